Context: an optimization exercise on an open-source flow, tuned for a short achievable clock period and few clock cycles. The choices shown serve that exercise and are no tape-out recipe. At most, simulation tests tie the RTL to the original design; equivalence was not proved. The runs stand in the order in which they began. Some may have run side by side, so a run need not build on the results above it, and the first need not be the original design. The series may have gaps, and a smaller design here may also do less where the tests do not look. Function not checked in runs 1 and 3: the RTL went through the layout flow alone. Power and IR drop assume default switching activity.

==> design/flow/design.v <==
module alu_32bit(
    input  wire [31:0] a,
    input  wire [31:0] b,
    input  wire [3:0]  alu_ctrl,
    output reg  [31:0] y,
    output wire        zero
);
    assign zero = (y == 32'b0);
    always @* begin
        case (alu_ctrl)
            4'b0000: y = a & b;
            4'b0001: y = a | b;
            4'b0010: y = a + b;
            4'b0110: y = a - b;
            4'b0111: y = ($signed(a) < $signed(b)) ? 32'd1 : 32'd0;
            4'b1100: y = ~(a | b);
            default: y = 32'b0;
        endcase
    end
endmodule
module register_file(
    input  wire        clk,
    input  wire        we3,
    input  wire [4:0]  a1, a2, a3,
    input  wire [31:0] wd3,
    output wire [31:0] rd1, rd2
);
    reg [31:0] rf[31:0];
    assign rd1 = (a1 == 0) ? 32'b0 : rf[a1];
    assign rd2 = (a2 == 0) ? 32'b0 : rf[a2];
    always @(posedge clk) begin
        if (we3 && (a3 != 0)) rf[a3] <= wd3;
    end
endmodule
module pc_reg(
    input  wire        clk,
    input  wire        rst,
    input  wire [31:0] pc_next,
    output reg  [31:0] pc
);
    always @(posedge clk or posedge rst) begin
        if (rst) pc <= 32'b0;
        else     pc <= pc_next;
    end
endmodule
module signext(input wire [15:0] a, output wire [31:0] y);
    assign y = {{16{a[15]}}, a};
endmodule
module sl2(input wire [31:0] a, output wire [31:0] y);
    assign y = {a[29:0], 2'b00};
endmodule
module mux2 #(parameter W=32) (
    input  wire [W-1:0] d0, d1,
    input  wire         s,
    output wire [W-1:0] y
);
    assign y = s ? d1 : d0;
endmodule
module mux3 #(parameter W=32) (
    input  wire [W-1:0] d0, d1, d2,
    input  wire [1:0]   s,
    output reg  [W-1:0] y
);
    always @* begin
        case (s)
            2'b00: y = d0;
            2'b01: y = d1;
            2'b10: y = d2;
            default: y = d0;
        endcase
    end
endmodule
module maindec(
    input  wire [5:0] op,
    output reg        memtoreg, memwrite,
    output reg        branch, alusrc,
    output reg        regdst, regwrite,
    output reg        jump,
    output reg  [1:0] aluop
);
    always @* begin
        memtoreg=0; memwrite=0; branch=0; alusrc=0;
        regdst=0; regwrite=0; jump=0; aluop=2'b00;
        case(op)
            6'b000000: begin regdst=1; regwrite=1; aluop=2'b10; end  
            6'b100011: begin memtoreg=1; regwrite=1; alusrc=1; aluop=2'b00; end  
            6'b101011: begin memwrite=1; alusrc=1; aluop=2'b00; end  
            6'b000100: begin branch=1; aluop=2'b01; end  
            6'b001000: begin regwrite=1; alusrc=1; aluop=2'b00; end  
            6'b000010: begin jump=1; end  
        endcase
    end
endmodule
module aludec(
    input  wire [5:0] funct,
    input  wire [1:0] aluop,
    output reg  [3:0] alucontrol
);
    always @* begin
        case (aluop)
            2'b00: alucontrol = 4'b0010;  
            2'b01: alucontrol = 4'b0110;  
            default: begin  
                case (funct)
                    6'b100000: alucontrol = 4'b0010;       
                    6'b100010: alucontrol = 4'b0110;       
                    6'b100100: alucontrol = 4'b0000;       
                    6'b100101: alucontrol = 4'b0001;       
                    6'b101010: alucontrol = 4'b0111;       
                    default:   alucontrol = 4'b0000;
                endcase
            end
        endcase
    end
endmodule
module controller_single(
    input  wire [5:0] op, funct,
    output wire       memtoreg, memwrite,
    output wire       branch, alusrc,
    output wire       regdst, regwrite,
    output wire       jump,
    output wire [3:0] alucontrol
);
    wire [1:0] aluop;
    maindec md(op, memtoreg, memwrite, branch, alusrc, regdst, regwrite, jump, aluop);
    aludec  ad(funct, aluop, alucontrol);
endmodule
module mips_single_cycle (
    input  wire        clk,
    input  wire        rst,
    output wire [31:0] imem_addr,
    input  wire [31:0] imem_rdata,
    output wire        dmem_we,
    output wire [31:0] dmem_addr,
    output wire [31:0] dmem_wdata,
    input  wire [31:0] dmem_rdata
);
    wire [31:0] pc, instr, signimm, srca, srcb, aluout, readdata, pcplus4, pcbranch, pcjump;
    wire        memtoreg, memwrite, branch, alusrc, regdst, regwrite, jump, zero;
    wire [3:0]  alucontrol;
    wire [4:0]  writereg;
    wire [31:0] result;
    controller_single ctrl(
        .op(instr[31:26]), .funct(instr[5:0]),
        .memtoreg(memtoreg), .memwrite(memwrite),
        .branch(branch), .alusrc(alusrc),
        .regdst(regdst), .regwrite(regwrite),
        .jump(jump),
        .alucontrol(alucontrol)
    );
    wire [31:0] pcnext;
    pc_reg PC(clk, rst, pcnext, pc);
    assign imem_addr  = pc;
    assign instr      = imem_rdata;
    assign dmem_we    = memwrite;
    assign dmem_addr  = aluout;
    assign dmem_wdata = srcb;
    assign readdata   = dmem_rdata;
    wire [31:0] writedata;
    assign writereg = regdst ? instr[15:11] : instr[20:16];
    register_file RF(clk, regwrite, instr[25:21], instr[20:16], writereg, writedata, srca, srcb);
    signext SE(instr[15:0], signimm);
    wire [31:0] srcb_mux = alusrc ? signimm : srcb;
    alu_32bit ALU(srca, srcb_mux, alucontrol, aluout, zero);
    assign result    = memtoreg ? readdata : aluout;
    assign writedata = result;
    assign pcplus4  = pc + 32'd4;
    assign pcbranch = pcplus4 + ({{14{instr[15]}}, instr[15:0], 2'b00});  
    assign pcjump   = {pcplus4[31:28], instr[25:0], 2'b00};
    wire pcsrc = branch & zero;
    assign pcnext = jump ? pcjump : (pcsrc ? pcbranch : pcplus4);
endmodule
==> design/flow/run.sh <==
#!/bin/bash
# synth_recipe.tcl (not shown) runs the flow's synth.tcl, then flattens the netlist and writes it again
# the make line also repeats each setting of config.mk as NAME=value (left out here)
make -C /OpenROAD-flow-scripts/flow DESIGN_CONFIG=/design/flow/config.mk WORK_HOME=/design/flow/orfs CLKGATE_MAP_FILE= SYNTH_SCRIPT=/design/flow/synth_recipe.tcl finish
==> design/flow/config.mk <==
export PLATFORM = sky130hd
export DESIGN_NAME = mips_single_cycle
export DESIGN_NICKNAME = mips_single_cycle
export VERILOG_FILES = /design/flow/design.v
export SDC_FILE = /design/flow/constraint.sdc
export NUM_CORES = 4
export LEC_CHECK = 0
export ABC_CLOCK_PERIOD_IN_PS = 4000
export CAP_MARGIN = 20
export CORE_MARGIN = 2
export CORE_UTILIZATION = 45
export SETUP_SLACK_MARGIN = 3.0
export SLEW_MARGIN = 20
==> design/flow/constraint.sdc <==
create_clock -name core_clock -period 8.0 [get_ports {clk}]
set_input_delay 1.6000 -clock core_clock [delete_from_list [all_inputs] [get_ports {clk}]]
set_output_delay 1.6000 -clock core_clock [all_outputs]
set_load 0.01 [all_outputs]
==> results of run 1 <==
critical path: stages:
cell and delay (ps):
buf_16 130, buf_12 130, buf_16 130, buf_4 120, buf_12 100, mux4_2 490, mux4_2 510, mux2i_2 220
buf_4 180, nor3_2 40, a21o_1 200, ha_4 320, buf_6 110, nor2_2 40, a21oi_2 210, nand3_4 150
a211oi_4 330, buf_4 170, a31oi_2 100, or4_1 410, o211ai_1 220, buf_2 220
power by group through the flow:
stage / clock network (mW) / logic, mW / registers (mW)
final: 5.19 / 5.41 / 7.12
after global routing: 5.45 / 5.76 / 7.13
after CTS: 5.24 / 5.05 / 7.12
after detailed placement: 0 / 4.77 / 7.24
after global placement: 0 / 4.75 / 7.23
after floorplan: 0 / 2.56 / 7.22
routing by layer:
metal / wire length [microns] / track usage / vias to the layer above / part of all wire
met4: 7740 / 0.110 / 0 / 0.040
met1: 75000 / 0.413 / 20000 / 0.39
li1: - / - / 16100 / -
met3: 19200 / 0.0545 / 381 / 0.10
met2: 90400 / 0.473 / 1942 / 0.47
met5: 0 / 0 / - / 0
stage by stage:
step                      std cells  setup TNS, ps  total power [mW]  setup WS, ps
after floorplan                3529              0              9.78           833
final                          6080              0              17.7           244
after global placement         5705         -15870              12.0          -530
after CTS                      5990              0              17.4           222
after global routing           6080              0              18.3          81.2
after detailed placement       5705         -19560              12.0          -544
how the worst max path moves through the flow:
| stage | end | cells past startpoint | startpoint | slack, ps |
|---|---|---|---|---|
| floorplan | dmem_addr[29] | 20 | imem_rdata[16] | 830 |
| global placement | dmem_addr[31] | 21 | imem_rdata[16] | -530 |
| detailed placement | PC.pc[12] | 26 | imem_rdata[16] | -540 |
| CTS | dmem_addr[29] | 24 | imem_rdata[16] | 220 |
| global route | dmem_addr[29] | 26 | imem_rdata[16] | 80 |
| finish | dmem_addr[19] | 22 | imem_rdata[16] | 240 |
what timing repair did:
| action | in CTS | in global routing |
|---|---|---|
| pin swaps | 66 | 114 |
| resized for setup | 260 | 242 |
| endpoints found under the hold margin | 0 | 0 |
| buffers inserted | 64 | 83 |
| setup endpoints to repair | 1357 | 1589 |
| cloned | 20 | 5 |
area by class of cell:
| type | count | area [sq um] |
|---|---|---|
| multi-input combinational | 2117 | 25700 |
| clock buffer | 123 | 2780 |
| antenna | 1 | 2.50 |
| inverter | 116 | 438 |
| fill | 9400 | 51100 |
| tap | 1637 | 2050 |
| clock inverter | 78 | 832 |
| sequential | 1054 | 31500 |
| timing repair buffer | 954 | 9520 |
cells in the final DEF, fill, tap and decap left out, types with 79 or more instances in the layout:
cell / instances
edfxtp_1: 1024
buf_4: 619
mux4_2: 548
nor2_1: 140
mux2i_1: 127
nand2_1: 119
clkdlybuf4s50_1: 117
clkbuf_16: 113
inv_1: 106
a21oi_1: 100
ha_1: 99
buf_6: 79
cell families (layout without fill, tap and decap cells):
group           Yosys count  in the layout  share of synthesized area
flops                  1054           1054                      0.560
mux                     757            757                      0.258
simple gates            609            609                     0.0526
compound gates          511            512                     0.0632
buf+inv                 359           1271                     0.0252
fa+ha+maj               129            129                     0.0291
xor+xnor                 76             76                     0.0118
other cells               1             35                  0.0000666
==> impl_metrics.csv, run 1 <==
group,metric,value,unit
worst_setup_path,crit_path_start_kind,"input port",
clocking,htree_levels,3,
pwr,seqPwrFrac,0.402,
placement,gp_congestion,0.947,
worst_setup_path,r2r-end,"PC.pc[10]",
placement,io_buffer_count,160,
yosys,ys.flop_type,"edfxtp_1",
route,drt_wl_total,192,mm
sta,finalCritPeriodShare,0.969,
clocking,clockBufferDepth,3,
route,drc_errors,0,
sta,fin_crit,7760,ps
worst_setup_path,r2r_slack,1340,ps
global_routing,grt_pass1_wl,271,mm
route,post_drt_wl_per_cell,31.6,microns
floorplanning,core,124000,sq um
yosys,yosysMostFrequentCell,"edfxtp_1",
worst_setup_path,worst-path-max-fanout,6,
worst_hold_path,hold-path-cell-count,2,
yosys,yosysSeqAreaShare,0.560,
worst_setup_path,rr_worst_depth,27,
sta,hold_ws,654,ps
floorplanning,start_util,0.454,
placement,dp.final_hpwl,124,mm
route,routed_via_density,6.32,
sta,fmax,129,MHz
route,vias,38400,
floorplanning,rows,129,
clocking,numCtsBuffers,109,
pwr,p_leak,26.0,nW
pwr,switching_share,0.301,
sta,fin_skew,36.2,ps
pwr,p_sw,5.33,mW
floorplanning,top_level_ports,163,
layout,drive_above_1_share,0.444,
floorplanning,dieArea,128000,sq um
worst_hold_path,hold_start,"PC.pc[31]",
yosys,yosys_warnings,5,
worst_hold_path,hold_path_end,"PC.pc[31]",
worst_setup_path,required,6400,ps
yosys,syn_inst,3496,
sta,setup_violations,0,
clocking,postCtsHoldBufs,0,
yosys,synth-edff-count,1024,
layout,largest_reg_flops,1024,
worst_setup_path,cp_data_arrival_time,6160,ps
clocking,cts_sinks,1054,
layout,fin_area,72800,sq um
global_routing,track_usage,0.298,
sta,slew_headroom,0.211,
yosys,netlist_area,56300,sq um
yosys,syn_area_per_cell,16.1,sq um
clocking,clkSlewWorstSetupHoldPaths,70,ps
sta,maxSlewViolCount,0,
global_routing,grt.overflow.total,0,
pwr,combPwrFrac,0.305,
clocking,cts_root_buf,"clkbuf_16",
clocking,cts_tree,"yes",
worst_setup_path,crit_type,"input port to output port",
sta,tightestPinTransition,1180,ps
sta,rsz0062_at_grt,"yes",
placement,place_area,65500,sq um
yosys,synth_top_cell_by_area,"edfxtp_1",
yosys,async_flop_share,0.0285,
pwr,vdd_drop_max,185,uV
floorplanning,die_h,358,microns
pwr,powerDensity,243,nW/um^2
global_routing,antenna_found_initial,3,
floorplanning,dieWidth,358,microns
worst_setup_path,end_kind,"output port",
layout,syn_to_final_growth,29.4,%
yosys,synth.distinct_cells,87,
pwr,power.internal,12.4,mW
yosys,yosys.area.top_type_share,0.546,
route,drtIter0Drc,4450,
worst_setup_path,reg2reg_from,"RF.rf[15][11]",
global_routing,grt_max_degree,47,
pwr,share_clk_of_total_power,0.293,
sta,hold_violations,0,
flow_run,cap_violations,0,
layout,finish.utilization,0.588,
yosys,ys_top_cells_by_area,"edfxtp_1 (55%), mux4_2 (22%), ha_1 (2.8%), mux2i_1 (2.4%), mux2_2 (1.4%)",
clocking,clk_latency,750,ps
route,ant_nets,0,
yosys,ys_top_cells_by_count,"edfxtp_1 (1,024), mux4_2 (548), nor2_1 (188)",
layout,nets,4547,
run_status,status,"finished clean",
worst_hold_path,min_path_type,"register to register",
global_routing,grt_pass1_vias,38000,
route,dr.pass1.iters,5,
yosys,ys_ff_latch,1054,
==> inputs of run 2 (changes only) <==
--- a/design/flow/design.v
+++ b/design/flow/design.v
@@ -28,6 +28,6 @@
     reg [31:0] rf[31:0];
-    assign rd1 = (a1 == 0) ? 32'b0 : rf[a1];
-    assign rd2 = (a2 == 0) ? 32'b0 : rf[a2];
+    assign rd1 = rf[a1];
+    assign rd2 = rf[a2];
     always @(posedge clk) begin
-        if (we3 && (a3 != 0)) rf[a3] <= wd3;
+        if (we3) rf[a3] <= wd3;
     end
@@ -137,36 +137,121 @@
 );
-    wire [31:0] pc, instr, signimm, srca, srcb, aluout, readdata, pcplus4, pcbranch, pcjump;
-    wire        memtoreg, memwrite, branch, alusrc, regdst, regwrite, jump, zero;
-    wire [3:0]  alucontrol;
-    wire [4:0]  writereg;
-    wire [31:0] result;
-    controller_single ctrl(
-        .op(instr[31:26]), .funct(instr[5:0]),
-        .memtoreg(memtoreg), .memwrite(memwrite),
-        .branch(branch), .alusrc(alusrc),
-        .regdst(regdst), .regwrite(regwrite),
-        .jump(jump),
-        .alucontrol(alucontrol)
-    );
-    wire [31:0] pcnext;
-    pc_reg PC(clk, rst, pcnext, pc);
+    localparam OP_R = 6'b000000, OP_LW = 6'b100011, OP_SW = 6'b101011,
+               OP_BEQ = 6'b000100, OP_ADDI = 6'b001000, OP_J = 6'b000010;
+    reg  [31:0] pc;
+    reg         valid_d;
+    reg  [31:0] ir_d, pc4_d;
+    reg         valid_e;
+    reg  [31:0] a_e, b_e, sd_e, bt_e;
+    reg         add_e, sub_e, and_e, or_e, slt_e;
+    reg         wr_e, ld_e, st_e, br_e;
+    reg  [4:0]  rd_e;
+    reg  [31:0] alu_m, sd_m;
+    reg         wr_m, ld_m, st_m;
+    reg  [4:0]  rd_m;
+    reg  [31:0] res_w;
+    reg         wr_w;
+    reg  [4:0]  rd_w;
+    wire [31:0] sum  = a_e + b_e;
+    wire [31:0] diff = a_e - b_e;
+    wire        lt   = (a_e[31] & ~b_e[31]) | (~(a_e[31] ^ b_e[31]) & diff[31]);
+    wire [31:0] alu  = ({32{add_e}} & sum) | ({32{sub_e}} & diff) |
+                       ({32{and_e}} & (a_e & b_e)) | ({32{or_e}} & (a_e | b_e)) |
+                       {31'b0, slt_e & lt};
+    wire        redir_e = valid_e & br_e & (a_e == b_e);
+    wire [5:0]  op_d  = ir_d[31:26];
+    wire [5:0]  fn_d  = ir_d[5:0];
+    wire [4:0]  rs_d  = ir_d[25:21];
+    wire [4:0]  rt_d  = ir_d[20:16];
+    wire [4:0]  rdf_d = ir_d[15:11];
+    wire [31:0] imm_d = {{16{ir_d[15]}}, ir_d[15:0]};
+    wire is_r    = op_d == OP_R;
+    wire is_lw   = op_d == OP_LW;
+    wire is_sw   = op_d == OP_SW;
+    wire is_beq  = op_d == OP_BEQ;
+    wire is_addi = op_d == OP_ADDI;
+    wire imm0    = ir_d[15:0] == 16'd0;
+    wire same    = rs_d == rt_d;
+    wire beq_d   = is_beq & ~imm0 & ~same;
+    wire redir_d = valid_d & ~redir_e & is_beq & ~imm0 & same;
+    wire use_rs  = is_r | is_lw | is_sw | is_addi | beq_d;
+    wire use_rt  = is_r | is_sw | beq_d;
+    wire [4:0] dst_d = is_r ? rdf_d : rt_d;
+    wire wr_d    = (is_r | is_lw | is_addi) & (dst_d != 5'd0);
+    wire r_add = is_r & (fn_d == 6'b100000);
+    wire r_sub = is_r & (fn_d == 6'b100010);
+    wire r_or  = is_r & (fn_d == 6'b100101);
+    wire r_slt = is_r & (fn_d == 6'b101010);
+    wire r_and = is_r & ~r_add & ~r_sub & ~r_or & ~r_slt;
+    wire stall = valid_d & valid_e & ld_e & wr_e &
+                 ((use_rs & (rs_d == rd_e)) | (use_rt & (rt_d == rd_e)));
+    wire [31:0] rf1, rf2;
+    register_file RF(clk, wr_w, rs_d, rt_d, rd_w, res_w, rf1, rf2);
+    wire [31:0] mval = ld_m ? dmem_rdata : alu_m;
+    wire hs_e = wr_e & (rs_d == rd_e);
+    wire hs_m = wr_m & (rs_d == rd_m);
+    wire hs_w = wr_w & (rs_d == rd_w);
+    wire ht_e = wr_e & (rt_d == rd_e);
+    wire ht_m = wr_m & (rt_d == rd_m);
+    wire ht_w = wr_w & (rt_d == rd_w);
+    wire [31:0] rs_old = hs_m ? mval : hs_w ? res_w : (rs_d == 5'd0) ? 32'd0 : rf1;
+    wire [31:0] rt_old = ht_m ? mval : ht_w ? res_w : (rt_d == 5'd0) ? 32'd0 : rf2;
+    wire [31:0] rs_val = hs_e ? alu : rs_old;
+    wire [31:0] rt_val = ht_e ? alu : rt_old;
+    wire        alusrc = is_lw | is_sw | is_addi;
+    wire [31:0] b_val  = (ht_e & ~alusrc) ? alu : (alusrc ? imm_d : rt_old);
+    wire [31:0] pc4   = pc + 32'd4;
+    wire        j_f   = imem_rdata[31:26] == OP_J;
+    wire [31:0] jt_f  = {pc4[31:28], imem_rdata[25:0], 2'b00};
+    wire [31:0] bt_d  = pc4_d + {imm_d[29:0], 2'b00};
+    wire        take_j = j_f & ~redir_e & ~redir_d & ~stall;
+    wire [31:0] pc_nj = redir_e ? bt_e : redir_d ? bt_d : stall ? pc : pc4;
+    wire [31:0] pc_next = take_j ? jt_f : pc_nj;
+    always @(posedge clk or posedge rst) begin
+        if (rst) begin
+            pc      <= 32'd0;
+            valid_d <= 1'b0;
+            valid_e <= 1'b0;
+            wr_e <= 1'b0; ld_e <= 1'b0; st_e <= 1'b0; br_e <= 1'b0;
+            wr_m <= 1'b0; ld_m <= 1'b0; st_m <= 1'b0;
+            wr_w <= 1'b0;
+        end else begin
+            pc <= pc_next;
+            if (redir_e | redir_d) valid_d <= 1'b0;
+            else if (!stall)       valid_d <= 1'b1;
+            if (redir_e | stall | ~valid_d) begin
+                valid_e <= 1'b0;
+                wr_e <= 1'b0; ld_e <= 1'b0; st_e <= 1'b0; br_e <= 1'b0;
+            end else begin
+                valid_e <= 1'b1;
+                wr_e <= wr_d; ld_e <= is_lw; st_e <= is_sw; br_e <= beq_d;
+            end
+            wr_m <= wr_e; ld_m <= ld_e; st_m <= st_e;
+            wr_w <= wr_m;
+        end
+    end
+    always @(posedge clk) begin
+        if (!stall) begin
+            ir_d  <= imem_rdata;
+            pc4_d <= pc4;
+        end
+        a_e   <= rs_val;
+        b_e   <= b_val;
+        sd_e  <= rt_val;
+        bt_e  <= bt_d;
+        rd_e  <= dst_d;
+        add_e <= r_add | alusrc;
+        sub_e <= r_sub;
+        and_e <= r_and;
+        or_e  <= r_or;
+        slt_e <= r_slt;
+        alu_m <= alu;
+        sd_m  <= sd_e;
+        rd_m  <= rd_e;
+        res_w <= mval;
+        rd_w  <= rd_m;
+    end
     assign imem_addr  = pc;
-    assign instr      = imem_rdata;
-    assign dmem_we    = memwrite;
-    assign dmem_addr  = aluout;
-    assign dmem_wdata = srcb;
-    assign readdata   = dmem_rdata;
-    wire [31:0] writedata;
-    assign writereg = regdst ? instr[15:11] : instr[20:16];
-    register_file RF(clk, regwrite, instr[25:21], instr[20:16], writereg, writedata, srca, srcb);
-    signext SE(instr[15:0], signimm);
-    wire [31:0] srcb_mux = alusrc ? signimm : srcb;
-    alu_32bit ALU(srca, srcb_mux, alucontrol, aluout, zero);
-    assign result    = memtoreg ? readdata : aluout;
-    assign writedata = result;
-    assign pcplus4  = pc + 32'd4;
-    assign pcbranch = pcplus4 + ({{14{instr[15]}}, instr[15:0], 2'b00});  
-    assign pcjump   = {pcplus4[31:28], instr[25:0], 2'b00};
-    wire pcsrc = branch & zero;
-    assign pcnext = jump ? pcjump : (pcsrc ? pcbranch : pcplus4);
-endmodule
+    assign dmem_we    = st_m;
+    assign dmem_addr  = alu_m;
+    assign dmem_wdata = sd_m;
+endmodule
--- a/design/flow/config.mk
+++ b/design/flow/config.mk
@@ -7,3 +7,3 @@
 export LEC_CHECK = 0
-export ABC_CLOCK_PERIOD_IN_PS = 4000
+export ABC_CLOCK_PERIOD_IN_PS = 2000
 export CAP_MARGIN = 20
@@ -11,3 +11,3 @@
 export CORE_UTILIZATION = 45
-export SETUP_SLACK_MARGIN = 3.0
+export SETUP_SLACK_MARGIN = 5.0
 export SLEW_MARGIN = 20
==> impl_metrics.csv, run 2 <==
group,metric,value,unit
worst_setup_path,startpoint,"a_e[6]",
route,ant_nets,0,
yosys,netlist_area,66200,sq um
clocking,clockBufferDepth,3,
worst_setup_path,crit_path_start_kind,"register",
sta,fmax,278,MHz
clocking,cts_sinks,1384,
route,drt_wl_total,222,mm
global_routing,antenna_found_initial,4,
pwr,total_power,20.2,mW
layout,drive_above_1_share,0.418,
sta,hold_violations,0,
sta,tightestPinTransition,1060,ps
sta,slew_headroom,0.294,
clocking,htree_levels,4,
floorplanning,top_level_ports,163,
worst_setup_path,required,8640,ps
clocking,cts_root_buf,"clkbuf_16",
yosys,yosys.area.top_type_share,0.493,
floorplanning,die_h,388,microns
sta,rsz0062_at_grt,"yes",
sta,worst_slack,4410,ps
pwr,powerDensity,249,nW/um^2
floorplanning,rows,140,
placement,gp_congestion,0.909,
yosys,synth-edff-count,1088,
yosys,yosysSeqAreaShare,0.586,
yosys,syn_area_per_cell,16.4,sq um
yosys,ys_top_cells_by_area,"edfxtp_1 (49%), mux4_2 (22%), dfxtp_1 (7.7%), ha_1 (2.4%), dfrtp_1 (1.6%)",
yosys,yosysMostFrequentCell,"edfxtp_1",
worst_setup_path,cp_data_arrival_time,4240,ps
floorplanning,core,146000,sq um
layout,largest_reg_flops,1024,
worst_hold_path,hold-path-cell-count,0,
global_routing,grt.overflow.total,0,
clocking,clkSlewWorstSetupHoldPaths,60,ps
clocking,postCtsHoldBufs,0,
sta,finalCritPeriodShare,0.449,
route,vias,43100,
global_routing,grt_pass1_wl,310,mm
global_routing,grt_max_degree,69,
route,drtIter0Drc,5540,
floorplanning,dieArea,150000,sq um
layout,final_cell_mix,"edfxtp_1 (1,088), mux4_2 (637), buf_4 (256)",
yosys,yosys_warnings,2,
worst_setup_path,worst-path-max-fanout,4,
worst_hold_path,hold_start,"sd_e[6]",
floorplanning,dieWidth,388,microns
yosys,ys.flop_type,"edfxtp_1",
layout,regMostFlops,"RF.rf",
placement,dp.final_hpwl,119,mm
yosys,ys_top_cells_by_count,"edfxtp_1 (1,088), mux4_2 (637), dfxtp_1 (254)",
worst_setup_path,rr_worst_depth,16,
sta,fin_crit,3590,ps
yosys,syn_inst,4047,
worst_hold_path,min_path_type,"register to register",
worst_setup_path,end_kind,"register",
yosys,async_flop_share,0.0303,
layout,nets,4670,
pwr,vdd_drop_max,214,uV
layout,syn_to_final_growth,22.6,%
placement,io_buffer_count,162,
worst_setup_path,r2r_slack,4410,ps
yosys,ys_ff_latch,1384,
worst_setup_path,reg2reg_from,"a_e[6]",
sta,setup_violations,0,
pwr,p_leak,28.0,nW
route,routed_via_density,6.61,
sta,tns,0,ps
run_status,status,"finished clean",
layout,fillerInstances,11200,
yosys,synth_top_cell_by_area,"edfxtp_1",
route,post_drt_wl_per_cell,34.0,microns
layout,final_common_cell,"edfxtp_1",
yosys,synth.distinct_cells,95,
floorplanning,start_util,0.454,
clocking,clk_latency,810,ps
flow_run,cap_violations,0,
clocking,numCtsBuffers,149,
worst_hold_path,hold_path_end,"sd_m[6]",
placement,dpl_worst_slack,3530,ps
global_routing,grt_pass1_vias,41800,
global_routing,track_usage,0.288,
sta,hold_ws,325,ps
route,drc_errors,0,
route,dr.pass1.iters,5,
worst_setup_path,crit_type,"register to register",
clocking,cts_tree,"yes",
sta,maxSlewViolCount,0,
worst_setup_path,r2r-end,"a_e[31]",
sta,fin_skew,36.2,ps
run 2: routing by layer:
metal	share of wire	wire length (microns)	track usage
met3	0.089	19700	0.0520
met5	0.00015	33	0
met2	0.48	107000	0.462
met4	0.045	10100	0.121
met1	0.39	85400	0.390
run 2: per-stage QoR:
step / utilization / instances / area (sq um)
after global routing: 0.556 / 6518 / 81100
after detailed placement: 0.483 / 5941 / 70400
after floorplan: - / 4047 / 66500
final: 0.556 / 6519 / 81100
after CTS: 0.539 / 6399 / 78700
after global placement: 0.482 / 5940 / 70400
run 2: worst max-delay path by stage:
stage | slack (ps) | to
after CTS | 4400 | b_e[0]
final | 4410 | a_e[31]
after global placement | 3580 | pc[21]
after floorplan | 4860 | pc[25]
after detailed placement | 3530 | pc[25]
after global routing | 4250 | a_e[31]
run 2: layout make-up:
type / count / area [sq um] / area share
flip-flops and latches: 1384 / 39000 / 0.481
multi-input cells: 2243 / 28400 / 0.350
repair buffers: 553 / 5830 / 0.0719
clock buffers: 200 / 4200 / 0.0518
well taps: 1917 / 2400 / 0.0296
clock inverters: 77 / 767 / 0.00945
inverters: 144 / 573 / 0.00706
diodes: 1 / 2.50 / 0.0000308
run 2: cell families after synthesis:
kind of cell	Yosys count	synth area share
AO/OA/AOI/OAI	687	0.0695
adder cells (fa/ha/maj)	129	0.0248
AND/OR/NAND/NOR	528	0.0379
buffers and inverters	424	0.0261
flip-flops	1384	0.586
XOR/XNOR	98	0.0130
multiplexers	797	0.243
run 2: worst max-delay path, stage by stage (launching register included):
cell and delay [ps]:
dfxtp_4 390, inv_4 40, ha_4 250, nor4_4 390, o311ai_2 180, nand4_1 240, a21boi_4 110, nor4_4 320
o31ai_2 140, nor2_1 110, nor2_1 50, o21bai_2 160, fa_2 470, a22oi_2 200, o21ai_2 90, a21oi_2 220
o21ai_1 80
run 2: repair_timing:
action                                  CTS  global route
gates cloned                             26            15
endpoints found under the setup margin  346           155
pin swaps                                73           154
gates resized for setup                 687           335
setup buffers                           155           104
run 2: report_power, final:
part	total, mW	switching [mW]	internal (mW)
clock network	7.06	2.96	4.10
registers	9.07	0.544	8.53
logic	4.10	2.29	1.81
total	20.2	5.80	14.4
Testbench counts for the RTL of run 2, summed over its fixed seeds: cycles 47,351.
==> inputs of run 3 (changes only) <==
--- a/design/flow/design.v
+++ b/design/flow/design.v
@@ -1,20 +1,29 @@
-module alu_32bit(
-    input  wire [31:0] a,
-    input  wire [31:0] b,
-    input  wire [3:0]  alu_ctrl,
-    output reg  [31:0] y,
-    output wire        zero
-);
-    assign zero = (y == 32'b0);
-    always @* begin
-        case (alu_ctrl)
-            4'b0000: y = a & b;
-            4'b0001: y = a | b;
-            4'b0010: y = a + b;
-            4'b0110: y = a - b;
-            4'b0111: y = ($signed(a) < $signed(b)) ? 32'd1 : 32'd0;
-            4'b1100: y = ~(a | b);
-            default: y = 32'b0;
-        endcase
-    end
+module ks_add #(parameter W = 32) (
+    input  wire [W-1:0] a,
+    input  wire [W-1:0] b,
+    input  wire         cin,
+    output wire [W-1:0] s
+);
+    localparam L = $clog2(W);
+    wire [(L+1)*W-1:0] g;
+    wire [(L+1)*W-1:0] p;
+    wire [W-1:0] x = a ^ b;
+    assign g[W-1:0] = (a & b) | {{(W-1){1'b0}}, cin & x[0]};
+    assign p[W-1:0] = x;
+    genvar i, k;
+    generate
+        for (k = 0; k < L; k = k + 1) begin : lvl
+            for (i = 0; i < W; i = i + 1) begin : col
+                if (i >= (1 << k)) begin : comb
+                    assign g[(k+1)*W+i] = g[k*W+i] | (p[k*W+i] & g[k*W+i-(1<<k)]);
+                    assign p[(k+1)*W+i] = p[k*W+i] & p[k*W+i-(1<<k)];
+                end else begin : pass
+                    assign g[(k+1)*W+i] = g[k*W+i];
+                    assign p[(k+1)*W+i] = p[k*W+i];
+                end
+            end
+        end
+    endgenerate
+    wire [W-1:0] c = {g[L*W +: W-1], cin};
+    assign s = x ^ c;
 endmodule
@@ -153,4 +162,5 @@
     reg  [4:0]  rd_w;
-    wire [31:0] sum  = a_e + b_e;
-    wire [31:0] diff = a_e - b_e;
+    wire [31:0] sum, diff;
+    ks_add #(32) add_s(a_e, b_e, 1'b0, sum);
+    ks_add #(32) add_d(a_e, ~b_e, 1'b1, diff);
     wire        lt   = (a_e[31] & ~b_e[31]) | (~(a_e[31] ^ b_e[31]) & diff[31]);
@@ -201,6 +211,8 @@
     wire [31:0] b_val  = (ht_e & ~alusrc) ? alu : (alusrc ? imm_d : rt_old);
-    wire [31:0] pc4   = pc + 32'd4;
+    wire [31:0] pc4;
+    ks_add #(32) add_p(pc, 32'd4, 1'b0, pc4);
     wire        j_f   = imem_rdata[31:26] == OP_J;
     wire [31:0] jt_f  = {pc4[31:28], imem_rdata[25:0], 2'b00};
-    wire [31:0] bt_d  = pc4_d + {imm_d[29:0], 2'b00};
+    wire [31:0] bt_d;
+    ks_add #(32) add_b(pc4_d, {imm_d[29:0], 2'b00}, 1'b0, bt_d);
     wire        take_j = j_f & ~redir_e & ~redir_d & ~stall;
==> impl_metrics.csv, run 3 <==
group,metric,value,unit
worst_setup_path,required,8680,ps
yosys,yosysMostFrequentCell,"edfxtp_1",
sta,rsz0062_at_grt,"yes",
layout,fillerInstances,11500,
floorplanning,top_level_ports,163,
sta,slew_headroom,0.323,
worst_setup_path,crit_type,"register to register",
flow_run,cap_violations,0,
route,drtIter0Drc,5185,
worst_hold_path,hold-path-cell-count,0,
clocking,cts_sinks,1384,
worst_setup_path,r2r-end,"b_e[0]",
global_routing,track_usage,0.288,
yosys,synth-edff-count,1088,
worst_hold_path,hold_path_end,"sd_m[26]",
pwr,p_leak,28.4,nW
floorplanning,die_h,389,microns
route,dr.pass1.iters,6,
worst_setup_path,reg2reg_from,"a_e[1]",
clocking,cts_root_buf,"clkbuf_16",
layout,nets,4732,
yosys,async_flop_share,0.0303,
sta,hold_violations,0,
route,ant_nets,0,
worst_setup_path,rr_worst_depth,17,
route,routed_via_density,6.56,
layout,final_cell_mix,"edfxtp_1 (1,088), mux4_2 (636), buf_4 (237)",
pwr,total_power,19.8,mW
sta,fin_crit,3510,ps
sta,tns,0,ps
layout,n_antenna_cell,0,
clocking,postCtsHoldBufs,0,
yosys,netlist_area,66700,sq um
yosys,ys_ff_latch,1384,
worst_setup_path,crit_slowest_cell,"fa_2",
worst_setup_path,r2r_slack,4490,ps
worst_setup_path,path_cells,"inv_4 > ha_4 > o21bai_4 > a21oi_4 > o211a_4 > nor3b_4 > o311ai_2 > a21o_1 > nand2_2 > a21oi_2 > nor2_2 > nor2_2 > fa_2 > a22oi_2 > o211ai_1 > a21o_1 > mux2_2",
clocking,clk_latency,810,ps
pwr,vdd_drop_max,165,uV
global_routing,antenna_found_initial,3,
placement,dp.final_hpwl,118,mm
yosys,syn_inst,4138,
route,vias,43200,
sta,fin_skew,28.8,ps
floorplanning,dieArea,151000,sq um
layout,largest_reg_flops,1024,
placement,io_buffer_count,162,
pwr,powerDensity,243,nW/um^2
yosys,ys.flop_type,"edfxtp_1",
sta,maxSlewViolCount,0,
layout,regMostFlops,"RF.rf",
worst_hold_path,min_path_type,"register to register",
sta,tightestPinTransition,1020,ps
sta,fmax,285,MHz
yosys,ys_top_cells_by_count,"edfxtp_1 (1,088), mux4_2 (636), dfxtp_1 (254)",
route,drt_wl_total,221,mm
clocking,numCtsBuffers,142,
yosys,synth.distinct_cells,88,
floorplanning,rows,141,
worst_setup_path,end_kind,"register",
yosys,syn_area_per_cell,16.1,sq um
run_status,status,"finished clean",
yosys,yosys.area.top_type_share,0.490,
worst_hold_path,hold_start,"sd_e[26]",
sta,worst_slack,4490,ps
worst_setup_path,cp_data_arrival_time,4190,ps
placement,gp_congestion,0.909,
layout,drive_above_1_share,0.409,
worst_setup_path,crit_path_start_kind,"register",
sta,setup_violations,0,
route,post_drt_wl_per_cell,33.5,microns
worst_setup_path,worst-path-max-fanout,3,
worst_setup_path,slowest_delay,430,ps
global_routing,grt_max_degree,75,
global_routing,grt_pass1_wl,310,mm
yosys,yosys_warnings,2,
clocking,cts_tree,"yes",
clocking,clkSlewWorstSetupHoldPaths,70,ps
global_routing,grt.overflow.total,0,
placement,dpl_worst_slack,3620,ps
floorplanning,core,147000,sq um
sta,finalCritPeriodShare,0.439,
clocking,clockBufferDepth,3,
layout,final_common_cell,"edfxtp_1",
global_routing,grt_pass1_vias,42500,
layout,syn_to_final_growth,22.2,%
yosys,synth_top_cell_by_area,"edfxtp_1",
yosys,ys_top_cells_by_area,"edfxtp_1 (49%), mux4_2 (21%), dfxtp_1 (7.6%), ha_1 (2.4%), mux2_2 (1.7%)",
layout,finish.utilization,0.553,
yosys,yosysSeqAreaShare,0.582,
clocking,htree_levels,4,
floorplanning,dieWidth,389,microns
route,drc_errors,0,
floorplanning,start_util,0.452,
## run 3: worst max-delay path by stage
stage	from	cells past startpoint	slack, ps	endpoint
floorplan	b_e[3]	18	4900	b_e[0]
global placement	register	9	3590	b_e[25]
detailed placement	register	9	3620	b_e[25]
CTS	a_e[4]	17	4390	b_e[0]
global route	a_e[1]	17	4390	b_e[0]
finish	a_e[1]	17	4490	b_e[0]
## run 3: where the power goes
part	total [mW]	switching, mW	internal (mW)
Clock	6.90	2.92	3.98
Combinational	3.91	2.12	1.79
Sequential	8.98	0.530	8.45
Total	19.8	5.57	14.2
## run 3: repair_timing
action / CTS / global route
setup buffers: 182 / 85
hold endpoints to repair: 0 / 0
gates resized for setup: 754 / 209
gates cloned: 41 / 11
pin swaps: 81 / 90
setup endpoints to repair: 298 / 167
## run 3: area by class of cell
class | instances | area [sq um] | share of cell area
clock buffers | 179 | 3890 | 0.0477
well taps | 1930 | 2410 | 0.0296
clock inverters | 80 | 907 | 0.0111
inverters | 159 | 614 | 0.00754
flip-flops and latches | 1384 | 39000 | 0.478
repair buffers | 565 | 6450 | 0.0792
multi-input cells | 2285 | 28300 | 0.347
## run 3: logic make-up (layout without fill, tap and decap cells)
family                     Yosys count  in the layout  share of synthesized area
AOI/OAI and AO/OA                  662            662                     0.0663
xor gates and xnor gates            99             99                     0.0130
adders and majority gates          129            129                     0.0246
buffers and inverters              475            983                     0.0306
DFF                               1384           1384                      0.582
muxes                              804            804                      0.242
and+or+nand+nor                    585            591                     0.0415
## run 3: stage by stage
stage	instances	instance area [sq um]	hold WS [ps]
after floorplan	4138	67000	310
after global placement	6004	70600	311
after detailed placement	6004	70600	312
after CTS	6486	79700	325
after global routing	6582	81500	324
final	6582	81500	323
## run 3: layer usage
layer  share of wire  wire, microns  GRT usage  up-vias
met5        0.000091             20          0        -
met4           0.046          10100      0.120        2
met2            0.48         106000      0.465     2406
met3           0.090          19800     0.0511      520
li1                -              -          -    17600
met1            0.39          85200      0.386    22700
## run 3: critical path: cells and delay by family, from the launching register on
| family | cells | cell delay [ps] |
|---|---|---|
| flops | 1 | 360 |
| fa+ha+maj | 2 | 680 |
| buf+inv | 1 | 40 |
| simple gates | 4 | 600 |
| mux | 1 | 250 |
| compound gates | 9 | 1440 |
==> inputs of run 4 (changes only) <==
--- a/design/flow/design.v
+++ b/design/flow/design.v
@@ -6,3 +6,3 @@
 );
-    localparam L = $clog2(W);
+    parameter L = 5;   
     wire [(L+1)*W-1:0] g;
@@ -150,5 +150,7 @@
     reg         valid_d;
-    reg  [31:0] ir_d, pc4_d;
+    reg  [31:0] ir_d, pc4_d, ra_d, rb_d;
+    reg         se_s, sw_s, sx_s, sr_s;
+    reg         se_t, sw_t, sx_t, sr_t;
     reg         valid_e;
-    reg  [31:0] a_e, b_e, sd_e, bt_e;
+    reg  [31:0] a_e, b_e, sd_e, bt_e, ad_e;
     reg         add_e, sub_e, and_e, or_e, slt_e;
@@ -156,5 +158,2 @@
     reg  [4:0]  rd_e;
-    reg  [31:0] alu_m, sd_m;
-    reg         wr_m, ld_m, st_m;
-    reg  [4:0]  rd_m;
     reg  [31:0] res_w;
@@ -162,2 +161,3 @@
     reg  [4:0]  rd_w;
+    reg  [31:0] res_x;
     wire [31:0] sum, diff;
@@ -169,2 +169,3 @@
                        {31'b0, slt_e & lt};
+    wire [31:0] res_e   = ld_e ? dmem_rdata : alu;
     wire        redir_e = valid_e & br_e & (a_e == b_e);
@@ -183,6 +184,3 @@
     wire same    = rs_d == rt_d;
-    wire beq_d   = is_beq & ~imm0 & ~same;
-    wire redir_d = valid_d & ~redir_e & is_beq & ~imm0 & same;
-    wire use_rs  = is_r | is_lw | is_sw | is_addi | beq_d;
-    wire use_rt  = is_r | is_sw | beq_d;
+    wire beq_d   = is_beq & ~imm0;
     wire [4:0] dst_d = is_r ? rdf_d : rt_d;
@@ -194,19 +192,34 @@
     wire r_and = is_r & ~r_add & ~r_sub & ~r_or & ~r_slt;
-    wire stall = valid_d & valid_e & ld_e & wr_e &
-                 ((use_rs & (rs_d == rd_e)) | (use_rt & (rt_d == rd_e)));
+    wire stall = valid_d & (is_lw | is_sw) & se_s;
+    wire [31:0] rs_wx = ({32{sw_s}} & res_w) | ({32{sx_s}} & res_x) | ({32{sr_s}} & ra_d);
+    wire [31:0] rt_wx = ({32{sw_t}} & res_w) | ({32{sx_t}} & res_x) | ({32{sr_t}} & rb_d);
+    wire [31:0] rs_val = se_s ? res_e : rs_wx;
+    wire [31:0] rt_val = se_t ? res_e : rt_wx;
+    wire        alusrc = is_addi;
+    wire [31:0] b_val  = (se_t & ~alusrc) ? res_e : (alusrc ? imm_d : rt_wx);
+    wire        sumdep = add_e & (se_s ^ se_t);
+    wire [31:0] kval   = se_s ? rt_wx : rs_wx;
+    wire [31:0] rq     = a_e ^ b_e ^ kval;                  
+    wire [31:0] co     = (a_e & b_e) | (rq & (a_e ^ b_e));  
+    wire        eq_sum = ~rq[0] & (rq[31:1] == co[30:0]);
+    wire        eq_wx  = rs_wx == rt_wx;
+    wire        nodep  = ~se_s & ~se_t;
+    wire        redir_d = valid_d & ~redir_e & beq_d &
+                          (same | (nodep & eq_wx) | (sumdep & eq_sum));
+    wire        br_d   = beq_d & ~same & ~nodep & ~sumdep;
+    wire [31:0] ad_d;
+    ks_add #(32) add_a(rs_wx, imm_d, 1'b0, ad_d);
+    wire [4:0]  rs_f = imem_rdata[25:21];
+    wire [4:0]  rt_f = imem_rdata[20:16];
     wire [31:0] rf1, rf2;
-    register_file RF(clk, wr_w, rs_d, rt_d, rd_w, res_w, rf1, rf2);
-    wire [31:0] mval = ld_m ? dmem_rdata : alu_m;
-    wire hs_e = wr_e & (rs_d == rd_e);
-    wire hs_m = wr_m & (rs_d == rd_m);
-    wire hs_w = wr_w & (rs_d == rd_w);
-    wire ht_e = wr_e & (rt_d == rd_e);
-    wire ht_m = wr_m & (rt_d == rd_m);
-    wire ht_w = wr_w & (rt_d == rd_w);
-    wire [31:0] rs_old = hs_m ? mval : hs_w ? res_w : (rs_d == 5'd0) ? 32'd0 : rf1;
-    wire [31:0] rt_old = ht_m ? mval : ht_w ? res_w : (rt_d == 5'd0) ? 32'd0 : rf2;
-    wire [31:0] rs_val = hs_e ? alu : rs_old;
-    wire [31:0] rt_val = ht_e ? alu : rt_old;
-    wire        alusrc = is_lw | is_sw | is_addi;
-    wire [31:0] b_val  = (ht_e & ~alusrc) ? alu : (alusrc ? imm_d : rt_old);
+    register_file RF(clk, wr_w, rs_f, rt_f, rd_w, res_w, rf1, rf2);
+    wire        wr_dv = valid_d & wr_d;
+    wire        fe_s = wr_dv & (rs_f == dst_d);
+    wire        fw_s = ~fe_s & wr_e & (rs_f == rd_e);
+    wire        fx_s = ~fe_s & ~fw_s & wr_w & (rs_f == rd_w);
+    wire        fr_s = ~fe_s & ~fw_s & ~fx_s & (rs_f != 5'd0);
+    wire        fe_t = wr_dv & (rt_f == dst_d);
+    wire        fw_t = ~fe_t & wr_e & (rt_f == rd_e);
+    wire        fx_t = ~fe_t & ~fw_t & wr_w & (rt_f == rd_w);
+    wire        fr_t = ~fe_t & ~fw_t & ~fx_t & (rt_f != 5'd0);
     wire [31:0] pc4;
@@ -217,5 +230,4 @@
     ks_add #(32) add_b(pc4_d, {imm_d[29:0], 2'b00}, 1'b0, bt_d);
-    wire        take_j = j_f & ~redir_e & ~redir_d & ~stall;
-    wire [31:0] pc_nj = redir_e ? bt_e : redir_d ? bt_d : stall ? pc : pc4;
-    wire [31:0] pc_next = take_j ? jt_f : pc_nj;
+    wire [31:0] pc_f  = stall ? pc : j_f ? jt_f : pc4;
+    wire [31:0] pc_next = redir_e ? bt_e : redir_d ? bt_d : pc_f;
     always @(posedge clk or posedge rst) begin
@@ -226,3 +238,2 @@
             wr_e <= 1'b0; ld_e <= 1'b0; st_e <= 1'b0; br_e <= 1'b0;
-            wr_m <= 1'b0; ld_m <= 1'b0; st_m <= 1'b0;
             wr_w <= 1'b0;
@@ -237,6 +248,5 @@
                 valid_e <= 1'b1;
-                wr_e <= wr_d; ld_e <= is_lw; st_e <= is_sw; br_e <= beq_d;
+                wr_e <= wr_d; ld_e <= is_lw; st_e <= is_sw; br_e <= br_d;
             end
-            wr_m <= wr_e; ld_m <= ld_e; st_m <= st_e;
-            wr_w <= wr_m;
+            wr_w <= wr_e;
         end
@@ -244,5 +254,14 @@
     always @(posedge clk) begin
-        if (!stall) begin
+        if (stall) begin
+            ra_d <= rs_wx;
+            rb_d <= rt_wx;
+            se_s <= 1'b0; sw_s <= se_s; sx_s <= 1'b0; sr_s <= ~se_s;
+            se_t <= 1'b0; sw_t <= se_t; sx_t <= 1'b0; sr_t <= ~se_t;
+        end else begin
             ir_d  <= imem_rdata;
             pc4_d <= pc4;
+            ra_d  <= rf1;
+            rb_d  <= rf2;
+            se_s <= fe_s; sw_s <= fw_s; sx_s <= fx_s; sr_s <= fr_s;
+            se_t <= fe_t; sw_t <= fw_t; sx_t <= fx_t; sr_t <= fr_t;
         end
@@ -252,2 +271,3 @@
         bt_e  <= bt_d;
+        ad_e  <= ad_d;
         rd_e  <= dst_d;
@@ -258,12 +278,10 @@
         slt_e <= r_slt;
-        alu_m <= alu;
-        sd_m  <= sd_e;
-        rd_m  <= rd_e;
-        res_w <= mval;
-        rd_w  <= rd_m;
+        res_w <= res_e;
+        rd_w  <= rd_e;
+        res_x <= res_w;
     end
     assign imem_addr  = pc;
-    assign dmem_we    = st_m;
-    assign dmem_addr  = alu_m;
-    assign dmem_wdata = sd_m;
-endmodule
+    assign dmem_we    = st_e;
+    assign dmem_addr  = ad_e;
+    assign dmem_wdata = sd_e;
+endmodule
==> design/flow/flow/run.sh (new file) <==
#!/bin/bash
# Standard ORFS layout (standard.sh, unchanged synthesis script and
# registers), except that Yosys's full/half-adder extraction is skipped
# (ADDER_MAP_FILE empty) so that ABC maps the adders as plain logic.
set -euo pipefail
bash standard.sh ADDER_MAP_FILE= finish > make_finish.log 2>&1
==> design/flow/standard.sh (new file) <==
#!/bin/bash
# synth_recipe.tcl (not shown) runs the flow's synth.tcl, then flattens the netlist and writes it again
# the make line also repeats each setting of config.mk as NAME=value (left out here)
make -C /OpenROAD-flow-scripts/flow DESIGN_CONFIG=/design/flow/config.mk WORK_HOME=/design/flow/orfs CLKGATE_MAP_FILE= SYNTH_SCRIPT=/design/flow/synth_recipe.tcl "${@:-finish}"
removed: design/flow/run.sh
==> impl_metrics.csv, run 4 <==
group,metric,value,unit
clocking,postCtsHoldBufs,0,
yosys,synth-edff-count,1088,
layout,finish.utilization,0.569,
clocking,clockBufferDepth,3,
sta,setup_violations,0,
placement,dp.final_hpwl,138,mm
layout,fin_area,88700,sq um
clocking,cts_root_buf,"clkbuf_16",
route,drt_wl_total,249,mm
yosys,synth_top_cell_by_area,"edfxtp_1",
yosys,netlist_area,70600,sq um
sta,fmax,272,MHz
yosys,ys_top_cells_by_count,"edfxtp_1 (1,088), mux4_2 (634), nand2_1 (320)",
worst_hold_path,hold_start,"pc4_d[1]",
clocking,clkSlewWorstSetupHoldPaths,60,ps
sta,tightestPinTransition,1020,ps
yosys,ys_top_cells_by_area,"edfxtp_1 (46%), mux4_2 (20%), dfxtp_1 (8.8%), xnor2_1 (2.9%), nand2_1 (1.7%)",
pwr,powerDensity,229,nW/um^2
yosys,yosys_warnings,2,
placement,gp_congestion,0.947,
worst_setup_path,crit_path_start_kind,"register",
placement,io_buffer_count,162,
layout,largest_reg_flops,1024,
yosys,yosysMostFrequentCell,"edfxtp_1",
worst_setup_path,crit_slowest_cell,"a222oi_1",
worst_setup_path,slowest_delay,490,ps
yosys,async_flop_share,0.0271,
layout,stdcell_count,7537,
placement,dpl_worst_slack,3160,ps
route,drtIter0Drc,6638,
global_routing,track_usage,0.303,
floorplanning,start_util,0.453,
layout,final_common_cell,"edfxtp_1",
global_routing,grt_pass1_vias,47300,
clocking,cts_tree,"yes",
worst_setup_path,cp_data_arrival_time,4390,ps
worst_setup_path,required,8710,ps
worst_setup_path,path_cells,"buf_12 > a222oi_1 > buf_4 > a211oi_2 > a211o_1 > o2111ai_4 > nand2_1 > nand4b_4 > a31oi_4 > buf_6 > a211o_4 > mux2i_4 > xnor2_2",
clocking,clk_latency,820,ps
worst_setup_path,rr_worst_depth,13,
global_routing,antenna_found_initial,9,
yosys,ys.flop_type,"edfxtp_1",
floorplanning,die_h,400,microns
pwr,vdd_drop_max,213,uV
yosys,yosysSeqAreaShare,0.565,
worst_setup_path,crit_type,"register to register",
clocking,numCtsBuffers,154,
route,dr.pass1.iters,8,
route,highest_layer,"met5",
layout,syn_to_final_growth,25.6,%
route,met3_length,25.7,mm
route,drc_errors,0,
sta,fin_crit,3680,ps
placement,dp_cells,6733,
sta,hold_violations,0,
layout,drive_above_1_share,0.413,
global_routing,grt.overflow.total,0,
floorplanning,top_level_ports,163,
yosys,syn_inst,4769,
worst_setup_path,startpoint,"sx_s",
sta,tns,0,ps
floorplanning,dieArea,160000,sq um
layout,regMostFlops,"RF.rf",
yosys,ys_ff_latch,1438,
sta,slew_headroom,0.320,
sta,hold_ws,370,ps
worst_hold_path,hold-path-cell-count,0,
worst_setup_path,end_kind,"register",
global_routing,grt_max_degree,92,
clocking,cts_sinks,1438,
route,routed_via_density,6.54,
sta,fin_skew,38.4,ps
layout,final_cell_mix,"edfxtp_1 (1,088), mux4_2 (634), buf_4 (471)",
pwr,p_leak,31.2,nW
route,wl_met1,93.3,mm
flow_run,cap_violations,0,
yosys,yosys.area.top_type_share,0.463,
global_routing,grt_pass1_wl,344,mm
pwr,total_power,20.3,mW
worst_setup_path,reg2reg_from,"sx_s",
clocking,htree_levels,4,
sta,finalCritPeriodShare,0.460,
sta,worst_slack,4320,ps
layout,nets,5411,
run_status,status,"finished clean",
route,ant_nets,0,
sta,rsz0062_at_grt,"yes",
route,met2_length,117,mm
route,post_drt_wl_per_cell,33.1,microns
sta,maxSlewViolCount,0,
floorplanning,dieWidth,400,microns
yosys,syn_area_per_cell,14.8,sq um
floorplanning,rows,145,
worst_setup_path,worst-path-max-fanout,6,
yosys,synth.distinct_cells,100,
placement,place_area,74800,sq um
worst_hold_path,min_path_type,"register to register",
floorplanning,core,156000,sq um
route,vias,49300,
[run 4: cell count changes in the layout (fill, tap and decap cells not counted), sizes merged, moves of 62 or more]
| cell | change |
|---|---|
| a222oi | +63 |
| inv | -67 |
| buf | +266 |
| xnor2 | +177 |
| nand2 | +166 |
| o21ai | +62 |
| ha | -126 |
[run 4: cells by family (layout without fill, tap and decap cells)]
logic type	count (synthesis)	count (layout)	share of synthesized area
AND/OR/NAND/NOR	947	950	0.0637
buffers and inverters	496	1197	0.0297
XOR/XNOR	327	327	0.0408
multiplexers	781	781	0.225
AO/OA/AOI/OAI	737	737	0.0706
adder cells (fa/ha/maj)	43	43	0.00616
other	0	6	0
flip-flops	1438	1438	0.565
[run 4: worst paths after layout]
| check | endpoint | slack [ps] |
|---|---|---|
| worst max-delay path | ad_e[30] | 4320 |
| min in group asynchronous | pc[9] | 1290 |
| max in group asynchronous | pc[29] | 6190 |
| worst min-delay path | bt_e[1] | 370 |
| worst min register to register | bt_e[1] | 370 |
| worst max register to register | ad_e[30] | 4320 |
[run 4: final cells by class]
cell class | count | area (sq um)
fill | 12100 | 67300
sequential | 1438 | 40100
multi-input combinational | 2838 | 31900
timing repair buffer | 820 | 8720
clock buffer | 212 | 4330
tap | 2058 | 2570
clock inverter | 72 | 632
inverter | 93 | 377
antenna | 6 | 15.0
[run 4: routing by layer]
layer  track usage  vias to the layer above
met5             0                        -
met2         0.479                     2882
met3        0.0494                      587
met1         0.413                    25600
met4         0.143                        4
li1              -                    20200
[run 4: repair_timing]
item | in CTS | in global routing
endpoints found under the setup margin | 542 | 252
setup buffers | 328 | 122
pin swaps | 143 | 156
gates resized for setup | 953 | 300
gates cloned | 47 | 17
[run 4: critical path, delay by kind of cell, from the launching register on]
kind,cells,cell delay (ps)
muxes,1,330
and+or+nand+nor,2,270
AOI/OAI and AO/OA,6,1780
buffers and inverters,3,600
xor gates and xnor gates,1,190
DFF,1,400
[run 4: power by group]
group	leakage (nW)	internal, mW	switching [mW]
Sequential	13.3	8.36	0.401
Clock	2.43	4.08	3.04
Combinational	15.5	2.15	2.31
Testbench counts for the RTL of run 4, summed over its fixed seeds: cycles 45,528.
==> inputs of run 5 (changes only) <==
--- a/design/flow/design.v
+++ b/design/flow/design.v
@@ -1,2 +1,2 @@
-module ks_add #(parameter W = 32) (
+module ks_add #(parameter W = 32, parameter L = 5) (
     input  wire [W-1:0] a,
@@ -6,3 +6,2 @@
 );
-    parameter L = 5;   
     wire [(L+1)*W-1:0] g;
@@ -28,2 +27,28 @@
     assign s = x ^ c;
+endmodule
+module agu_add(
+    input  wire [31:0] base,
+    input  wire [15:0] off,
+    output wire [31:0] addr
+);
+    wire [15:0] lo;
+    wire        c16;
+    wire [15:0] hi = base[31:16];
+    ks_add #(16, 4) add_lo(base[15:0], off, 1'b0, lo);
+    assign c16 = (base[15] & off[15]) | ((base[15] ^ off[15]) & ~lo[15]);
+    wire [15:0] inc, dec;
+    genvar i;
+    generate
+        for (i = 0; i < 16; i = i + 1) begin : id
+            if (i == 0) begin : b0
+                assign inc[i] = ~hi[i];
+                assign dec[i] = ~hi[i];
+            end else begin : bn
+                assign inc[i] = hi[i] ^ (&hi[i-1:0]);
+                assign dec[i] = hi[i] ^ ~(|hi[i-1:0]);
+            end
+        end
+    endgenerate
+    wire s = off[15];
+    assign addr = {(c16 & ~s) ? inc : (~c16 & s) ? dec : hi, lo};
 endmodule
@@ -199,14 +224,9 @@
     wire [31:0] b_val  = (se_t & ~alusrc) ? res_e : (alusrc ? imm_d : rt_wx);
-    wire        sumdep = add_e & (se_s ^ se_t);
-    wire [31:0] kval   = se_s ? rt_wx : rs_wx;
-    wire [31:0] rq     = a_e ^ b_e ^ kval;                  
-    wire [31:0] co     = (a_e & b_e) | (rq & (a_e ^ b_e));  
-    wire        eq_sum = ~rq[0] & (rq[31:1] == co[30:0]);
-    wire        eq_wx  = rs_wx == rt_wx;
-    wire        nodep  = ~se_s & ~se_t;
-    wire        redir_d = valid_d & ~redir_e & beq_d &
-                          (same | (nodep & eq_wx) | (sumdep & eq_sum));
-    wire        br_d   = beq_d & ~same & ~nodep & ~sumdep;
+    wire        zdep   = add_e & ((se_s & (rt_d == 5'd0)) | (se_t & (rs_d == 5'd0)));
+    wire [31:0] hx     = a_e ^ b_e;
+    wire        sum0   = ~hx[0] & (hx[31:1] == (a_e[30:0] | b_e[30:0]));
+    wire        redir_d = valid_d & ~redir_e & beq_d & (same | (zdep & sum0));
+    wire        br_d   = beq_d & ~same & ~zdep;
     wire [31:0] ad_d;
-    ks_add #(32) add_a(rs_wx, imm_d, 1'b0, ad_d);
+    agu_add add_a(rs_wx, ir_d[15:0], ad_d);
     wire [4:0]  rs_f = imem_rdata[25:21];
==> impl_metrics.csv, run 5 <==
group,metric,value,unit
run_status,status,"finished clean",
layout,nets,5134,
worst_setup_path,required,8680,ps
global_routing,grt_max_degree,87,
sta,slew_headroom,0.118,
sta,rsz0062_at_grt,"yes",
layout,final_common_cell,"edfxtp_1",
route,drt_wl_total,244,mm
route,ant_nets,0,
global_routing,grt_pass1_wl,337,mm
yosys,ys_top_cells_by_count,"edfxtp_1 (1,088), mux4_2 (640), dfxtp_1 (311)",
layout,final_cell_mix,"edfxtp_1 (1,088), mux4_2 (640), buf_4 (391)",
flow_run,cap_violations,0,
worst_setup_path,worst-path-max-fanout,10,
global_routing,grt_pass1_vias,46200,
worst_setup_path,startpoint,"sw_s",
yosys,synth.distinct_cells,96,
pwr,powerDensity,231,nW/um^2
global_routing,track_usage,0.301,
clocking,numCtsBuffers,151,
clocking,htree_levels,4,
floorplanning,start_util,0.453,
route,vias,47900,
floorplanning,dieArea,158000,sq um
route,drtIter0Drc,6352,
route,post_drt_wl_per_cell,33.7,microns
pwr,vdd_drop_max,144,uV
route,dr.pass1.iters,9,
sta,tns,0,ps
yosys,netlist_area,69700,sq um
worst_setup_path,end_kind,"register",
clocking,cts_tree,"yes",
clocking,clkSlewWorstSetupHoldPaths,60,ps
sta,hold_violations,0,
sta,maxSlewViolCount,0,
yosys,ys_ff_latch,1438,
route,routed_via_density,6.62,
yosys,ys_top_cells_by_area,"edfxtp_1 (47%), mux4_2 (21%), dfxtp_1 (8.9%), xnor2_1 (2.0%), nand2_1 (1.5%)",
placement,dpl_worst_slack,3360,ps
sta,finalCritPeriodShare,0.432,
layout,syn_to_final_growth,23.5,%
worst_setup_path,cp_data_arrival_time,4140,ps
layout,drive_above_1_share,0.399,
sta,tightestPinTransition,1320,ps
floorplanning,die_h,398,microns
sta,worst_slack,4550,ps
worst_setup_path,r2r-end,"ad_e[31]",
clocking,clk_latency,810,ps
route,drc_errors,0,
worst_setup_path,rr_worst_depth,13,
sta,fmax,289,MHz
layout,regMostFlops,"RF.rf",
sta,setup_violations,0,
global_routing,antenna_found_initial,9,
layout,fillerInstances,12000,
yosys,yosys_warnings,2,
sta,fin_skew,29.6,ps
yosys,yosys.area.top_type_share,0.469,
floorplanning,dieWidth,398,microns
yosys,async_flop_share,0.0271,
clocking,cts_sinks,1438,
floorplanning,rows,144,
placement,io_buffer_count,162,
worst_setup_path,crit_type,"register to register",
worst_setup_path,critPathCapture,"ad_e[31]",
pwr,p_leak,29.9,nW
yosys,synth_top_cell_by_area,"edfxtp_1",
sta,fin_crit,3450,ps
yosys,ys.flop_type,"edfxtp_1",
placement,dp.final_hpwl,136,mm
global_routing,grt.overflow.total,0,
worst_setup_path,crit_path_start_kind,"register",
yosys,syn_area_per_cell,15.2,sq um
yosys,synth-edff-count,1088,
worst_hold_path,min_path_type,"register to register",
worst_setup_path,r2r_slack,4550,ps
worst_setup_path,reg2reg_from,"sw_s",
clocking,clockBufferDepth,3,
clocking,cts_root_buf,"clkbuf_16",
layout,largest_reg_flops,1024,
yosys,yosysMostFrequentCell,"edfxtp_1",
placement,gp_congestion,0.952,
floorplanning,core,154000,sq um
yosys,yosysSeqAreaShare,0.572,
yosys,syn_inst,4593,
floorplanning,top_level_ports,163,
## run 5: metrics by stage
step	instances	utilization	instance area, sq um	hold WS, ps	total power, mW
after floorplan	4593	-	70700	348	10.8
after global placement	6542	0.479	73800	353	11.8
after detailed placement	6554	0.480	73900	357	11.8
after CTS	7081	0.542	83400	371	19.4
after global routing	7238	0.559	86100	377	20.5
final	7240	0.560	86100	373	19.9
## run 5: area by class of cell
cell class | instances | area (sq um) | share of cell area
Antenna cell | 2 | 5.00 | 0.0000581
Sequential cell | 1438 | 40200 | 0.467
Clock inverter | 70 | 666 | 0.00773
Inverter | 70 | 285 | 0.00331
Tap cell | 2044 | 2560 | 0.0297
Timing Repair Buffer | 700 | 7190 | 0.0835
Clock buffer | 209 | 4330 | 0.0502
Multi-Input combinational cell | 2707 | 30900 | 0.358
## run 5: where the power goes
group,total [mW],switching [mW],leakage [nW],internal (mW)
Combinational,3.97,2.08,14.2,1.88
Clock,7.14,3.03,2.45,4.12
Sequential,8.77,0.402,13.3,8.37
Total,19.9,5.51,29.9,14.4
## run 5: worst min path at each step
stage               cells past startpoint      end  slack [ps]  startpoint
global placement                        0  bt_e[0]         350    pc4_d[0]
detailed placement                      0  bt_e[1]         360    pc4_d[1]
global route                            0  bt_e[1]         380    pc4_d[1]
finish                                  0  bt_e[1]         370    pc4_d[1]
CTS                                     0  bt_e[1]         370    pc4_d[1]
floorplan                               0  bt_e[0]         350    pc4_d[0]
## run 5: cells by family after synthesis
| logic type | count (synthesis) | share of synthesized area |
|---|---|---|
| AOI/OAI and AO/OA | 718 | 0.0722 |
| DFF | 1438 | 0.572 |
| muxes | 783 | 0.229 |
| adders and majority gates | 36 | 0.00531 |
| xor gates and xnor gates | 251 | 0.0317 |
| and+or+nand+nor | 919 | 0.0633 |
| buffers and inverters | 448 | 0.0267 |
## run 5: routing by layer
layer | GRT usage | wire [microns]
met1 | 0.389 | 88200
met2 | 0.492 | 118000
met3 | 0.0542 | 24400
met4 | 0.144 | 13500
met5 | 0 | 0
## run 5: timing repair
item,CTS,global route
hold endpoints to repair,0,0
cloned,28,15
pin swaps,112,173
buffers inserted,220,141
endpoints found under the setup margin,478,235
resized for setup,802,290
hold buffers,0,0
## run 5: worst max-delay path: stages (launching register included)
cell and delay, ps:
dfxtp_4 420, buf_12 180, buf_4 140, a222oi_1 450
buf_4 260, buf_4 160, nand3_1 200, nor2_1 200
nand3_2 200, nor4b_4 450, nand2_2 160, nor3_4 190
mux2i_1 140, xor2_1 170
Testbench counts for the RTL of run 5, summed over its fixed seeds: cycles 45,562.
==> inputs of run 6 (changes only) <==
==> design/flow/flow/run.sh (replaced) <==
#!/bin/bash
# Standard ORFS layout (standard.sh: unchanged synthesis script and
# registers), with three changes to how the layout is made:
#  - Yosys's full/half-adder extraction is skipped (ADDER_MAP_FILE empty),
#    so ABC maps the adders as plain logic;
#  - the resizer may change a cell's footprint when it resizes it
#    (MATCH_CELL_FOOTPRINT 0);
#  - every input and output port still gets a buffer, a buf_8 rather than
#    the default choice.
set -euo pipefail
bash standard.sh ADDER_MAP_FILE= MATCH_CELL_FOOTPRINT=0 \
    "BUFFER_PORTS_ARGS=-buffer_cell sky130_fd_sc_hd__buf_8" finish > make_finish.log 2>&1
==> impl_metrics.csv, run 6 <==
group,metric,value,unit
yosys,ys.flop_type,"edfxtp_1",
global_routing,grt_max_degree,111,
clocking,htree_levels,4,
layout,final_common_cell,"edfxtp_1",
pwr,p_leak,30.2,nW
worst_setup_path,required,8700,ps
yosys,synth-edff-count,1088,
worst_setup_path,r2r_slack,4620,ps
global_routing,grt_pass1_wl,332,mm
layout,fillerInstances,11900,
pwr,total_power,20.0,mW
floorplanning,start_util,0.453,
yosys,yosys.area.top_type_share,0.469,
layout,multi_input_area,30900,sq um
worst_hold_path,hold_start,"pc4_d[1]",
placement,dp.final_hpwl,134,mm
route,ant_nets,0,
sta,finalCritPeriodShare,0.422,
worst_setup_path,cp_data_arrival_time,4080,ps
sta,tightestPinTransition,1140,ps
layout,regMostFlops,"RF.rf",
clocking,cts_sinks,1438,
global_routing,track_usage,0.295,
global_routing,grt.overflow.total,0,
worst_setup_path,cp_num_buf_inv,4,
worst_setup_path,worst-path-max-fanout,8,
yosys,synth_top_cell_by_area,"edfxtp_1",
sta,slew_headroom,0.240,
layout,drive_above_1_share,0.414,
route,post_drt_wl_per_cell,33.4,microns
yosys,netlist_area,69700,sq um
sta,hold_violations,0,
yosys,async_flop_share,0.0271,
placement,gp_congestion,0.972,
pwr,powerDensity,230,nW/um^2
clocking,numCtsBuffers,155,
worst_setup_path,crit_type,"register to register",
sta,fmax,296,MHz
sta,tns,0,ps
flow_run,cap_violations,0,
worst_setup_path,reg2reg_from,"sw_s",
yosys,yosysMostFrequentCell,"edfxtp_1",
route,vias,47500,
clocking,clockBufferDepth,3,
worst_setup_path,end_kind,"register",
layout,largest_reg_flops,1024,
yosys,ys_top_cells_by_count,"edfxtp_1 (1,088), mux4_2 (640), dfxtp_1 (311)",
layout,syn_to_final_growth,24.6,%
worst_setup_path,critPathTopFamily,"adder cells",
layout,nets,5132,
route,drt_wl_total,242,mm
yosys,syn_area_per_cell,15.2,sq um
floorplanning,rows,144,
worst_hold_path,min_path_type,"register to register",
run_status,status,"finished clean",
global_routing,antenna_found_initial,4,
sta,setup_violations,0,
pwr,vdd_drop_max,146,uV
worst_hold_path,hold-path-cell-count,0,
floorplanning,dieArea,158000,sq um
worst_setup_path,rr_worst_depth,13,
clocking,clk_latency,810,ps
worst_setup_path,path_cells,"buf_12 > buf_4 > a222oi_1 > buf_4 > and2b_1 > nor2_1 > nand4_1 > buf_4 > o22ai_4 > maj3_2 > maj3_2 > maj3_2 > xor2_2",
floorplanning,top_level_ports,163,
yosys,yosysSeqAreaShare,0.572,
sta,fin_crit,3380,ps
clocking,clkSlewWorstSetupHoldPaths,60,ps
layout,regArea,40200,sq um
worst_hold_path,hold_path_end,"bt_e[1]",
yosys,ys_ff_latch,1438,
yosys,yosys_warnings,2,
layout,n_antenna_cell,0,
route,drtIter0Drc,6484,
sta,fin_skew,30.7,ps
worst_setup_path,crit_path_start_kind,"register",
worst_setup_path,crit_slowest_cell,"a222oi_1",
placement,io_buffer_count,162,
yosys,synth.distinct_cells,96,
yosys,syn_inst,4593,
floorplanning,die_h,398,microns
yosys,ys_top_cells_by_area,"edfxtp_1 (47%), mux4_2 (21%), dfxtp_1 (8.9%), xnor2_1 (2.0%), nand2_1 (1.5%)",
sta,maxSlewViolCount,0,
global_routing,grt_pass1_vias,45600,
worst_setup_path,r2r-end,"ad_e[14]",
floorplanning,dieWidth,398,microns
worst_setup_path,slowest_delay,440,ps
sta,hold_ws,396,ps
route,drc_errors,0,
route,dr.pass1.iters,7,
sta,rsz0062_at_grt,"yes",
route,routed_via_density,6.56,
clocking,cts_tree,"yes",
floorplanning,core,154000,sq um
clocking,cts_root_buf,"clkbuf_16",
layout,final_cell_mix,"edfxtp_1 (1,088), mux4_2 (640), buf_4 (380)",
[run 6: kinds of logic after synthesis]
family          after synthesis  share of synthesized area
compound gates              718                     0.0722
xor+xnor                    251                     0.0317
simple gates                919                     0.0633
mux                         783                      0.229
flops                      1438                      0.572
buf+inv                     448                     0.0267
fa+ha+maj                    36                    0.00531
[run 6: routing by layer]
metal | global-route usage | wire, microns
met1 | 0.397 | 91000
met2 | 0.475 | 115000
met3 | 0.0561 | 24500
met4 | 0.114 | 10900
met5 | 0 | 0
[run 6: layout make-up]
cell class / instances / area share
clock buffer: 207 / 0.0487
clock inverter: 78 / 0.00838
inverter: 70 / 0.00320
multi-input combinational: 2707 / 0.356
sequential: 1438 / 0.462
tap: 2044 / 0.0294
timing repair buffer: 694 / 0.0924
[run 6: worst reg2reg max path: stages (launching register included)]
cell,delay [ps]
dfxtp_4,350
buf_12,150
buf_4,140
a222oi_1,440
buf_4,240
and2b_1,260
nor2_1,90
nand4_1,190
buf_4,170
o22ai_4,70
maj3_2,340
maj3_2,330
maj3_2,320
xor2_2,210
[run 6: timing repair]
item	in CTS	in global routing
hold endpoints to repair	0	0
setup buffers	211	147
pin swaps	96	179
gates resized for setup	453	347
gates cloned	29	21
endpoints found under the setup margin	424	252
hold buffers	0	0
[run 6: worst max-delay path by stage]
stage	startpoint	to	depth (start not counted)
floorplan	imem_rdata[21]	ra_d[24]	8
global placement	sx_s	ad_e[30]	11
detailed placement	imem_rdata[21]	ra_d[7]	6
CTS	sx_s	ad_e[14]	12
global route	sx_s	ad_e[14]	13
finish	sw_s	ad_e[14]	13
[run 6: report_power, final]
group	leakage, nW	internal [mW]	total, mW	switching, mW
clock network	2.42	4.03	7.09	3.06
logic	14.6	2.01	4.10	2.09
registers	13.2	8.36	8.79	0.427
total	30.2	14.4	20.0	5.58
[run 6: per-stage QoR]
step / util / setup WS, ps / cell area (sq um) / std cells
after floorplan: - / 4520 / 70800 / 4593
after global placement: 0.484 / 3090 / 74500 / 6543
after detailed placement: 0.484 / 3110 / 74500 / 6545
after CTS: 0.544 / 4680 / 83700 / 7070
after global routing: 0.565 / 4540 / 86900 / 7238
final: 0.565 / 4620 / 86900 / 7238
==> inputs of run 7 (changes only) <==
--- a/design/flow/design.v
+++ b/design/flow/design.v
@@ -175,3 +175,7 @@
     reg         valid_d;
-    reg  [31:0] ir_d, pc4_d, ra_d, rb_d;
+    reg  [31:0] ir_d, pc4_d, ra_d, rb_d, pc_d;
+    reg  [29:0] pcm_d;       
+    reg         tk_d;        
+    reg  [15:0] pimm_d;      
+    reg         hb_d;        
     reg         se_s, sw_s, sx_s, sr_s;
@@ -180,2 +184,3 @@
     reg  [31:0] a_e, b_e, sd_e, bt_e, ad_e;
+    reg         fx_e;        
     reg         add_e, sub_e, and_e, or_e, slt_e;
@@ -195,3 +200,3 @@
     wire [31:0] res_e   = ld_e ? dmem_rdata : alu;
-    wire        redir_e = valid_e & br_e & (a_e == b_e);
+    wire        redir_e = valid_e & ((br_e & (a_e == b_e)) | fx_e);
     wire [5:0]  op_d  = ir_d[31:26];
@@ -227,4 +232,47 @@
     wire        sum0   = ~hx[0] & (hx[31:1] == (a_e[30:0] | b_e[30:0]));
-    wire        redir_d = valid_d & ~redir_e & beq_d & (same | (zdep & sum0));
-    wire        br_d   = beq_d & ~same & ~zdep;
+    wire        taken_d = beq_d & (same | (zdep & sum0));
+    wire        redir_d = valid_d & ~redir_e & ~tk_d & taken_d;
+    wire        fix_d   = tk_d & ~(taken_d & (ir_d[15:0] == pimm_d));
+    wire        br_d   = beq_d & ~same & ~zdep & ~tk_d;
+    wire [31:0] ax     = ra_d ^ imm_d;
+    wire        addi0  = valid_d & is_addi & sr_s & (rt_d != 5'd0) &
+                         ~ax[0] & (ax[31:1] == (ra_d[30:0] | imm_d[30:0]));
+    localparam NB = 8;
+    reg  [NB-1:0] bv;
+    reg  [29:0] btag [0:NB-1];
+    reg  [31:0] btgt [0:NB-1];
+    reg  [15:0] bimm [0:NB-1];
+    reg         bsame[0:NB-1];
+    reg  [4:0]  bx   [0:NB-1];
+    reg  [2:0]  bptr;
+    reg         hit_n;
+    reg  [31:0] tgt_n;
+    reg  [15:0] imm_n;
+    reg         same_n;
+    reg  [4:0]  x_n;
+    integer bi;
+    always @* begin
+        hit_n = 1'b0; tgt_n = 32'd0; imm_n = 16'd0; same_n = 1'b0; x_n = 5'd0;
+        for (bi = 0; bi < NB; bi = bi + 1) begin
+            if (bv[bi] && btag[bi] == pc[31:2]) begin
+                hit_n  = 1'b1;
+                tgt_n  = tgt_n | btgt[bi];
+                imm_n  = imm_n | bimm[bi];
+                same_n = same_n | bsame[bi];
+                x_n    = x_n | bx[bi];
+            end
+        end
+    end
+    reg         hit_r;       
+    reg         seq_r;       
+    reg  [31:0] tgt_r;
+    reg  [15:0] imm_r;
+    reg         same_r;
+    reg  [4:0]  x_r;
+    wire        hit_f  = seq_r & hit_r;
+    wire        tk_f   = hit_f & (same_r | (addi0 & (x_r == rt_d)));
+    wire [31:0] tgt_f  = tgt_r;
+    wire [15:0] pimm_f = imm_r;
+    wire        alloc = valid_d & ~hb_d & beq_d &
+                        (same | (rt_d == 5'd0) | (rs_d == 5'd0));
     wire [31:0] ad_d;
@@ -250,4 +298,8 @@
     ks_add #(32) add_b(pc4_d, {imm_d[29:0], 2'b00}, 1'b0, bt_d);
-    wire [31:0] pc_f  = stall ? pc : j_f ? jt_f : pc4;
-    wire [31:0] pc_next = redir_e ? bt_e : redir_d ? bt_d : pc_f;
+    wire        hold_f = redir_e | redir_d | stall;
+    wire        take_b = tk_f & ~hold_f;
+    wire [31:0] pc_nf = redir_e ? bt_e : redir_d ? bt_d : stall ? pc :
+                        take_b ? tgt_f : pc4;
+    wire [31:0] pc_next = (j_f & ~hold_f) ? jt_f : pc_nf;
+    wire        seq_n   = ~hold_f & ~j_f & ~take_b;
     always @(posedge clk or posedge rst) begin
@@ -259,4 +311,12 @@
             wr_w <= 1'b0;
+            bptr <= 3'd0;
+            bv   <= {NB{1'b0}};
+            seq_r <= 1'b0;
         end else begin
+            if (alloc) begin
+                bv[bptr] <= 1'b1;
+                bptr <= bptr + 3'd1;
+            end
             pc <= pc_next;
+            seq_r <= seq_n;
             if (redir_e | redir_d) valid_d <= 1'b0;
@@ -282,2 +342,7 @@
             pc4_d <= pc4;
+            pc_d  <= pc;
+            pcm_d <= pc[31:2] - 30'd1;
+            tk_d  <= take_b & ~j_f;
+            pimm_d <= pimm_f;
+            hb_d  <= hit_f;
             ra_d  <= rf1;
@@ -287,2 +352,14 @@
         end
+        hit_r  <= hit_n;
+        tgt_r  <= tgt_n;
+        imm_r  <= imm_n;
+        same_r <= same_n;
+        x_r    <= x_n;
+        if (alloc) begin
+            btag[bptr]  <= pcm_d;
+            btgt[bptr]  <= bt_d;
+            bimm[bptr]  <= ir_d[15:0];
+            bsame[bptr] <= same;
+            bx[bptr]    <= (rt_d == 5'd0) ? rs_d : rt_d;
+        end
         a_e   <= rs_val;
@@ -290,3 +367,4 @@
         sd_e  <= rt_val;
-        bt_e  <= bt_d;
+        bt_e  <= tk_d ? pc4_d : bt_d;
+        fx_e  <= valid_d & ~stall & ~redir_e & fix_d;
         ad_e  <= ad_d;
==> impl_metrics.csv, run 7 <==
group,metric,value,unit
run_status,status,"finished clean",
floorplanning,core,220000,sq um
worst_setup_path,crit_slowest_cell,"xnor2_4",
sta,fin_crit,3510,ps
sta,setup_violations,0,
clocking,postCtsHoldBufs,0,
route,routed_via_density,6.56,
yosys,synth.distinct_cells,110,
floorplanning,rows,172,
clocking,cts_tree,"yes",
layout,drive_above_1_share,0.374,
floorplanning,start_util,0.453,
yosys,ys_ff_latch,2225,
flow_run,cap_violations,0,
worst_setup_path,required,8780,ps
yosys,yosysMostFrequentCell,"edfxtp_1",
yosys,syn_area_per_cell,15.9,sq um
placement,io_buffer_count,162,
global_routing,track_usage,0.298,
route,vias,66300,
route,drt_wl_total,354,mm
worst_setup_path,slowest_delay,420,ps
placement,dp.final_hpwl,184,mm
yosys,yosys_warnings,2,
layout,largest_reg_flops,1024,
worst_setup_path,end_kind,"register",
clocking,clockBufferDepth,3,
yosys,syn_inst,6279,
route,drc_errors,0,
sta,tns,0,ps
sta,fmax,285,MHz
worst_setup_path,reg2reg_from,"b_e[20]",
yosys,yosys.area.top_type_share,0.545,
worst_setup_path,cp_num_buf_inv,4,
layout,fillerInstances,16600,
pwr,vdd_drop_max,241,uV
yosys,ys_top_cells_by_count,"edfxtp_1 (1,807), mux4_2 (634), xnor2_1 (396)",
sta,hold_violations,0,
clocking,numCtsBuffers,226,
global_routing,grt_pass1_vias,62800,
route,dr.pass1.iters,6,
global_routing,grt_max_degree,105,
worst_setup_path,path_cells,"xnor2_4 > a21oi_1 > a2111oi_0 > nand4_1 > nor4_4 > buf_12 > buf_8 > o21a_4 > buf_6 > nor3_4 > buf_6 > a221o_1 > a21oi_2 > o21ai_1",
layout,syn_to_final_growth,25.1,%
yosys,synth_top_cell_by_area,"edfxtp_1",
yosys,synth-edff-count,1807,
layout,final_common_cell,"edfxtp_1",
yosys,ys.flop_type,"edfxtp_1",
placement,gp_congestion,0.915,
worst_setup_path,worst-path-max-fanout,10,
worst_hold_path,hold_start,"imm_r[12]",
layout,nets,6999,
route,post_drt_wl_per_cell,35.0,microns
layout,final_cell_mix,"edfxtp_1 (1,807), mux4_2 (634), buf_4 (417)",
global_routing,grt.overflow.total,0,
global_routing,antenna_found_initial,16,
layout,regMostFlops,"RF.rf",
clocking,htree_levels,4,
sta,maxSlewViolCount,0,
clocking,clkSlewWorstSetupHoldPaths,70,ps
pwr,p_leak,42.6,nW
worst_setup_path,startpoint,"b_e[20]",
floorplanning,top_level_ports,163,
layout,reg_top3,"RF.rf: 1024 flops, btgt: 256 flops, btag: 240 flops",
clocking,clk_latency,900,ps
sta,tightestPinTransition,1160,ps
clocking,cts_sinks,2225,
route,drtIter0Drc,9859,
worst_setup_path,crit_type,"register to register",
pwr,total_power,31.5,mW
sta,finalCritPeriodShare,0.439,
floorplanning,dieWidth,474,microns
worst_setup_path,crit_top_cell,"buf_6",
sta,rsz0062_at_grt,"yes",
yosys,ys_top_cells_by_area,"edfxtp_1 (55%), mux4_2 (14%), dfxtp_1 (7.4%), xnor2_1 (3.5%), dfrtp_1 (1.3%)",
yosys,async_flop_share,0.0229,
worst_hold_path,min_path_type,"register to register",
clocking,cts_root_buf,"clkbuf_16",
sta,slew_headroom,0.230,
worst_setup_path,critPathTopFamily,"compound AO/OA/AOI/OAI gates",
route,ant_nets,0,
worst_setup_path,cp_data_arrival_time,4290,ps
sta,fin_skew,78.1,ps
worst_setup_path,crit_path_start_kind,"register",
pwr,powerDensity,253,nW/um^2
floorplanning,die_h,474,microns
global_routing,grt_pass1_wl,475,mm
floorplanning,dieArea,225000,sq um
yosys,yosysSeqAreaShare,0.632,
yosys,netlist_area,99500,sq um
## run 7: cell types whose count changed in the layout (fill, tap and decap cells not counted), sizes merged, moves of 31 or more
cell / before / now
a22oi: 21 / 124
buf: 658 / 827
nand3: 63 / 115
a221oi: 25 / 80
xnor2: 161 / 404
edfxtp: 1088 / 1807
a22o: 2 / 60
dfxtp: 311 / 367
nand4: 44 / 81
clkbuf: 243 / 378
inv: 76 / 116
xor2: 90 / 145
mux2: 71 / 102
## run 7: per-layer routing
metal	routed length [microns]	GRT usage	vias up
met5	49	0	-
met4	12600	0.0906	8
met3	46600	0.0685	690
met2	157000	0.445	4546
met1	138000	0.434	34500
li1	-	-	26500
## run 7: per-stage QoR
step	hold WS (ps)	setup WS [ps]	std cells	cell area, sq um	util
after floorplan	373	3890	6279	100000	-
after global placement	387	2930	9098	106000	0.480
after detailed placement	389	2900	9106	106000	0.481
after CTS	390	4570	9934	121000	0.551
after global routing	409	4440	10100	125000	0.567
final	390	4490	10100	125000	0.567
## run 7: layout make-up
type,instances,area (sq um),share of cell area
clock inverter,125,1530,0.0123
clock buffer,308,6280,0.0504
inverter,109,438,0.00352
multi-input combinational,3474,38200,0.307
tap,2958,3700,0.0297
sequential,2225,63100,0.507
timing repair buffer,897,11300,0.0905
antenna,3,7.51,0.0000603
## run 7: timing repair
| action | in CTS | in global routing |
|---|---|---|
| pin swaps | 197 | 164 |
| gates cloned | 50 | 44 |
| endpoints found under the setup margin | 1304 | 1078 |
| gates resized for setup | 890 | 346 |
| setup buffers | 345 | 113 |
## run 7: cells by family after synthesis
family / synth area share
DFF: 0.632
muxes: 0.160
buffers and inverters: 0.0248
AOI/OAI and AO/OA: 0.0751
and+or+nand+nor: 0.0541
xor gates and xnor gates: 0.0489
adders and majority gates: 0.00543
## run 7: final timing paths
path / endpoint / slack [ps] / cells after the start
max in group asynchronous: pc[10] / 6110 / 3
worst max register to register: pc[20] / 4490 / 14
worst min-delay path: pimm_d[12] / 390 / 0
worst max-delay path: pc[20] / 4490 / 14
worst min register to register: pimm_d[12] / 390 / 0
min in group asynchronous: bv[5] / 610 / 2
## run 7: power by group
group / switching [mW] / internal [mW] / total [mW]
Combinational: 3.40 / 2.94 / 6.33
Clock: 4.67 / 6.42 / 11.1
Sequential: 0.742 / 13.3 / 14.0
Total: 8.81 / 22.7 / 31.5
Testbench counts for the RTL of run 7, summed over its fixed seeds: cycles 44,211.
==> inputs of run 8 (changes only) <==
--- a/design/flow/design.v
+++ b/design/flow/design.v
@@ -175,7 +175,3 @@
     reg         valid_d;
-    reg  [31:0] ir_d, pc4_d, ra_d, rb_d, pc_d;
-    reg  [29:0] pcm_d;       
-    reg         tk_d;        
-    reg  [15:0] pimm_d;      
-    reg         hb_d;        
+    reg  [31:0] ir_d, pc4_d, ra_d, rb_d;
     reg         se_s, sw_s, sx_s, sr_s;
@@ -184,3 +180,2 @@
     reg  [31:0] a_e, b_e, sd_e, bt_e, ad_e;
-    reg         fx_e;        
     reg         add_e, sub_e, and_e, or_e, slt_e;
@@ -200,3 +195,3 @@
     wire [31:0] res_e   = ld_e ? dmem_rdata : alu;
-    wire        redir_e = valid_e & ((br_e & (a_e == b_e)) | fx_e);
+    wire        redir_e = valid_e & br_e & (a_e == b_e);
     wire [5:0]  op_d  = ir_d[31:26];
@@ -207,17 +202,5 @@
     wire [31:0] imm_d = {{16{ir_d[15]}}, ir_d[15:0]};
-    wire is_r    = op_d == OP_R;
-    wire is_lw   = op_d == OP_LW;
-    wire is_sw   = op_d == OP_SW;
-    wire is_beq  = op_d == OP_BEQ;
-    wire is_addi = op_d == OP_ADDI;
-    wire imm0    = ir_d[15:0] == 16'd0;
-    wire same    = rs_d == rt_d;
-    wire beq_d   = is_beq & ~imm0;
-    wire [4:0] dst_d = is_r ? rdf_d : rt_d;
-    wire wr_d    = (is_r | is_lw | is_addi) & (dst_d != 5'd0);
-    wire r_add = is_r & (fn_d == 6'b100000);
-    wire r_sub = is_r & (fn_d == 6'b100010);
-    wire r_or  = is_r & (fn_d == 6'b100101);
-    wire r_slt = is_r & (fn_d == 6'b101010);
-    wire r_and = is_r & ~r_add & ~r_sub & ~r_or & ~r_slt;
+    reg  is_r, is_lw, is_sw, is_addi, beq_d, same, rs0_d, rt0_d, wr_d;
+    reg  r_add, r_sub, r_or, r_slt, r_and;
+    reg  [4:0] dst_d;
     wire stall = valid_d & (is_lw | is_sw) & se_s;
@@ -229,50 +212,7 @@
     wire [31:0] b_val  = (se_t & ~alusrc) ? res_e : (alusrc ? imm_d : rt_wx);
-    wire        zdep   = add_e & ((se_s & (rt_d == 5'd0)) | (se_t & (rs_d == 5'd0)));
+    wire        zdep   = add_e & ((se_s & rt0_d) | (se_t & rs0_d));
     wire [31:0] hx     = a_e ^ b_e;
     wire        sum0   = ~hx[0] & (hx[31:1] == (a_e[30:0] | b_e[30:0]));
-    wire        taken_d = beq_d & (same | (zdep & sum0));
-    wire        redir_d = valid_d & ~redir_e & ~tk_d & taken_d;
-    wire        fix_d   = tk_d & ~(taken_d & (ir_d[15:0] == pimm_d));
-    wire        br_d   = beq_d & ~same & ~zdep & ~tk_d;
-    wire [31:0] ax     = ra_d ^ imm_d;
-    wire        addi0  = valid_d & is_addi & sr_s & (rt_d != 5'd0) &
-                         ~ax[0] & (ax[31:1] == (ra_d[30:0] | imm_d[30:0]));
-    localparam NB = 8;
-    reg  [NB-1:0] bv;
-    reg  [29:0] btag [0:NB-1];
-    reg  [31:0] btgt [0:NB-1];
-    reg  [15:0] bimm [0:NB-1];
-    reg         bsame[0:NB-1];
-    reg  [4:0]  bx   [0:NB-1];
-    reg  [2:0]  bptr;
-    reg         hit_n;
-    reg  [31:0] tgt_n;
-    reg  [15:0] imm_n;
-    reg         same_n;
-    reg  [4:0]  x_n;
-    integer bi;
-    always @* begin
-        hit_n = 1'b0; tgt_n = 32'd0; imm_n = 16'd0; same_n = 1'b0; x_n = 5'd0;
-        for (bi = 0; bi < NB; bi = bi + 1) begin
-            if (bv[bi] && btag[bi] == pc[31:2]) begin
-                hit_n  = 1'b1;
-                tgt_n  = tgt_n | btgt[bi];
-                imm_n  = imm_n | bimm[bi];
-                same_n = same_n | bsame[bi];
-                x_n    = x_n | bx[bi];
-            end
-        end
-    end
-    reg         hit_r;       
-    reg         seq_r;       
-    reg  [31:0] tgt_r;
-    reg  [15:0] imm_r;
-    reg         same_r;
-    reg  [4:0]  x_r;
-    wire        hit_f  = seq_r & hit_r;
-    wire        tk_f   = hit_f & (same_r | (addi0 & (x_r == rt_d)));
-    wire [31:0] tgt_f  = tgt_r;
-    wire [15:0] pimm_f = imm_r;
-    wire        alloc = valid_d & ~hb_d & beq_d &
-                        (same | (rt_d == 5'd0) | (rs_d == 5'd0));
+    wire        redir_d = valid_d & ~redir_e & beq_d & (same | (zdep & sum0));
+    wire        br_d   = beq_d & ~same & ~zdep;
     wire [31:0] ad_d;
@@ -281,2 +221,12 @@
     wire [4:0]  rt_f = imem_rdata[20:16];
+    wire [5:0]  op_f    = imem_rdata[31:26];
+    wire [5:0]  fn_f    = imem_rdata[5:0];
+    wire        f_r     = op_f == OP_R;
+    wire        f_lw    = op_f == OP_LW;
+    wire        f_addi  = op_f == OP_ADDI;
+    wire [4:0]  f_dst   = f_r ? imem_rdata[15:11] : rt_f;
+    wire        f_radd  = f_r & (fn_f == 6'b100000);
+    wire        f_rsub  = f_r & (fn_f == 6'b100010);
+    wire        f_ror   = f_r & (fn_f == 6'b100101);
+    wire        f_rslt  = f_r & (fn_f == 6'b101010);
     wire [31:0] rf1, rf2;
@@ -298,8 +248,4 @@
     ks_add #(32) add_b(pc4_d, {imm_d[29:0], 2'b00}, 1'b0, bt_d);
-    wire        hold_f = redir_e | redir_d | stall;
-    wire        take_b = tk_f & ~hold_f;
-    wire [31:0] pc_nf = redir_e ? bt_e : redir_d ? bt_d : stall ? pc :
-                        take_b ? tgt_f : pc4;
-    wire [31:0] pc_next = (j_f & ~hold_f) ? jt_f : pc_nf;
-    wire        seq_n   = ~hold_f & ~j_f & ~take_b;
+    wire [31:0] pc_f  = stall ? pc : j_f ? jt_f : pc4;
+    wire [31:0] pc_next = redir_e ? bt_e : redir_d ? bt_d : pc_f;
     always @(posedge clk or posedge rst) begin
@@ -311,12 +257,4 @@
             wr_w <= 1'b0;
-            bptr <= 3'd0;
-            bv   <= {NB{1'b0}};
-            seq_r <= 1'b0;
         end else begin
-            if (alloc) begin
-                bv[bptr] <= 1'b1;
-                bptr <= bptr + 3'd1;
-            end
             pc <= pc_next;
-            seq_r <= seq_n;
             if (redir_e | redir_d) valid_d <= 1'b0;
@@ -341,8 +279,18 @@
             ir_d  <= imem_rdata;
+            is_r    <= f_r;
+            is_lw   <= f_lw;
+            is_sw   <= op_f == OP_SW;
+            is_addi <= f_addi;
+            beq_d   <= (op_f == OP_BEQ) & (imem_rdata[15:0] != 16'd0);
+            same    <= rs_f == rt_f;
+            rs0_d   <= rs_f == 5'd0;
+            rt0_d   <= rt_f == 5'd0;
+            dst_d   <= f_dst;
+            wr_d    <= (f_r | f_lw | f_addi) & (f_dst != 5'd0);
+            r_add   <= f_radd;
+            r_sub   <= f_rsub;
+            r_or    <= f_ror;
+            r_slt   <= f_rslt;
+            r_and   <= f_r & ~f_radd & ~f_rsub & ~f_ror & ~f_rslt;
             pc4_d <= pc4;
-            pc_d  <= pc;
-            pcm_d <= pc[31:2] - 30'd1;
-            tk_d  <= take_b & ~j_f;
-            pimm_d <= pimm_f;
-            hb_d  <= hit_f;
             ra_d  <= rf1;
@@ -352,14 +300,2 @@
         end
-        hit_r  <= hit_n;
-        tgt_r  <= tgt_n;
-        imm_r  <= imm_n;
-        same_r <= same_n;
-        x_r    <= x_n;
-        if (alloc) begin
-            btag[bptr]  <= pcm_d;
-            btgt[bptr]  <= bt_d;
-            bimm[bptr]  <= ir_d[15:0];
-            bsame[bptr] <= same;
-            bx[bptr]    <= (rt_d == 5'd0) ? rs_d : rt_d;
-        end
         a_e   <= rs_val;
@@ -367,4 +303,3 @@
         sd_e  <= rt_val;
-        bt_e  <= tk_d ? pc4_d : bt_d;
-        fx_e  <= valid_d & ~stall & ~redir_e & fix_d;
+        bt_e  <= bt_d;
         ad_e  <= ad_d;
==> impl_metrics.csv, run 8 <==
group,metric,value,unit
yosys,ys_top_cells_by_area,"edfxtp_1 (48%), mux4_2 (21%), dfxtp_1 (9.1%), xnor2_1 (1.9%), nand2_1 (1.5%)",
global_routing,track_usage,0.297,
sta,maxSlewViolCount,0,
worst_setup_path,critPathTopFamily,"adder cells",
flow_run,cap_violations,0,
yosys,synth_top_cell_by_area,"edfxtp_1",
yosys,yosys_warnings,2,
sta,worst_slack,4600,ps
yosys,syn_inst,4403,
pwr,power.internal,14.4,mW
worst_setup_path,cp_num_buf_inv,3,
yosys,netlist_area,68600,sq um
yosys,synth.distinct_cells,97,
clocking,clockBufferDepth,3,
worst_setup_path,path_cells,"buf_6 > a222oi_1 > buf_4 > nor2b_2 > maj3_2 > maj3_2 > a31oi_4 > buf_12 > o22ai_4 > maj3_2 > maj3_2 > maj3_2 > xor2_2",
run_status,status,"finished clean",
layout,drive_above_1_share,0.440,
layout,regArea,40200,sq um
placement,io_buffer_count,162,
clocking,postCtsHoldBufs,0,
route,vias,46300,
pwr,vdd_drop_max,200,uV
worst_setup_path,crit_type,"register to register",
floorplanning,dieWidth,395,microns
layout,regMostFlops,"RF.rf",
layout,largest_reg_flops,1024,
yosys,async_flop_share,0.0271,
layout,final_common_cell,"edfxtp_1",
pwr,p_sw,5.46,mW
pwr,powerDensity,230,nW/um^2
floorplanning,die_h,395,microns
sta,fin_skew,24.5,ps
route,drt_wl_total,238,mm
pwr,share_clk_of_total_power,0.355,
pwr,combPwrFrac,0.203,
layout,syn_to_final_growth,25.6,%
route,drtIter0Drc,6197,
route,ant_nets,0,
yosys,ys_top_cells_by_count,"edfxtp_1 (1,090), mux4_2 (640), dfxtp_1 (311)",
yosys,syn_area_per_cell,15.6,sq um
clocking,numCtsBuffers,152,
sta,rsz0062_at_grt,"yes",
clocking,clkSlewWorstSetupHoldPaths,60,ps
worst_setup_path,end_kind,"register",
floorplanning,rows,143,
route,post_drt_wl_per_cell,33.6,microns
layout,fillerInstances,11700,
worst_hold_path,min_path_type,"register to register",
worst_setup_path,slowest_delay,390,ps
worst_setup_path,rr_worst_depth,13,
placement,gp_congestion,0.968,
sta,tightestPinTransition,1200,ps
worst_setup_path,cp_data_arrival_time,4060,ps
sta,fmax,294,MHz
worst_setup_path,crit_path_start_kind,"register",
yosys,synth-edff-count,1090,
global_routing,antenna_found_initial,7,
layout,fin_area,86200,sq um
global_routing,grt_max_degree,76,
sta,finalCritPeriodShare,0.425,
worst_setup_path,worst-path-max-fanout,3,
route,dr.pass1.iters,6,
yosys,ys.flop_type,"edfxtp_1",
clocking,cts_tree,"yes",
layout,multi_input_area,29900,sq um
pwr,total_power,19.9,mW
worst_setup_path,crit_slowest_cell,"a222oi_1",
sta,tns,0,ps
worst_setup_path,crit_cells,13,
placement,place_area,73500,sq um
yosys,yosys.area.top_type_share,0.477,
worst_setup_path,crit_top_cell,"maj3_2",
placement,dp.final_hpwl,127,mm
floorplanning,dieArea,156000,sq um
sta,setup_violations,0,
layout,nets,4997,
yosys,yosysMostFrequentCell,"edfxtp_1",
global_routing,grt_pass1_vias,45000,
yosys,ys_ff_latch,1440,
route,routed_via_density,6.53,
sta,hold_violations,0,
clocking,cts_root_buf,"clkbuf_16",
yosys,yosysSeqAreaShare,0.582,
clocking,cts_sinks,1440,
worst_setup_path,required,8660,ps
route,drc_errors,0,
floorplanning,top_level_ports,163,
layout,final_cell_mix,"edfxtp_1 (1,090), mux4_2 (640), buf_4 (387)",
layout,finish.utilization,0.568,
pwr,seqPwrFrac,0.442,
worst_hold_path,hold-path-cell-count,0,
floorplanning,core,152000,sq um
sta,slew_headroom,0.197,
pwr,p_leak,30.2,nW
pwr,switching_share,0.275,
global_routing,grt.overflow.total,0,
sta,fin_crit,3400,ps
clocking,clk_latency,810,ps
clocking,htree_levels,4,
placement,dpl_worst_slack,2750,ps
global_routing,grt_pass1_wl,330,mm
floorplanning,start_util,0.452,
==> run 8: cell types whose count changed after synthesis, moves of 56 or more <==
| cell | before | now |
|---|---|---|
| a22oi_1 | 124 | 19 |
| nand3_1 | 111 | 42 |
| dfxtp_1 | 367 | 311 |
| xnor2_1 | 396 | 149 |
| a22o_1 | 60 | 3 |
| edfxtp_1 | 1807 | 1090 |
==> run 8: worst register-to-register path, stage by stage, from the launching register on <==
cell      delay [ps]
dfxtp_4          360
buf_6            120
a222oi_1         390
buf_4            230
nor2b_2           50
maj3_2           290
maj3_2           320
a31oi_4          170
buf_12           150
o22ai_4           80
maj3_2           310
maj3_2           310
maj3_2           320
xor2_2           160
==> run 8: through the flow <==
step,hold slack [ps],std cells
finish,343,7089
global route,358,7088
CTS,345,6944
detailed placement,327,6347
global placement,326,6346
floorplan,323,4403
==> run 8: area by class of cell <==
cell class,count,share of cell area
inverter,85,0.00389
timing repair inverter,1,0.0000870
sequential,1440,0.466
tap,2030,0.0295
multi-input combinational,2523,0.346
antenna,1,0.0000290
timing repair buffer,728,0.0972
clock buffer,202,0.0490
clock inverter,79,0.00781
==> run 8: timing repair <==
action / in CTS / in global routing
buffers inserted: 273 / 121
pin swaps: 145 / 160
cloned: 43 / 19
endpoints found under the setup margin: 560 / 324
resized for setup: 550 / 272
==> run 8: power groups by stage <==
| stage | Sequential [mW] | Clock, mW | Combinational (mW) |
|---|---|---|---|
| after floorplan | 8.72 | 0 | 2.00 |
| after global placement | 8.91 | 0 | 2.88 |
| after detailed placement | 8.92 | 0 | 2.87 |
| after CTS | 8.77 | 7.10 | 3.62 |
| after global routing | 8.82 | 7.39 | 4.24 |
| final | 8.78 | 7.04 | 4.04 |
==> run 8: cells by family after synthesis <==
logic type	after synthesis	synth area share
DFF	1440	0.582
muxes	771	0.230
and+or+nand+nor	764	0.0518
AOI/OAI and AO/OA	688	0.0692
buffers and inverters	442	0.0266
xor gates and xnor gates	255	0.0336
adders and majority gates	43	0.00647
==> run 8: worst paths after layout <==
kind / start / end / slack [ps]
max: sx_s / ad_e[14] / 4600
min: r_or / or_e / 340
max reg2reg: sx_s / ad_e[14] / 4600
min reg2reg: r_or / or_e / 340
max in group asynchronous: rst / pc[19] / 6470
min in group asynchronous: rst / pc[1] / 910
==> run 8: routing by layer <==
metal | vias to the layer above | part of all wire | GRT usage
met5 | - | 0.00018 | 0
met4 | 8 | 0.043 | 0.113
met3 | 542 | 0.11 | 0.0620
met2 | 2800 | 0.47 | 0.473
met1 | 24100 | 0.38 | 0.402
li1 | 18900 | - | -
Testbench counts for the RTL of run 8, summed over its fixed seeds: cycles 45,562.
==> inputs of run 9 (changes only) <==
--- a/design/flow/design.v
+++ b/design/flow/design.v
@@ -175,3 +175,8 @@
     reg         valid_d;
-    reg  [31:0] ir_d, pc4_d, ra_d, rb_d;
+    reg  [31:0] ir_d, pc4_d, ra_d, rb_d, pc_d;
+    reg  [29:0] pcm_d;       
+    reg         seq_d;       
+    reg         tk_d;        
+    reg  [15:0] pimm_d;      
+    reg         hb_d;        
     reg         se_s, sw_s, sx_s, sr_s;
@@ -180,2 +185,3 @@
     reg  [31:0] a_e, b_e, sd_e, bt_e, ad_e;
+    reg         fx_e;        
     reg         add_e, sub_e, and_e, or_e, slt_e;
@@ -195,3 +201,3 @@
     wire [31:0] res_e   = ld_e ? dmem_rdata : alu;
-    wire        redir_e = valid_e & br_e & (a_e == b_e);
+    wire        redir_e = valid_e & ((br_e & (a_e == b_e)) | fx_e);
     wire [5:0]  op_d  = ir_d[31:26];
@@ -215,4 +221,47 @@
     wire        sum0   = ~hx[0] & (hx[31:1] == (a_e[30:0] | b_e[30:0]));
-    wire        redir_d = valid_d & ~redir_e & beq_d & (same | (zdep & sum0));
-    wire        br_d   = beq_d & ~same & ~zdep;
+    wire        taken_d = beq_d & (same | (zdep & sum0));
+    wire        redir_d = valid_d & ~redir_e & ~tk_d & taken_d;
+    wire        fix_d   = tk_d & ~(taken_d & (ir_d[15:0] == pimm_d));
+    wire        br_d   = beq_d & ~same & ~zdep & ~tk_d;
+    wire [31:0] ax     = ra_d ^ imm_d;
+    wire        addi0  = valid_d & is_addi & sr_s & (rt_d != 5'd0) &
+                         ~ax[0] & (ax[31:1] == (ra_d[30:0] | imm_d[30:0]));
+    localparam NB = 8;
+    reg  [NB-1:0] bv;
+    reg  [29:0] btag [0:NB-1];
+    reg  [31:0] btgt [0:NB-1];
+    reg  [15:0] bimm [0:NB-1];
+    reg         bsame[0:NB-1];
+    reg  [4:0]  bx   [0:NB-1];
+    reg  [2:0]  bptr;
+    reg         hit_n;
+    reg  [31:0] tgt_n;
+    reg  [15:0] imm_n;
+    reg         same_n;
+    reg  [4:0]  x_n;
+    integer bi;
+    always @* begin
+        hit_n = 1'b0; tgt_n = 32'd0; imm_n = 16'd0; same_n = 1'b0; x_n = 5'd0;
+        for (bi = 0; bi < NB; bi = bi + 1) begin
+            if (bv[bi] && btag[bi] == pc[31:2]) begin
+                hit_n  = 1'b1;
+                tgt_n  = tgt_n | btgt[bi];
+                imm_n  = imm_n | bimm[bi];
+                same_n = same_n | bsame[bi];
+                x_n    = x_n | bx[bi];
+            end
+        end
+    end
+    reg         hit_r;       
+    reg         seq_r;       
+    reg  [31:0] tgt_r;
+    reg  [15:0] imm_r;
+    reg         same_r;
+    reg  [4:0]  x_r;
+    wire        hit_f  = seq_r & hit_r;
+    wire        tk_f   = hit_f & (same_r | (addi0 & (x_r == rt_d)));
+    wire [31:0] tgt_f  = tgt_r;
+    wire [15:0] pimm_f = imm_r;
+    wire        alloc = valid_d & seq_d & ~hb_d & beq_d &
+                        (same | rt0_d | rs0_d);
     wire [31:0] ad_d;
@@ -248,4 +297,7 @@
     ks_add #(32) add_b(pc4_d, {imm_d[29:0], 2'b00}, 1'b0, bt_d);
-    wire [31:0] pc_f  = stall ? pc : j_f ? jt_f : pc4;
-    wire [31:0] pc_next = redir_e ? bt_e : redir_d ? bt_d : pc_f;
+    wire        hold_f = redir_e | redir_d | stall;
+    wire        take_b = tk_f & ~hold_f;
+    wire [31:0] pc_f  = j_f ? jt_f : tk_f ? tgt_f : pc4;
+    wire [31:0] pc_next = redir_e ? bt_e : redir_d ? bt_d : stall ? pc : pc_f;
+    wire        seq_n   = ~hold_f & ~j_f & ~take_b;
     always @(posedge clk or posedge rst) begin
@@ -257,4 +309,12 @@
             wr_w <= 1'b0;
+            bptr <= 3'd0;
+            bv   <= {NB{1'b0}};
+            seq_r <= 1'b0;
         end else begin
+            if (alloc) begin
+                bv[bptr] <= 1'b1;
+                bptr <= bptr + 3'd1;
+            end
             pc <= pc_next;
+            seq_r <= seq_n;
             if (redir_e | redir_d) valid_d <= 1'b0;
@@ -295,2 +355,8 @@
             pc4_d <= pc4;
+            pc_d  <= pc;
+            pcm_d <= pc_d[31:2];
+            seq_d <= seq_r;
+            tk_d  <= take_b & ~j_f;
+            pimm_d <= pimm_f;
+            hb_d  <= hit_f;
             ra_d  <= rf1;
@@ -300,2 +366,14 @@
         end
+        hit_r  <= hit_n;
+        tgt_r  <= tgt_n;
+        imm_r  <= imm_n;
+        same_r <= same_n;
+        x_r    <= x_n;
+        if (alloc) begin
+            btag[bptr]  <= pcm_d;
+            btgt[bptr]  <= bt_d;
+            bimm[bptr]  <= ir_d[15:0];
+            bsame[bptr] <= same;
+            bx[bptr]    <= rt0_d ? rs_d : rt_d;
+        end
         a_e   <= rs_val;
@@ -303,3 +381,4 @@
         sd_e  <= rt_val;
-        bt_e  <= bt_d;
+        bt_e  <= tk_d ? pc4_d : bt_d;
+        fx_e  <= valid_d & ~stall & ~redir_e & fix_d;
         ad_e  <= ad_d;
==> impl_metrics.csv, run 9 <==
group,metric,value,unit
layout,regMostFlops,"RF.rf",
global_routing,grt_pass1_wl,478,mm
yosys,synth_top_cell_by_area,"edfxtp_1",
worst_setup_path,crit_type,"register to register",
layout,reg_top3,"RF.rf: 1024 flops, btgt: 256 flops, btag: 240 flops",
yosys,synth.distinct_cells,90,
clocking,postCtsHoldBufs,0,
placement,io_buffer_count,162,
layout,final_common_cell,"edfxtp_1",
yosys,async_flop_share,0.0225,
layout,final_cell_mix,"edfxtp_1 (1,851), mux4_2 (640), buf_4 (455)",
yosys,syn_inst,6157,
worst_setup_path,crit_path_start_kind,"register",
route,post_drt_wl_per_cell,35.9,microns
worst_setup_path,slowest_delay,510,ps
placement,dp.final_hpwl,191,mm
layout,fillerInstances,16600,
worst_hold_path,hold-path-cell-count,0,
clocking,cts_sinks,2269,
sta,setup_violations,0,
global_routing,grt.overflow.total,0,
global_routing,grt_pass1_vias,62000,
floorplanning,rows,172,
yosys,yosys_warnings,2,
yosys,ys_top_cells_by_count,"edfxtp_1 (1,851), mux4_2 (640), xnor2_1 (397)",
sta,rsz0062_at_grt,"yes",
layout,largest_reg_flops,1024,
route,ant_nets,0,
yosys,netlist_area,99300,sq um
worst_setup_path,cp_data_arrival_time,4320,ps
layout,drive_above_1_share,0.377,
route,drc_errors,0,
floorplanning,dieArea,225000,sq um
sta,maxSlewViolCount,0,
layout,syn_to_final_growth,25.0,%
sta,fin_skew,85.1,ps
floorplanning,dieWidth,474,microns
floorplanning,start_util,0.453,
global_routing,track_usage,0.302,
route,drtIter0Drc,9997,
placement,gp_congestion,0.914,
run_status,status,"finished clean",
global_routing,antenna_found_initial,26,
global_routing,grt_max_degree,84,
yosys,syn_area_per_cell,16.1,sq um
sta,finalCritPeriodShare,0.444,
worst_setup_path,rr_worst_depth,15,
clocking,numCtsBuffers,228,
placement,place_area,106000,sq um
layout,nets,6907,
clocking,cts_tree,"yes",
yosys,yosysMostFrequentCell,"edfxtp_1",
clocking,clk_latency,910,ps
worst_hold_path,min_path_type,"register to register",
yosys,ys_top_cells_by_area,"edfxtp_1 (56%), mux4_2 (15%), dfxtp_1 (7.4%), xnor2_1 (3.5%), a22oi_1 (1.8%)",
worst_setup_path,crit_cells,15,
sta,hold_violations,0,
pwr,p_leak,42.1,nW
pwr,powerDensity,254,nW/um^2
clocking,clkSlewWorstSetupHoldPaths,60,ps
pwr,total_power,31.6,mW
worst_setup_path,crit_top_cell,"buf_6",
route,routed_via_density,6.62,
worst_setup_path,cp_num_buf_inv,5,
yosys,synth-edff-count,1851,
sta,slew_headroom,0.118,
worst_setup_path,required,8770,ps
clocking,cts_root_buf,"clkbuf_16",
floorplanning,core,220000,sq um
yosys,yosysSeqAreaShare,0.646,
sta,tightestPinTransition,1320,ps
pwr,vdd_drop_max,246,uV
worst_setup_path,crit_slowest_cell,"a222oi_1",
floorplanning,top_level_ports,163,
worst_setup_path,critPathTopFamily,"compound AO/OA/AOI/OAI gates",
clocking,htree_levels,4,
sta,hold_ws,339,ps
worst_setup_path,worst-path-max-fanout,7,
route,dr.pass1.iters,9,
flow_run,cap_violations,0,
worst_setup_path,end_kind,"register",
sta,fmax,282,MHz
sta,tns,0,ps
route,drt_wl_total,356,mm
worst_setup_path,path_cells,"buf_12 > a222oi_1 > buf_4 > buf_6 > xnor2_4 > nand4_1 > and3_1 > a21o_1 > a311o_2 > buf_6 > nor3b_4 > buf_6 > nor3_4 > a31oi_2 > xor2_1",
layout,fin_area,124000,sq um
sta,fin_crit,3550,ps
yosys,yosys.area.top_type_share,0.559,
route,vias,65600,
yosys,ys.flop_type,"edfxtp_1",
yosys,ys_ff_latch,2269,
floorplanning,die_h,474,microns
clocking,clockBufferDepth,3,
==> run 9: stage by stage <==
stage / util / setup slack (ps) / cells
3_3_place_gp: 0.482 / 2810 / 8943
6_report: 0.566 / 4450 / 9922
2_1_floorplan: - / 4280 / 6157
3_5_place_dp: 0.482 / 2750 / 8959
5_1_grt: 0.566 / 4440 / 9916
4_1_cts: 0.548 / 4570 / 9727
==> run 9: worst paths after layout <==
path,startpoint,end,slack (ps)
setup / recovery,sw_s,ad_e[26],4450
hold / removal,r_or,or_e,340
setup reg to reg,sw_s,ad_e[26],4450
hold reg to reg,r_or,or_e,340
max in group asynchronous,rst,pc[24],5970
min in group asynchronous,rst,bv[6],800
==> run 9: layer usage <==
metal | routed length, microns | track usage | up-vias
met4 | 15900 | 0.108 | 12
li1 | - | - | 26100
met2 | 160000 | 0.458 | 4273
met1 | 138000 | 0.430 | 34400
met5 | 107 | 0 | -
met3 | 42800 | 0.0667 | 823
==> run 9: what timing repair did <==
action / 4_1_cts / 5_1_grt
cloned: 40 / 35
buffers inserted: 295 / 150
setup endpoints to repair: 1236 / 554
pin swaps: 156 / 207
gates resized for setup: 826 / 399
==> run 9: report_power, final <==
group	total (mW)	switching, mW	internal, mW
Sequential	14.4	0.793	13.7
Combinational	6.10	3.29	2.82
Clock	11.0	4.72	6.31
Total	31.6	8.80	22.8
==> run 9: cell families (layout without fill, tap and decap cells) <==
group	Yosys count	after routing	synth area share
AO/OA/AOI/OAI	980	980	0.0683
XOR/XNOR	539	539	0.0475
adder cells (fa/ha/maj)	40	40	0.00407
buffers and inverters	543	1425	0.0221
flip-flops	2269	2269	0.646
multiplexers	795	795	0.162
other	0	7	0
AND/OR/NAND/NOR	991	996	0.0497
==> run 9: cell type report <==
cell class / count / area (sq um) / area share
inverters: 85 / 367 / 0.00295
diodes: 7 / 17.5 / 0.000141
repair buffers: 907 / 11000 / 0.0885
multi-input cells: 3350 / 37000 / 0.298
clock inverters: 130 / 1440 / 0.0116
clock buffers: 303 / 6250 / 0.0504
flip-flops and latches: 2269 / 64500 / 0.520
well taps: 2871 / 3590 / 0.0289
Testbench counts for the RTL of run 9, summed over its fixed seeds: cycles 44,211.
==> inputs of run 10 (changes only) <==
--- a/design/flow/design.v
+++ b/design/flow/design.v
@@ -175,8 +175,3 @@
     reg         valid_d;
-    reg  [31:0] ir_d, pc4_d, ra_d, rb_d, pc_d;
-    reg  [29:0] pcm_d;       
-    reg         seq_d;       
-    reg         tk_d;        
-    reg  [15:0] pimm_d;      
-    reg         hb_d;        
+    reg  [31:0] ir_d, pc4_d, ra_d, rb_d;
     reg         se_s, sw_s, sx_s, sr_s;
@@ -185,3 +180,2 @@
     reg  [31:0] a_e, b_e, sd_e, bt_e, ad_e;
-    reg         fx_e;        
     reg         add_e, sub_e, and_e, or_e, slt_e;
@@ -201,3 +195,3 @@
     wire [31:0] res_e   = ld_e ? dmem_rdata : alu;
-    wire        redir_e = valid_e & ((br_e & (a_e == b_e)) | fx_e);
+    wire        redir_e = valid_e & br_e & (a_e == b_e);
     wire [5:0]  op_d  = ir_d[31:26];
@@ -221,49 +215,10 @@
     wire        sum0   = ~hx[0] & (hx[31:1] == (a_e[30:0] | b_e[30:0]));
-    wire        taken_d = beq_d & (same | (zdep & sum0));
-    wire        redir_d = valid_d & ~redir_e & ~tk_d & taken_d;
-    wire        fix_d   = tk_d & ~(taken_d & (ir_d[15:0] == pimm_d));
-    wire        br_d   = beq_d & ~same & ~zdep & ~tk_d;
-    wire [31:0] ax     = ra_d ^ imm_d;
-    wire        addi0  = valid_d & is_addi & sr_s & (rt_d != 5'd0) &
-                         ~ax[0] & (ax[31:1] == (ra_d[30:0] | imm_d[30:0]));
-    localparam NB = 8;
-    reg  [NB-1:0] bv;
-    reg  [29:0] btag [0:NB-1];
-    reg  [31:0] btgt [0:NB-1];
-    reg  [15:0] bimm [0:NB-1];
-    reg         bsame[0:NB-1];
-    reg  [4:0]  bx   [0:NB-1];
-    reg  [2:0]  bptr;
-    reg         hit_n;
-    reg  [31:0] tgt_n;
-    reg  [15:0] imm_n;
-    reg         same_n;
-    reg  [4:0]  x_n;
-    integer bi;
-    always @* begin
-        hit_n = 1'b0; tgt_n = 32'd0; imm_n = 16'd0; same_n = 1'b0; x_n = 5'd0;
-        for (bi = 0; bi < NB; bi = bi + 1) begin
-            if (bv[bi] && btag[bi] == pc[31:2]) begin
-                hit_n  = 1'b1;
-                tgt_n  = tgt_n | btgt[bi];
-                imm_n  = imm_n | bimm[bi];
-                same_n = same_n | bsame[bi];
-                x_n    = x_n | bx[bi];
-            end
-        end
-    end
-    reg         hit_r;       
-    reg         seq_r;       
-    reg  [31:0] tgt_r;
-    reg  [15:0] imm_r;
-    reg         same_r;
-    reg  [4:0]  x_r;
-    wire        hit_f  = seq_r & hit_r;
-    wire        tk_f   = hit_f & (same_r | (addi0 & (x_r == rt_d)));
-    wire [31:0] tgt_f  = tgt_r;
-    wire [15:0] pimm_f = imm_r;
-    wire        alloc = valid_d & seq_d & ~hb_d & beq_d &
-                        (same | rt0_d | rs0_d);
-    wire [31:0] ad_d;
-    agu_add add_a(rs_wx, ir_d[15:0], ad_d);
+    wire        redir_d = valid_d & ~redir_e & beq_d & (same | (zdep & sum0));
+    wire        br_d   = beq_d & ~same & ~zdep;
+    wire [31:0] ad_w, ad_x, ad_r;
+    ks_add #(32) add_aw(res_w, imm_d, 1'b0, ad_w);
+    ks_add #(32) add_ax(res_x, imm_d, 1'b0, ad_x);
+    ks_add #(32) add_ar(ra_d,  imm_d, 1'b0, ad_r);
+    wire [31:0] ad_d = ({32{sw_s}} & ad_w) | ({32{sx_s}} & ad_x) | ({32{sr_s}} & ad_r) |
+                       ({32{~sw_s & ~sx_s & ~sr_s}} & imm_d);
     wire [4:0]  rs_f = imem_rdata[25:21];
@@ -297,7 +252,4 @@
     ks_add #(32) add_b(pc4_d, {imm_d[29:0], 2'b00}, 1'b0, bt_d);
-    wire        hold_f = redir_e | redir_d | stall;
-    wire        take_b = tk_f & ~hold_f;
-    wire [31:0] pc_f  = j_f ? jt_f : tk_f ? tgt_f : pc4;
-    wire [31:0] pc_next = redir_e ? bt_e : redir_d ? bt_d : stall ? pc : pc_f;
-    wire        seq_n   = ~hold_f & ~j_f & ~take_b;
+    wire [31:0] pc_f  = stall ? pc : j_f ? jt_f : pc4;
+    wire [31:0] pc_next = redir_e ? bt_e : redir_d ? bt_d : pc_f;
     always @(posedge clk or posedge rst) begin
@@ -309,12 +261,4 @@
             wr_w <= 1'b0;
-            bptr <= 3'd0;
-            bv   <= {NB{1'b0}};
-            seq_r <= 1'b0;
         end else begin
-            if (alloc) begin
-                bv[bptr] <= 1'b1;
-                bptr <= bptr + 3'd1;
-            end
             pc <= pc_next;
-            seq_r <= seq_n;
             if (redir_e | redir_d) valid_d <= 1'b0;
@@ -355,8 +299,2 @@
             pc4_d <= pc4;
-            pc_d  <= pc;
-            pcm_d <= pc_d[31:2];
-            seq_d <= seq_r;
-            tk_d  <= take_b & ~j_f;
-            pimm_d <= pimm_f;
-            hb_d  <= hit_f;
             ra_d  <= rf1;
@@ -366,14 +304,2 @@
         end
-        hit_r  <= hit_n;
-        tgt_r  <= tgt_n;
-        imm_r  <= imm_n;
-        same_r <= same_n;
-        x_r    <= x_n;
-        if (alloc) begin
-            btag[bptr]  <= pcm_d;
-            btgt[bptr]  <= bt_d;
-            bimm[bptr]  <= ir_d[15:0];
-            bsame[bptr] <= same;
-            bx[bptr]    <= rt0_d ? rs_d : rt_d;
-        end
         a_e   <= rs_val;
@@ -381,4 +307,3 @@
         sd_e  <= rt_val;
-        bt_e  <= tk_d ? pc4_d : bt_d;
-        fx_e  <= valid_d & ~stall & ~redir_e & fix_d;
+        bt_e  <= bt_d;
         ad_e  <= ad_d;
--- a/design/flow/config.mk
+++ b/design/flow/config.mk
@@ -13 +13,3 @@
 export SLEW_MARGIN = 20
+export SYNTH_HIERARCHICAL = 1
+export SYNTH_MINIMUM_KEEP_SIZE = 300
==> impl_metrics.csv, run 10 <==
group,metric,value,unit
run_status,status,"finished clean",
yosys,synth_fa_ha_area_frac,0.00696,
worst_setup_path,cp_num_buf_inv,4,
yosys,yosys.area.top_type_share,0.432,
route,post_drt_wl_per_cell,31.3,microns
global_routing,grt_max_degree,153,
pwr,powerDensity,224,nW/um^2
placement,dpl_worst_slack,2870,ps
route,drc_errors,0,
yosys,syn_inst,6693,
yosys,synth.distinct_cells,108,
yosys,yosys_warnings,8,
global_routing,grt.busiest_layer,"met2",
floorplanning,dieArea,172000,sq um
sta,hold_ws,352,ps
placement,gp_congestion,0.960,
yosys,ys_ff_latch,1440,
yosys,synthMuxAreaShare,0.145,
layout,final_common_cell,"edfxtp_1",
clocking,cts_root_buf,"clkbuf_16",
global_routing,grt.overflow.total,0,
worst_setup_path,crit_slowest_cell,"edfxtp_1",
clocking,clkSlewWorstSetupHoldPaths,60,ps
layout,final_cell_mix,"edfxtp_1 (1,090), mux2i_1 (1,065), nand2_1 (513)",
placement,dp.final_hpwl,162,mm
yosys,ys_top_cells_by_count,"edfxtp_1 (1,090), mux2i_1 (1,075), nand2_1 (529)",
yosys,yosys.area_share.simple,0.0918,
global_routing,antenna_found_initial,4,
yosys,synth-xor-area-share,0.0435,
sta,fin_crit,3350,ps
route,ant_nets,0,
layout,regMostFlops,"RF.rf",
floorplanning,start_util,0.454,
worst_setup_path,critPathTopFamily,"compound AO/OA/AOI/OAI gates",
sta,setup_violations,0,
route,routed_via_density,6.56,
route,dr.pass1.iters,13,
worst_setup_path,crit_path_start_kind,"register",
layout,nets,7070,
clocking,clockBufferDepth,3,
sta,hold_violations,0,
global_routing,met2_usage,0.498,
layout,regArea,40200,sq um
layout,syn_to_final_growth,22.3,%
yosys,ys.flop_type,"edfxtp_1",
sta,maxSlewViolCount,0,
yosys,synth_top_family_by_area,"multiplexers",
yosys,yosysMostFrequentCell,"edfxtp_1",
worst_setup_path,path_cells,"buf_6 > buf_6 > a31oi_4 > o211ai_1 > a2111oi_4 > o211ai_1 > buf_4 > o2bb2ai_4 > a41o_1 > o41ai_4 > buf_4 > a211oi_2 > mux2i_1 > xnor2_1 > o21ai_2",
yosys,synth-edff-count,1090,
clocking,cts_tree,"yes",
layout,fin_area,92800,sq um
floorplanning,core,167000,sq um
worst_setup_path,required,8640,ps
sta,slew_headroom,0.306,
yosys,synth_top_cell_by_area,"edfxtp_1",
global_routing,grt_util_met3,0.0531,
global_routing,track_usage,0.324,
flow_run,cap_violations,0,
clocking,numCtsBuffers,155,
pwr,vdd_drop_max,233,uV
placement,io_buffer_count,162,
clocking,clk_latency,810,ps
sta,tightestPinTransition,1040,ps
worst_setup_path,worst-path-max-fanout,7,
placement,place_area,79800,sq um
layout,multi_input_area,36200,sq um
floorplanning,top_level_ports,163,
sta,worst_slack,4650,ps
sta,tns,0,ps
worst_setup_path,cp_data_arrival_time,3990,ps
layout,largest_reg_flops,1024,
pwr,total_power,20.8,mW
sta,rsz0062_at_grt,"yes",
floorplanning,rows,150,
clocking,htree_levels,4,
sta,fin_skew,33.8,ps
clocking,postCtsHoldBufs,0,
pwr,p_leak,35.5,nW
worst_setup_path,slowest_delay,510,ps
worst_setup_path,end_kind,"register",
global_routing,grt_pass1_wl,409,mm
global_routing,grt_pass1_vias,57800,
yosys,yosysSeqAreaShare,0.526,
sta,fmax,298,MHz
route,vias,61300,
yosys,syn_area_per_cell,11.3,sq um
yosys,netlist_area,75900,sq um
sta,finalCritPeriodShare,0.419,
floorplanning,dieWidth,415,microns
floorplanning,die_h,415,microns
route,drtIter0Drc,8751,
layout,fillerInstances,14000,
global_routing,use_met1,0.452,
worst_setup_path,crit_type,"register to register",
yosys,synth-compound-area-share,0.142,
worst_hold_path,min_path_type,"register to register",
yosys,async_flop_share,0.0271,
layout,drive_above_1_share,0.227,
yosys,ys_top_cells_by_area,"edfxtp_1 (43%), mux2i_1 (14%), dfxtp_1 (8.2%), a21oi_1 (2.7%), nand2_1 (2.6%)",
clocking,cts_sinks,1440,
route,drt_wl_total,292,mm
run 10: cell types whose count changed after synthesis, moves of 190 or more:
cell and change:
mux2i_1 +1026, edfxtp_1 -761, mux4_2 -640, nand2_1 +273, a21oi_1 +256, nand3_1 +203, xnor2_1 -190
run 10: area by class of cell:
cell class | count | area share
tap | 2204 | 0.0297
timing repair buffer | 712 | 0.0879
multi-input combinational | 4594 | 0.390
inverter | 101 | 0.00423
clock inverter | 76 | 0.00751
sequential | 1440 | 0.434
antenna | 1 | 0.0000270
clock buffer | 204 | 0.0473
run 10: kinds of logic (layout without fill, tap and decap cells):
family	after synthesis	in the layout
muxes	1099	1099
adders and majority gates	52	52
xor gates and xnor gates	366	366
and+or+nand+nor	1491	1499
DFF	1440	1440
AOI/OAI and AO/OA	1576	1578
buffers and inverters	669	1093
other	0	1
run 10: modules after synthesis (local to each module, per instance):
module | flops+latches | times used | cells inside
register_file | 1024 | 1 | 3386
mips_single_cycle | 416 | 1 | 3307
run 10: metrics by stage:
step,util,std cells
floorplan,-,6693
global placement,0.477,8637
detailed placement,0.477,8637
CTS,0.538,9190
global route,0.555,9332
finish,0.555,9332
run 10: path summary, 6_finish.rpt:
check / startpoint / end / slack, ps / depth (start not counted)
min in group asynchronous: rst / pc[0] / 950 / 2
max in group asynchronous: rst / pc[31] / 6440 / 2
max: ir_d[5] / ad_e[31] / 4650 / 15
min: r_sub / sub_e / 350 / 0
min reg2reg: r_sub / sub_e / 350 / 0
max reg2reg: ir_d[5] / ad_e[31] / 4650 / 15
run 10: worst reg2reg max path: cells and delay by family, from the launching register on:
kind / cells / cell delay [ps]
buf+inv: 4 / 690
mux: 1 / 250
xor+xnor: 1 / 180
flops: 1 / 510
compound gates: 9 / 1550
run 10: repair_timing:
item | CTS | global route
gates cloned | 29 | 8
setup endpoints to repair | 331 | 226
resized for setup | 577 | 338
setup buffers | 244 | 133
pin swaps | 136 | 163
run 10: report_power, final:
group / total (mW) / leakage (nW) / internal (mW) / switching [mW]
combinational: 4.62 / 19.6 / 2.07 / 2.55
clock: 7.29 / 2.49 / 4.21 / 3.08
sequential: 8.88 / 13.4 / 8.37 / 0.510
total: 20.8 / 35.5 / 14.6 / 6.14
run 10: metal layers:
layer	wire length [microns]	vias up
li1	-	26100
met1	119000	30900
met2	130000	3582
met3	28800	724
met4	14500	2
met5	13	-
Testbench counts for the RTL of run 10, summed over its fixed seeds: cycles 45,562.

[afterwards: timing with drivers on the ports]
The flow's constraints put no driver on any port. The routed layouts listed below were extracted and timed again, unchanged, in two steps.
Step 1: set_driving_cell puts a clkbuf_16 on clk and a buf_2 on each other input, an assumption about the parent block.
Step 2, shift: input delay + t, output delay - t, t = (earliest + latest rising clock arrival at the registers) / 2. This alone moves slack from input paths to output paths.
Slacks: ideal ports / drivers / drivers and shift; pairs: ideal ports / drivers.
| run | shift t [ns] | setup slack, ns | worst hold slack (ns) | worst data-port slew with drivers (ns) |
|---|---|---|---|---|
| run 1 | 0.803 | 0.244 / -0.052 / -0.593 | 0.654 / 0.654 / 0.654 | 0.32 |
| run 2 | 0.867 | 4.407 / 4.407 / 4.188 | 0.325 / 0.325 / 0.325 | 0.06 |
| run 3 | 0.879 | 4.490 / 4.490 / 4.036 | 0.323 / 0.323 / 0.323 | 0.07 |
| run 4 | 0.883 | 4.323 / 4.323 / 3.801 | 0.370 / 0.370 / 0.370 | 0.50 |
| run 5 | 0.887 | 4.545 / 4.545 / 3.955 | 0.373 / 0.373 / 0.373 | 0.27 |
| run 6 | 0.889 | 4.620 / 4.620 / 3.805 | 0.396 / 0.396 / 0.396 | 0.47 |
| run 7 | 0.946 | 4.488 / 4.488 / 3.786 | 0.390 / 0.390 / 0.390 | 0.38 |
| run 8 | 0.877 | 4.601 / 4.601 / 3.801 | 0.343 / 0.343 / 0.343 | 0.48 |
| run 9 | 0.956 | 4.451 / 4.451 / 3.571 | 0.339 / 0.339 / 0.339 | 0.46 |
| run 10 | 0.881 | 4.647 / 4.647 / 3.935 | 0.352 / 0.352 / 0.352 | 0.29 |
Met with ideal ports but missed after step 2: setup timing in run 1. For run 9, which loses most, drivers alone change the setup slack by 0.000 ns; drivers and shift together by -0.880 ns.
